This design comes from an exercise in tuning for small area, a short achievable clock period and few clock cycles on the open sky130 flow, not from production work.
Where RTL was checked, it was by simulation tests only, not by an equivalence proof against the original.
The runs stand in the order in which they began. Some may have run side by side, so a run need not build on the results above it, and the first need not be the original design.
Not every run is shown, and edits may drop behaviour that the tests do not exercise.
The RTL of runs 1 and 3 to 5 was laid out without a check of its function.
In runs 14 to 18 the design's own scripts or RTL, not TritonCTS, make the clock network.
No driver is modelled on the clock port, so clock power and skew are understated where the tree is cut down; a real chip needs a root buffer or a tree.

File: config.mk
export PLATFORM = sky130hd
export DESIGN_NAME = exgcd_recursion
export DESIGN_NICKNAME = exgcd_recursion
export VERILOG_FILES = /design/flow/design.v
export SDC_FILE = /design/flow/constraint.sdc
export NUM_CORES = 4
export LEC_CHECK = 0
export CAP_MARGIN = 20
export CORE_MARGIN = 2
export CORE_UTILIZATION = 40
export SLEW_MARGIN = 20
File: design.v
module exgcd_recursion #(
	parameter WIDTH = 16
) (
	input 	clk,     
	input 	rst_n,   
	input	[WIDTH-1:0] data_a,
	input 	[WIDTH-1:0] data_b,
	input	valid_in,
	output 	[WIDTH-1:0] gcd,
	output  [WIDTH-1:0] inv,
	output  reg valid_out
);
localparam M  = 3;                       
localparam KMAX = (WIDTH - 1) / M;       
localparam KW = $clog2(KMAX + 1) > 0 ? $clog2(KMAX + 1) : 1;
reg             run;
reg [WIDTH-1:0] R;       
reg [WIDTH-1:0] B;       
reg [WIDTH-1:0] S0;      
reg [WIDTH-1:0] SS;      
reg [KW-1:0]    k;
assign gcd = R;
assign inv = S0;
wire bzero = (B == {WIDTH{1'b0}});
wire kzero = (k == {KW{1'b0}});
wire [WIDTH+M-1:0] bup = {B, {M{1'b0}}};
wire up = ~bzero && ({{M{1'b0}}, R} >= bup);
wire [WIDTH-1:0] rem [0:M];
wire [WIDTH-1:0] sacc [0:M];
assign rem[M]  = R;
assign sacc[M] = S0;
genvar i, p;
generate
	for (i = M - 1; i >= 0; i = i - 1) begin : stage
		wire [WIDTH+i-1:0] bs = B << i;
		wire [WIDTH+i-1:0] rx = rem[i+1];
		wire ge = (rx >= (B << i)) ;
		wire qb = ge & ~up;
		wire [WIDTH+i:0] bsx = {1'b0, B, {i{1'b0}}};
		wire [WIDTH+i:0] rsub = {{(i+1){1'b0}}, rem[i+1]} - bsx;
		assign rem[i] = qb ? rsub[WIDTH-1:0] : rem[i+1];
		wire [WIDTH-1:0] rot = (i == 0) ? SS : ((SS << i) | (SS >> (WIDTH - i)));
		wire [WIDTH-1:0] op;
		for (p = 0; p < WIDTH; p = p + 1) begin : bitm
			assign op[p] = rot[p] & qb & (p >= k * M + i);
		end
		assign sacc[i] = sacc[i+1] - op;
	end
endgenerate
wire swap   = run & ~up & kzero & ~bzero;
wire remz   = (rem[0] == {WIDTH{1'b0}});
wire done   = run & (bzero | (swap & remz));
always @(posedge clk or negedge rst_n) begin
	if (~rst_n) begin
		run <= 1'b0;
		valid_out <= 1'b0;
	end else begin
		run <= run ? ~done : valid_in;
		valid_out <= done;
	end
end
always @(posedge clk) begin
	if (~run) begin
		R  <= data_a;
		B  <= data_b;
		S0 <= {{(WIDTH-1){1'b0}}, 1'b1};
		SS <= {WIDTH{1'b0}};
		k  <= {KW{1'b0}};
	end else if (up) begin
		B  <= B << M;
		SS <= (SS << M) | (SS >> (WIDTH - M));
		k  <= k + 1'b1;
	end else if (swap) begin
		R  <= B;
		B  <= rem[0];
		S0 <= SS;
		SS <= sacc[0];
		k  <= {KW{1'b0}};
	end else begin
		R  <= rem[0];
		S0 <= sacc[0];
		B  <= B >> M;
		SS <= (SS >> M) | (SS << (WIDTH - M));
		k  <= k - 1'b1;
	end
end
endmodule
File: constraint.sdc
create_clock -name core_clock -period 50.0 [get_ports {clk}]
set_input_delay 10.0000 -clock core_clock [delete_from_list [all_inputs] [get_ports {clk}]]
set_output_delay 10.0000 -clock core_clock [all_outputs]
set_load 0.01 [all_outputs]
File: run.sh
#!/bin/bash
# synth_recipe.tcl (not shown) runs the flow's synth.tcl, then flattens the netlist and writes it again
# the make line also repeats each setting of config.mk as NAME=value (left out here)
make -C /OpenROAD-flow-scripts/flow DESIGN_CONFIG=/design/flow/config.mk WORK_HOME=/design/flow/orfs CLKGATE_MAP_FILE= SYNTH_SCRIPT=/design/flow/synth_recipe.tcl finish
==> results.json, run 1 <==
{
  "required_ns": 50.27,
  "crit_end": "S0[15]",
  "antennaDiodeCount": 0,
  "root_buffer": "clkbuf_16",
  "critical_path_class": "reg -> reg",
  "post-cts-setup-buffer-count": 0,
  "cts_repair_resize_count": 0,
  "antenna_found_initial": 0,
  "drtIter0Drc": 889,
  "area_delta_synth_final_pct": 13.7,
  "fin_crit_sh_pct": 25.8,
  "clk_latency_ns": 0.35,
  "max_stage_delay_ns": 0.69,
  "grt_overflow_total": 0,
  "nets": 1357,
  "clock_sinks": 69,
  "whs_path_depth": 2,
  "dr.pass1.iters": 5,
  "synth-seq-cells": 69,
  "start_kind": "register",
  "final_antenna_net_count": 0,
  "place_area_um2": 9690,
  "grt_pass1_wl_mm": 49.4,
  "clock_path_buffers": 2,
  "crit_start": "B[1]",
  "final_util_pct": 46.0,
  "drv_slew": 0,
  "finalSetupViolations": 0,
  "die_h_um": 152,
  "worstHoldStart": "S0[1]",
  "drv_cap": 0,
  "fin_skew_ns": 0.0132,
  "slew_headroom_pct": 31.4,
  "holdCritPathClass": "reg -> reg",
  "start_util_pct": 40.4,
  "core_um2": 21700,
  "finalNonFillerCells": 1486,
  "r2r_setup_slack_ns": 37.11,
  "synth_edf_count": 16,
  "grt_max_degree": 67,
  "cp_max_fo": 21,
  "ys_seq_area_share_pct": 17.7,
  "num_vias": 9044,
  "status": "timing/DRC/antenna clean",
  "drc": 0,
  "dp.cells": 1470,
  "rows": 54,
  "max_freq_mhz": 77.6,
  "viasPerCell": 6.09,
  "rsz0062_at_grt": "false",
  "tns_ns": 0,
  "clk_pin_slew_ns": 0.06,
  "pin_count": 68,
  "ys.flop_type": "dfxtp_1",
  "r2r-end": "S0[15]",
  "hold_viol_final": 0,
  "fin_crit_ns": 12.89,
  "end_kind": "register",
  "cts_buffers": 9,
  "syn-num-nets": 1313,
  "ctsHtreeMaxLevel": 3,
  "dp_hpwl_mm": 24.2,
  "reg2reg_depth": 41,
  "routed_wl_mm": 31.4,
  "place_congestion": 0.978,
  "io_buffer_count": 67,
  "grt_pass1_vias": 8920,
  "die_x_um": 152,
  "synthCells": 1157,
  "crit_arrival_ns": 13.16,
  "path_common_cell": "o21ai_0",
  "worstMarginPinSlew_ns": 1.03,
  "syn_area_um2": 8770,
  "ys_warn_count": 1,
  "drive_above_1_share_pct": 5.06,
  "wl_per_cell_um": 21.2,
  "async_reset_ff_share_pct": 2.90,
  "grt_use_total_pct": 26.8,
  "die_area_um2": 23100,
  "avgSynthCellArea_um2": 7.58,
  "finalInstanceArea_um2": 9970,
  "cts_tree": "done",
  "postCtsHoldBufs": 0,
  "synth.distinct_cells": 77,
  "slowest_stage": "nand2_1",
  "r2r_start": "B[1]"
}
[sequential cells by signal, summed over array words and instances, names as in the netlist]
register,flops
B,16
R,16
S0,16
SS,16
k,3
run,1
valid_out,1
[layout make-up]
cell class,instances,area (µm²)
clock inverters,2,10.0
repair buffers,78,753
fillers,2193,11700
clock buffers,14,264
inverters,86,323
well taps,280,350
flip-flops and latches,69,1550
multi-input cells,957,6720
[worst min path at each step]
stage,end
6_report,S0[1]
5_1_grt,S0[1]
4_1_cts,S0[1]
3_5_place_dp,S0[1]
3_3_place_gp,S0[1]
2_1_floorplan,SS[1]
[metal layers]
layer / vias up / wire (µm) / GRT usage, %
met3: 88 / 1890 / 3.11
li1: 4277 / - / -
met5: - / 0 / 0
met2: 406 / 14900 / 45.0
met1: 4273 / 12900 / 33.3
met4: 0 / 1770 / 15.8
[metrics by stage]
step                      hold slack, ns  setup WS [ns]
after CTS                          0.524          37.29
after detailed placement           0.516          37.36
final                              0.515          37.11
after global routing               0.559          36.23
after floorplan                    0.479          39.51
after global placement             0.504          37.69
[Yosys cell counts (4+ instances only)]
cell      number  area (µm²)
xnor2_1       31         272
edfxtp_1      16         480
o22ai_1       10        62.6
o21bai_1       4        30.0
a211oi_1      27         203
inv_1         83         312
fa_1          34         681
nand3b_1       5        37.5
nor4_1         7        43.8
buf_2          4        20.0
a221oi_1       8        70.1
a21o_1        16         120
o21ai_1        4        20.0
or2_2          5        31.3
nor2b_1        9        56.3
dfxtp_1       51        1020
o21a_1        13        97.6
and3_1        27         169
a21oi_1       85         425
xor2_1        26         228
mux2i_1        8        80.1
a22oi_1        8        60.1
ha_1          87        1090
mux2_2         6        67.6
o21ai_0       92         460
nor2_1       122         458
nand4_1       12        75.1
o211ai_1      15         113
a311oi_1       4        35.0
a22o_1         4        35.0
nor3_1        28         140
o31ai_1        9        67.6
o31a_1         4        35.0
nand2b_1      10        62.6
a31oi_1       15        93.8
o221ai_1       4        35.0
and2_1         8        50.1
buf_1          5        18.8
nand3_1       30         150
nand2_1      123         462
nor3b_1        6        45.0
clkbuf_1      34         128
a221o_1        4        40.0
[cells by family after synthesis]
group,Yosys count,synth area share [%]
buffers and inverters,131,5.84
muxes,14,1.68
and+or+nand+nor,404,21.5
adders and majority gates,121,20.2
DFF,69,17.7
AOI/OAI and AO/OA,360,27.1
xor gates and xnor gates,58,5.95
[critical path, delay by kind of cell, from the launching register on]
family | cells | cell delay, ns
flip-flops | 1 | 0.60
AO/OA/AOI/OAI | 23 | 6.06
buffers and inverters | 4 | 0.59
XOR/XNOR | 1 | 0.19
AND/OR/NAND/NOR | 7 | 2.74
adder cells (fa/ha/maj) | 6 | 2.59
[cell usage in the layout (no fill, tap or decap), types with 7 or more instances in the layout]
master and n:
o21a_1 13, ha_1 87, a211oi_1 27, o211ai_1 15
buf_4 11, and3_1 27, nor2b_1 9, a21o_1 16
a21oi_1 85, nor3_1 28, clkbuf_16 9, o22ai_1 10
nor4_1 7, nand2b_1 10, o21ai_0 92, mux2i_1 8
clkdlybuf4s50_1 67, xnor2_1 31, nand4_1 12, and2_1 7
a22oi_1 8, nor2_1 122, xor2_1 26, nand2_1 122
a221oi_1 8, o31ai_1 9, edfxtp_1 16, a31oi_1 15
nand3_1 30, dfxtp_1 51, inv_1 83, fa_1 34
Power of run 1 is not shown: default switching activity piles up to over one toggle a cycle in this logic, so the estimate is an artifact.
==> inputs of run 2 (changes only) <==
--- a/design.v
+++ b/design.v
@@ -12,7 +12,7 @@
 );
 localparam M  = 3;                       
 localparam KMAX = (WIDTH - 1) / M;       
-localparam KW = $clog2(KMAX + 1) > 0 ? $clog2(KMAX + 1) : 1;
+localparam KW = 3;                       
 reg             run;
 reg [WIDTH-1:0] R;       
 reg [WIDTH-1:0] B;       
==> results.json, run 2 <==
{
  "die_x_um": 152,
  "tns_ns": 0,
  "slowest_stage": "nand2_1",
  "io_buffer_count": 67,
  "synthCells": 1157,
  "grt_pass1_vias": 8920,
  "antenna_found_initial": 0,
  "core_um2": 21700,
  "netlist.area_leader.share_pct": 12.4,
  "crit_end": "S0[15]",
  "grt_overflow_total": 0,
  "ys_warn_count": 1,
  "worstMarginPinSlew_ns": 1.03,
  "drc": 0,
  "die_h_um": 152,
  "critical_path_class": "reg -> reg",
  "end_kind": "register",
  "hold_viol_final": 0,
  "dr.pass1.iters": 5,
  "yosys.area.top_type": "ha_1",
  "clock_sinks": 69,
  "ys.flop_type": "dfxtp_1",
  "final_cell_mix": "122 x nor2_1, 122 x nand2_1, 92 x o21ai_0",
  "max_stage_delay_ns": 0.69,
  "fin_skew_ns": 0.0132,
  "die_area_um2": 23100,
  "final_antenna_net_count": 0,
  "whs_path_depth": 2,
  "crit_start": "B[1]",
  "grt_use_total_pct": 26.8,
  "path_common_cell": "o21ai_0",
  "num_vias": 9044,
  "clk_latency_ns": 0.35,
  "async_reset_ff_share_pct": 2.90,
  "viasPerCell": 6.09,
  "cts_buffers": 9,
  "slew_headroom_pct": 31.4,
  "synth_edf_count": 16,
  "drv_cap": 0,
  "r2r-end": "S0[15]",
  "synth.distinct_cells": 77,
  "max_freq_mhz": 77.6,
  "fin_crit_sh_pct": 25.8,
  "syn-num-nets": 1313,
  "area_delta_synth_final_pct": 13.7,
  "holdCritPathClass": "reg -> reg",
  "clk_pin_slew_ns": 0.06,
  "drv_slew": 0,
  "path_depth": 41,
  "rsz0062_at_grt": "false",
  "ctsHtreeMaxLevel": 3,
  "antennaDiodeCount": 0,
  "drive_above_1_share_pct": 5.06,
  "synth_common_cells": "123 x nand2_1, 122 x nor2_1, 92 x o21ai_0",
  "yosysMostFrequentCell": "nand2_1",
  "cts_tree": "done",
  "wl_per_cell_um": 21.2,
  "root_buffer": "clkbuf_16",
  "path_delay_family": "compound AO/OA/AOI/OAI gates",
  "nets": 1357,
  "drtIter0Drc": 889,
  "routed_wl_mm": 31.4,
  "post-cts-setup-buffer-count": 0,
  "grt_max_degree": 67,
  "required_ns": 50.27,
  "crit_buf_inv": 4,
  "place_congestion": 0.978,
  "finalSetupViolations": 0,
  "grt_pass1_wl_mm": 49.4,
  "pin_count": 68,
  "r2r_start": "B[1]",
  "fin_crit_ns": 12.89,
  "postCtsHoldBufs": 0,
  "clock_path_buffers": 2,
  "cts_repair_resize_count": 0,
  "start_kind": "register",
  "status": "timing/DRC/antenna clean",
  "dp_hpwl_mm": 24.2,
  "r2r_setup_slack_ns": 37.11,
  "syn_area_um2": 8770,
  "synth-seq-cells": 69,
  "ys_top_cells_by_area": "ha_1 12%, dfxtp_1 12%, fa_1 7.8%, edfxtp_1 5.5%, nand2_1 5.3%",
  "avgSynthCellArea_um2": 7.58,
  "rows": 54,
  "crit_arrival_ns": 13.16,
  "reg2reg_depth": 41,
  "cp_max_fo": 21,
  "start_util_pct": 40.4,
  "ys_seq_area_share_pct": 17.7
}
==> run 2: layout make-up <==
type                    count  area, µm²
inverters                  86        323
multi-input cells         957       6720
fillers                  2193      11700
flip-flops and latches     69       1550
well taps                 280        350
repair buffers             78        753
clock inverters             2       10.0
clock buffers              14        264
==> run 2: metrics by stage <==
| step | area [µm²] | setup WS, ns | hold WS, ns | utilization [%] | cells |
|---|---|---|---|---|---|
| after floorplan | 8770 | 39.51 | 0.479 | - | 1157 |
| after global placement | 9690 | 37.69 | 0.504 | 44.7 | 1470 |
| after detailed placement | 9690 | 37.36 | 0.516 | 44.7 | 1470 |
| after CTS | 9970 | 37.29 | 0.524 | 46.0 | 1486 |
| after global routing | 9970 | 36.23 | 0.559 | 46.0 | 1486 |
| final | 9970 | 37.11 | 0.515 | 46.0 | 1486 |
==> run 2: worst min path at each step <==
| stage | end | slack, ns | startpoint |
|---|---|---|---|
| CTS | S0[1] | 0.52 | S0[1] |
| global placement | S0[1] | 0.50 | S0[1] |
| floorplan | SS[1] | 0.48 | SS[14] |
| global route | S0[1] | 0.56 | S0[1] |
| finish | S0[1] | 0.51 | S0[1] |
| detailed placement | S0[1] | 0.52 | S0[1] |
==> run 2: logic make-up after synthesis <==
kind of cell    synth area share, %
flops                          17.7
xor+xnor                       5.95
compound gates                 27.1
simple gates                   21.5
mux                            1.68
buf+inv                        5.84
fa+ha+maj                      20.2
==> run 2: worst register-to-register path: cells and delay by family (launching register included) <==
family          cells  cell delay [ns]
compound gates     23             6.08
xor+xnor            1             0.19
fa+ha+maj           6             2.59
buf+inv             4             0.60
flops               1             0.60
simple gates        7             2.74
==> run 2: metal layers <==
metal  track usage [%]  vias up  share of wire (%)
li1                  -     4277                  -
met1              33.3     4273                 41
met2              45.0      406                 47
met3              3.11       88                6.0
met4              15.8        0                5.6
met5                 0        -                  0
Testbench counts for the RTL of run 2, summed over its fixed seeds: cycles 106,906.
Power of run 2 is left out for the same reason.
==> inputs of run 3 (changes only) <==
==> design.v (replaced) <==
module exgcd_recursion #(
	parameter WIDTH = 16
) (
	input 	clk,     
	input 	rst_n,   
	input	[WIDTH-1:0] data_a,
	input 	[WIDTH-1:0] data_b,
	input	valid_in,
	output 	[WIDTH-1:0] gcd,
	output  [WIDTH-1:0] inv,
	output  reg valid_out
);
localparam M  = 3;                       
localparam KW = 3;                       
reg             run;
reg [WIDTH-1:0] R;       
reg [WIDTH-1:0] B;       
reg [WIDTH-1:0] S0;      
reg [WIDTH-1:0] SS;      
reg [KW-1:0]    k;
assign gcd = R;
assign inv = S0;
wire bzero = (B == {WIDTH{1'b0}});
wire kzero = (k == {KW{1'b0}});
wire up = ~bzero && (B[WIDTH-1:WIDTH-M] == {M{1'b0}}) &&
          (R[WIDTH-1:M] >= B[WIDTH-M-1:0]);
reg [WIDTH-1:0] therm;
integer t;
always @(*) begin
	for (t = 0; t < WIDTH; t = t + 1)
		therm[t] = (t >= k * M);
end
wire [WIDTH-1:0] rem [0:M];
wire [M-1:0]     qb;
wire [WIDTH-1:0] sop [0:M-1];    
assign rem[M] = R;
genvar i;
generate
	for (i = M - 1; i >= 0; i = i - 1) begin : stage
		wire [WIDTH-i:0] d = {1'b0, rem[i+1][WIDTH-1:i]} - {1'b0, B[WIDTH-1-i:0]};
		wire hi0 = (i == 0) ? 1'b1 : (B[WIDTH-1:WIDTH-1-i+1] == 0);
		assign qb[i] = hi0 & ~d[WIDTH-i] & ~up;
		if (i == 0) begin : n0
			assign rem[i] = qb[i] ? d[WIDTH-1:0] : rem[i+1];
		end else begin : ni
			assign rem[i] = qb[i] ? {d[WIDTH-i-1:0], rem[i+1][i-1:0]} : rem[i+1];
		end
		wire [WIDTH-1:0] rot = (i == 0) ? SS : ((SS << i) | (SS >> (WIDTH - i)));
		assign sop[i] = rot & (therm << i) & {WIDTH{qb[i]}};
	end
endgenerate
wire [WIDTH-1:0] n2 = ~sop[2], n1 = ~sop[1], n0 = ~sop[0];
wire [WIDTH-1:0] cs1_s = S0 ^ n2 ^ n1;
wire [WIDTH-1:0] cs1_c = {(S0[WIDTH-2:0] & n2[WIDTH-2:0]) | (S0[WIDTH-2:0] & n1[WIDTH-2:0]) |
                          (n2[WIDTH-2:0] & n1[WIDTH-2:0]), 1'b1};
wire [WIDTH-1:0] cs2_s = cs1_s ^ cs1_c ^ n0;
wire [WIDTH-1:0] cs2_c = {(cs1_s[WIDTH-2:0] & cs1_c[WIDTH-2:0]) | (cs1_s[WIDTH-2:0] & n0[WIDTH-2:0]) |
                          (cs1_c[WIDTH-2:0] & n0[WIDTH-2:0]), 1'b1};
wire [WIDTH-1:0] snew = cs2_s + cs2_c + 1'b1;
wire swap   = run & ~up & kzero & ~bzero;
wire remz   = (rem[0] == {WIDTH{1'b0}});
wire done   = run & (bzero | (swap & remz));
always @(posedge clk or negedge rst_n) begin
	if (~rst_n) begin
		run <= 1'b0;
		valid_out <= 1'b0;
	end else begin
		run <= run ? ~done : valid_in;
		valid_out <= done;
	end
end
always @(posedge clk) begin
	if (~run) begin
		R  <= data_a;
		B  <= data_b;
		S0 <= {{(WIDTH-1){1'b0}}, 1'b1};
		SS <= {WIDTH{1'b0}};
		k  <= {KW{1'b0}};
	end else if (up) begin
		B  <= B << M;
		SS <= (SS << M) | (SS >> (WIDTH - M));
		k  <= k + 1'b1;
	end else if (swap) begin
		R  <= B;
		B  <= rem[0];
		S0 <= SS;
		SS <= snew;
		k  <= {KW{1'b0}};
	end else begin
		R  <= rem[0];
		S0 <= snew;
		B  <= B >> M;
		SS <= (SS >> M) | (SS << (WIDTH - M));
		k  <= k - 1'b1;
	end
end
endmodule
==> flow/run.sh (new file) <==
#!/bin/bash
set -euo pipefail
MARGIN=$(cat flow/margin.txt)
bash standard.sh SETUP_SLACK_MARGIN=$MARGIN finish > standard_flow.log 2>&1
==> flow/margin.txt (new file) <==
39
==> standard.sh (new file) <==
#!/bin/bash
# synth_recipe.tcl (not shown) runs the flow's synth.tcl, then flattens the netlist and writes it again
# the make line also repeats each setting of config.mk as NAME=value (left out here)
make -C /OpenROAD-flow-scripts/flow DESIGN_CONFIG=/design/flow/config.mk WORK_HOME=/design/flow/orfs CLKGATE_MAP_FILE= SYNTH_SCRIPT=/design/flow/synth_recipe.tcl "${@:-finish}"
removed: run.sh
==> results.json, run 3 <==
{
  "synthCells": 1081,
  "dp_hpwl_mm": 20.9,
  "busiest_layer": "met2",
  "yosysMostFrequentCell": "nor2_1",
  "setup_ws_ns": 39.03,
  "yosys.area.top_type": "ha_1",
  "grt_pass1_vias": 8057,
  "rows": 53,
  "ys_top_cells_by_area": "ha_1 12%, dfxtp_1 12%, fa_1 7.4%, edfxtp_1 5.7%, nor2_1 5.1%",
  "end_kind": "output port",
  "slew_headroom_pct": 38.7,
  "synth.distinct_cells": 83,
  "io_buffer_count": 67,
  "viasPerCell": 5.93,
  "crit_path_cell_trace": "clkbuf_2",
  "grt_overflow_total": 0,
  "drv_cap": 0,
  "core_um2": 20900,
  "final_common_cell": "nor2_1",
  "die_x_um": 149,
  "ys_warn_count": 1,
  "dp.cells": 1388,
  "crit_start": "R[9]",
  "grt_max_degree": 68,
  "ctsHtreeMaxLevel": 3,
  "cts_tree": "done",
  "netlist.area_leader.share_pct": 12.3,
  "drc": 0,
  "crit_arrival_ns": 0.97,
  "rsz0062_at_grt": "false",
  "path_delay_family": "flip-flops",
  "slowest_stage": "edfxtp_1",
  "root_buffer": "clkbuf_16",
  "fin_crit_sh_pct": 21.9,
  "nets": 1288,
  "drtIter0Drc": 673,
  "antenna_found_initial": 1,
  "tns_ns": 0,
  "routed_wl_mm": 28.2,
  "grt_use_total_pct": 25.3,
  "async_reset_ff_share_pct": 2.90,
  "grt_pass1_wl_mm": 44.0,
  "place_congestion": 0.924,
  "r2r_setup_slack_ns": 39.46,
  "syn-num-nets": 1230,
  "clock_sinks": 69,
  "status": "timing/DRC/antenna clean",
  "drive_above_1_share_pct": 10.5,
  "finalSetupViolations": 0,
  "clk_pin_slew_ns": 0.07,
  "max_freq_mhz": 91.1,
  "grt_util_met1_pct": 32.7,
  "synth-seq-cells": 69,
  "ys.flop_type": "dfxtp_1",
  "cp_max_fo": 2,
  "area_delta_synth_final_pct": 15.3,
  "num_vias": 8416,
  "required_ns": 40.00,
  "start_util_pct": 40.4,
  "dr.pass1.iters": 5,
  "drv_slew": 0,
  "final_util_pct": 46.6,
  "avgSynthCellArea_um2": 7.80,
  "holdCritPathClass": "reg -> reg",
  "critical_path_class": "reg -> out",
  "fin_crit_ns": 10.97,
  "worstHoldStart": "S0[1]",
  "start_kind": "register",
  "die_area_um2": 22300,
  "ys_seq_area_share_pct": 18.4,
  "die_h_um": 149,
  "r2r_start": "B[10]",
  "grtUsageMet2_pct": 43.7,
  "clk_latency_ns": 0.36,
  "fin_skew_ns": 0.0106,
  "crit_buf_inv": 1,
  "worstMarginPinSlew_ns": 0.918,
  "synth_common_cells": "115 x nor2_1, 113 x nand2_1, 83 x ha_1",
  "final_antenna_net_count": 0,
  "cts_buffers": 9,
  "postCtsHoldBufs": 0,
  "syn_area_um2": 8430,
  "pin_count": 68,
  "wl_per_cell_um": 19.9,
  "dp_slack_ns": 38.96,
  "hold_viol_final": 0,
  "gr-usage-met3_pct": 2.97,
  "clock_path_buffers": 2,
  "final_cell_mix": "115 x nor2_1, 111 x nand2_1, 83 x ha_1",
  "finalNonFillerCells": 1420,
  "synth_edf_count": 16,
  "max_stage_delay_ns": 0.45
}
run 3: final timing paths:
check | endpoint | depth (start not counted)
setup / recovery | gcd[9] | 1
hold / removal | S0[1] | 2
setup reg to reg | S0[15] | 37
hold reg to reg | S0[1] | 2
max in group asynchronous | valid_out | 1
min in group asynchronous | run | 1
run 3: area by class of cell:
class,instances,area [µm²]
clock inverter,5,61.3
clock buffer,11,275
multi-input combinational,888,6440
timing repair buffer,93,758
sequential,69,1550
inverter,78,293
antenna,1,2.50
fill,2101,11200
tap,275,344
run 3: per-stage QoR:
stage | hold slack (ns) | instance area [µm²]
after global placement | 0.481 | 9330
after detailed placement | 0.491 | 9330
after floorplan | 0.459 | 8430
after CTS | 0.500 | 9720
after global routing | 0.522 | 9720
final | 0.490 | 9730
run 3: cells by family (layout without fill, tap and decap cells):
logic type      Yosys count  after routing  synth area share [%]
fa+ha+maj               114            114                  19.7
xor+xnor                 43             43                  4.64
mux                      28             28                  3.58
simple gates            382            382                  21.2
flops                    69             69                  18.4
buf+inv                 125            187                  6.22
compound gates          320            321                  26.3
other cells               0              1                     0
run 3: timing repair:
item | 4_1_cts | 5_1_grt
gates resized for setup | 64 | 35
setup buffers | 14 | 0
pin swaps | 0 | 1
gates cloned | 0 | 1
setup endpoints to repair | 33 | 32
run 3: routing by layer:
metal,up-vias,share of wire (%)
li1,4043,-
met1,4039,43
met2,280,48
met3,54,5.2
met4,0,3.2
met5,-,0
Power of run 3 is left out for the same reason.
==> inputs of run 4 (changes only) <==
--- a/design.v
+++ b/design.v
@@ -12,6 +12,30 @@
 );
 localparam M  = 3;                       
 localparam KW = 3;                       
+function [WIDTH:0] add16;
+	input [WIDTH-1:0] a;
+	input [WIDTH-1:0] b;
+	input             cin;
+	reg   [WIDTH-1:0] g, p, G, P;
+	integer n, l;
+	begin
+		p = a ^ b;
+		g = a & b;
+		g[0] = g[0] | (p[0] & cin);
+		G = g; P = p;
+		for (l = 1; l < WIDTH; l = l * 2)
+			for (n = 2 * l - 1; n < WIDTH; n = n + 2 * l) begin
+				G[n] = G[n] | (P[n] & G[n-l]);
+				P[n] = P[n] & P[n-l];
+			end
+		for (l = WIDTH / 4; l >= 1; l = l / 2)
+			for (n = 3 * l - 1; n < WIDTH; n = n + 2 * l) begin
+				G[n] = G[n] | (P[n] & G[n-l]);
+				P[n] = P[n] & P[n-l];
+			end
+		add16 = {G[WIDTH-1], p ^ {G[WIDTH-2:0], cin}};
+	end
+endfunction
 reg             run;
 reg [WIDTH-1:0] R;       
 reg [WIDTH-1:0] B;       
@@ -22,8 +46,8 @@
 assign inv = S0;
 wire bzero = (B == {WIDTH{1'b0}});
 wire kzero = (k == {KW{1'b0}});
-wire up = ~bzero && (B[WIDTH-1:WIDTH-M] == {M{1'b0}}) &&
-          (R[WIDTH-1:M] >= B[WIDTH-M-1:0]);
+wire [WIDTH:0] upd = add16({{M{1'b0}}, R[WIDTH-1:M]}, ~{{M{1'b0}}, B[WIDTH-M-1:0]}, 1'b1);
+wire up = ~bzero && (B[WIDTH-1:WIDTH-M] == {M{1'b0}}) && upd[WIDTH];
 reg [WIDTH-1:0] therm;
 integer t;
 always @(*) begin
@@ -37,7 +61,8 @@
 genvar i;
 generate
 	for (i = M - 1; i >= 0; i = i - 1) begin : stage
-		wire [WIDTH-i:0] d = {1'b0, rem[i+1][WIDTH-1:i]} - {1'b0, B[WIDTH-1-i:0]};
+		wire [WIDTH:0] dd = add16(rem[i+1] >> i, ~({{i{1'b0}}, B[WIDTH-1-i:0]}), 1'b1);
+		wire [WIDTH-i:0] d = {~dd[WIDTH], dd[WIDTH-i-1:0]};
 		wire hi0 = (i == 0) ? 1'b1 : (B[WIDTH-1:WIDTH-1-i+1] == 0);
 		assign qb[i] = hi0 & ~d[WIDTH-i] & ~up;
 		if (i == 0) begin : n0
@@ -56,7 +81,8 @@
 wire [WIDTH-1:0] cs2_s = cs1_s ^ cs1_c ^ n0;
 wire [WIDTH-1:0] cs2_c = {(cs1_s[WIDTH-2:0] & cs1_c[WIDTH-2:0]) | (cs1_s[WIDTH-2:0] & n0[WIDTH-2:0]) |
                           (cs1_c[WIDTH-2:0] & n0[WIDTH-2:0]), 1'b1};
-wire [WIDTH-1:0] snew = cs2_s + cs2_c + 1'b1;
+wire [WIDTH:0] sadd = add16(cs2_s, cs2_c, 1'b1);
+wire [WIDTH-1:0] snew = sadd[WIDTH-1:0];
 wire swap   = run & ~up & kzero & ~bzero;
 wire remz   = (rem[0] == {WIDTH{1'b0}});
 wire done   = run & (bzero | (swap & remz));
==> flow/run.sh (replaced) <==
#!/bin/bash
set -euo pipefail
args=()
while IFS= read -r line; do
	[[ -z "$line" || "$line" == \#* ]] && continue
	args+=("$line")
done < flow/extra.txt
bash standard.sh "${args[@]}" finish > standard_flow.log 2>&1
==> flow/extra.txt (new file) <==
SETUP_SLACK_MARGIN=39.3
BUFFER_PORTS_ARGS=-buffer_cell sky130_fd_sc_hd__buf_2
--- a/config.mk
+++ b/config.mk
@@ -7,5 +7,5 @@
 export LEC_CHECK = 0
 export CAP_MARGIN = 20
 export CORE_MARGIN = 2
-export CORE_UTILIZATION = 40
+export CORE_UTILIZATION = 65
 export SLEW_MARGIN = 20
removed: flow/margin.txt
==> results.json, run 4 <==
{
  "r2r_start": "R[3]",
  "clk_pin_slew_ns": 0.07,
  "ys_top_cells_by_area": "fa_1 14%, dfxtp_1 13%, ha_1 12%, edfxtp_1 6.2%, nand2_1 6.1%",
  "synthCells": 925,
  "critical_path_class": "reg -> out",
  "ys_seq_area_share_pct": 19.9,
  "crit_buf_inv": 1,
  "antennaDiodeCount": 0,
  "antenna_found_initial": 0,
  "place_congestion": 0.941,
  "async_reset_ff_share_pct": 2.90,
  "clock_sinks": 69,
  "die_x_um": 114,
  "fin_crit_ns": 10.95,
  "path_delay_family": "flip-flops",
  "yosys.area_share.xor_xnor_pct": 3.92,
  "viasPerCell": 6.49,
  "cts_buffers": 9,
  "grt_pass1_wl_mm": 39.2,
  "ys.flop_type": "dfxtp_1",
  "num_vias": 7625,
  "start_util_pct": 65.9,
  "crit_start": "R[14]",
  "grt_max_degree": 96,
  "drtIter0Drc": 797,
  "fill_cells": 811,
  "grt_pass1_vias": 7553,
  "synth-compound-area-share_pct": 19.6,
  "routed_wl_mm": 25.6,
  "synth_edf_count": 16,
  "rows": 40,
  "ys_warn_count": 1,
  "ctsHtreeMaxLevel": 3,
  "end_kind": "output port",
  "avgSynthCellArea_um2": 8.44,
  "holdCritPathClass": "reg -> reg",
  "die_h_um": 114,
  "nets": 1191,
  "drv_slew": 0,
  "final_antenna_net_count": 0,
  "max_stage_delay_ns": 0.42,
  "synth.distinct_cells": 74,
  "grt_overflow_total": 0,
  "grt_use_total_pct": 39.7,
  "io_buffer_count": 67,
  "slew_headroom_pct": 34.8,
  "synth_common_cells": "127 x nand2_1, 97 x inv_1, 78 x ha_1",
  "path_depth": 1,
  "crit_end": "gcd[14]",
  "dp_hpwl_mm": 17.8,
  "cp_max_fo": 2,
  "synth-seq-cells": 69,
  "core_um2": 11900,
  "tns_ns": 0,
  "area_delta_synth_final_pct": 19.1,
  "max_freq_mhz": 91.3,
  "hold_viol_final": 0,
  "final_cell_mix": "127 x nand2_1, 92 x inv_1, 77 x ha_1",
  "fin_skew_ns": 0.00905,
  "fin_crit_sh_pct": 21.9,
  "drive_above_1_share_pct": 22.8,
  "rsz0062_at_grt": "true",
  "finalSetupViolations": 0,
  "dr.pass1.iters": 5,
  "status": "timing/DRC/antenna clean",
  "syn-num-nets": 1094,
  "clock_path_buffers": 2,
  "clk_latency_ns": 0.36,
  "crit_arrival_ns": 0.95,
  "required_ns": 40.00,
  "syn_area_um2": 7810,
  "synthSimpleGateAreaFrac_pct": 18.4,
  "yosys.area.top_type": "fa_1",
  "yosysMostFrequentCell": "nand2_1",
  "pin_count": 68,
  "r2r_setup_slack_ns": 39.59,
  "root_buffer": "clkbuf_16",
  "worstMarginPinSlew_ns": 0.978,
  "die_area_um2": 12900,
  "synth_adder_area_share_pct": 26.8,
  "final_common_cell": "nand2_1",
  "slowest_stage": "edfxtp_1",
  "reg2reg_depth": 46,
  "whs_path_depth": 2,
  "drv_cap": 0,
  "crit_path_cell_trace": "buf_2",
  "postCtsHoldBufs": 0,
  "wl_per_cell_um": 21.8,
  "synth_top_family_by_area": "adder cells",
  "cts_tree": "done",
  "netlist.area_leader.share_pct": 14.4,
  "synth_mux_area_share_pct": 4.34,
  "start_kind": "register",
  "drc": 0,
  "r2r-end": "S0[15]"
}
[run 4: changes by cell type in the layout (fill, tap and decap cells not counted), moves of 22 or more]
cell             previous run  this run
a21oi_1                    74        25
buf_2                       8        50
buf_4                      26        58
clkdlybuf4s50_1            34         0
dfxtp_1                    51        28
fa_1                       31        55
nor2_1                    115        37
o211ai_1                   15        37
[run 4: worst min path at each step]
| stage | start | slack [ns] | end |
|---|---|---|---|
| after detailed placement | S0[10] | 0.50 | S0[10] |
| final | SS[15] | 0.53 | S0[15] |
| after global routing | SS[2] | 0.57 | SS[5] |
| after CTS | SS[15] | 0.53 | S0[15] |
| after floorplan | SS[10] | 0.46 | SS[13] |
| after global placement | S0[13] | 0.50 | S0[13] |
[run 4: kinds of logic after synthesis]
kind of cell | Yosys count
AOI/OAI and AO/OA | 224
xor gates and xnor gates | 35
adders and majority gates | 134
buffers and inverters | 141
DFF | 69
muxes | 31
and+or+nand+nor | 291
[run 4: area by class of cell]
cell class                      instances  area (µm²)  area share (%)
Clock buffer                           11         264            2.84
Clock inverter                          5        37.5           0.404
Inverter                               98         372            4.00
Multi-Input combinational cell        715        5920            63.6
Sequential cell                        69        1590            17.1
Tap cell                              147         184            1.98
Timing Repair Buffer                  129         931            10.0
[run 4: metrics by stage]
step,util (%),cells,instance area (µm²),hold slack (ns),worst slack [ns]
6_report,78.4,1174,9300,0.526,39.05
5_1_grt,78.4,1174,9300,0.570,39.05
4_1_cts,75.7,1156,8980,0.530,39.07
3_5_place_dp,69.4,1104,8230,0.502,38.29
3_3_place_gp,69.4,1104,8230,0.500,38.53
2_1_floorplan,-,925,7810,0.463,39.51
[run 4: metal layers]
layer	vias up	global-route usage [%]	part of all wire (%)	routed length (µm)
met3	126	7.23	8.9	2280
met5	-	0	0	0
met1	3635	47.3	36	9240
met2	445	67.9	49	12500
met4	0	22.1	6.0	1540
li1	3419	-	-	-
[run 4: what timing repair did]
action / 4_1_cts / 5_1_grt
pin swaps: 2 / 6
endpoints found under the setup margin: 45 / 35
buffers inserted: 36 / 17
resized for setup: 53 / 34
cloned: 0 / 0
Power of run 4 is left out for the same reason.
==> inputs of run 5 (changes only) <==
==> flow/extra.txt (replaced) <==
SETUP_SLACK_MARGIN=39.3
--- a/config.mk
+++ b/config.mk
@@ -7,5 +7,5 @@
 export LEC_CHECK = 0
 export CAP_MARGIN = 20
 export CORE_MARGIN = 2
-export CORE_UTILIZATION = 65
+export CORE_UTILIZATION = 40
 export SLEW_MARGIN = 20
==> results.json, run 5 <==
{
  "drv_cap": 0,
  "cts_tree": "done",
  "start_util_pct": 40.4,
  "status": "timing/DRC/antenna clean",
  "r2r_setup_slack_ns": 39.73,
  "io_buffer_count": 67,
  "fin_crit_sh_pct": 21.9,
  "rsz0062_at_grt": "true",
  "dp_hpwl_mm": 18.4,
  "fin_crit_ns": 10.94,
  "cts_buffers": 9,
  "grt_pass1_wl_mm": 39.5,
  "final-seq-area_um2": 1590,
  "die_h_um": 144,
  "fill_cells": 1898,
  "grt_pass1_vias": 6900,
  "ys_seq_area_share_pct": 19.9,
  "final_cell_mix": "127 x nand2_1, 96 x inv_1, 78 x ha_1",
  "rows": 51,
  "root_buffer": "clkbuf_16",
  "ctsHtreeMaxLevel": 3,
  "ys.flop_type": "dfxtp_1",
  "required_ns": 40.00,
  "num_vias": 7232,
  "hold_viol_final": 0,
  "clk_latency_ns": 0.36,
  "setup_ws_ns": 39.06,
  "dr.pass1.iters": 5,
  "critical_path_class": "reg -> out",
  "max_stage_delay_ns": 0.43,
  "start_kind": "register",
  "grt_use_total_pct": 25.2,
  "grt_max_degree": 74,
  "final_antenna_net_count": 0,
  "viasPerCell": 5.62,
  "syn_area_um2": 7810,
  "async_reset_ff_share_pct": 2.90,
  "drv_slew": 0,
  "clock_sinks": 69,
  "postCtsHoldBufs": 0,
  "antennaDiodeCount": 0,
  "slowest_stage": "edfxtp_1",
  "core_um2": 19300,
  "ys_top_cells_by_area": "fa_1 14%, dfxtp_1 13%, ha_1 12%, edfxtp_1 6.2%, nand2_1 6.1%",
  "synth_edf_count": 16,
  "drc": 0,
  "die_x_um": 144,
  "crit_path_cell_trace": "buf_2",
  "pin_count": 68,
  "slew_headroom_pct": 41.6,
  "finalSetupViolations": 0,
  "drtIter0Drc": 610,
  "drive_above_1_share_pct": 17.9,
  "multiInputGateArea_um2": 5840,
  "yosys.area.top_type": "fa_1",
  "crit_buf_inv": 1,
  "ys_warn_count": 1,
  "tns_ns": 0,
  "synth.distinct_cells": 74,
  "fin_skew_ns": 0.0149,
  "antenna_found_initial": 0,
  "area_delta_synth_final_pct": 20.8,
  "grt_overflow_total": 0,
  "yosysMostFrequentCell": "nand2_1",
  "clock_path_buffers": 2,
  "die_area_um2": 20700,
  "clk_pin_slew_ns": 0.06,
  "wl_per_cell_um": 19.5,
  "final_common_cell": "nand2_1",
  "path_delay_family": "flip-flops",
  "end_kind": "output port",
  "avgSynthCellArea_um2": 8.44,
  "max_freq_mhz": 91.4,
  "crit_arrival_ns": 0.94,
  "cp_max_fo": 2,
  "holdCritPathClass": "reg -> reg",
  "synth_common_cells": "127 x nand2_1, 97 x inv_1, 78 x ha_1",
  "nets": 1186,
  "routed_wl_mm": 25.1,
  "synth-seq-cells": 69,
  "syn-num-nets": 1094,
  "netlist.area_leader.share_pct": 14.4,
  "dp_slack_ns": 38.91,
  "synthCells": 925,
  "place_congestion": 0.962,
  "worstMarginPinSlew_ns": 0.877
}
-- run 5: routing by layer --
metal / wire [µm] / part of all wire, % / track usage, % / vias to the layer above
met3: 1490 / 5.9 / 3.47 / 47
met4: 675 / 2.7 / 9.60 / 0
li1: - / - / - / 3420
met2: 11300 / 45 / 39.0 / 263
met5: 0 / 0 / 0 / -
met1: 11700 / 46 / 35.8 / 3502
-- run 5: through the flow --
| stage | utilization (%) | cells | instance area (µm²) | hold slack [ns] |
|---|---|---|---|---|
| floorplan | - | 925 | 7810 | 0.463 |
| global placement | 45.1 | 1223 | 8720 | 0.473 |
| detailed placement | 45.1 | 1223 | 8720 | 0.480 |
| CTS | 47.5 | 1269 | 9190 | 0.485 |
| global route | 48.8 | 1287 | 9440 | 0.531 |
| finish | 48.8 | 1287 | 9440 | 0.480 |
-- run 5: final cells by class --
class | instances | share of cell area [%]
Tap cell | 265 | 3.51
Inverter | 98 | 3.94
Clock buffer | 12 | 2.61
Clock inverter | 4 | 0.252
Sequential cell | 69 | 16.8
Timing Repair Buffer | 124 | 11.0
Multi-Input combinational cell | 715 | 61.9
-- run 5: cells by family (layout without fill, tap and decap cells) --
group                      after synthesis  count (layout)  synth area share (%)
adders and majority gates              134             134                  26.8
muxes                                   31              31                  4.34
and+or+nand+nor                        291             291                  18.4
DFF                                     69              69                  19.9
AOI/OAI and AO/OA                      224             224                  19.6
buffers and inverters                  141             238                  7.02
xor gates and xnor gates                35              35                  3.92
-- run 5: worst paths after layout --
check,startpoint,endpoint,cells past startpoint
setup reg to reg,R[2],SS[15],47
hold reg to reg,S0[1],S0[1],2
setup / recovery,R[3],gcd[3],1
min in group asynchronous,rst_n,valid_out,1
hold / removal,S0[1],S0[1],2
max in group asynchronous,rst_n,run,1
-- run 5: what timing repair did --
action | in CTS | in global routing
buffers inserted | 30 | 18
resized for setup | 168 | 29
pin swaps | 1 | 10
endpoints found under the setup margin | 35 | 39
Power of run 5 is left out for the same reason.
==> inputs of run 6 (changes only) <==
--- a/design.v
+++ b/design.v
@@ -54,6 +54,7 @@
 	for (t = 0; t < WIDTH; t = t + 1)
 		therm[t] = (t >= k * M);
 end
+wire [WIDTH-1:0] SSm = SS & therm;    
 wire [WIDTH-1:0] rem [0:M];
 wire [M-1:0]     qb;
 wire [WIDTH-1:0] sop [0:M-1];    
@@ -70,8 +71,7 @@
 		end else begin : ni
 			assign rem[i] = qb[i] ? {d[WIDTH-i-1:0], rem[i+1][i-1:0]} : rem[i+1];
 		end
-		wire [WIDTH-1:0] rot = (i == 0) ? SS : ((SS << i) | (SS >> (WIDTH - i)));
-		assign sop[i] = rot & (therm << i) & {WIDTH{qb[i]}};
+		assign sop[i] = (SSm << i) & {WIDTH{qb[i]}};
 	end
 endgenerate
 wire [WIDTH-1:0] n2 = ~sop[2], n1 = ~sop[1], n0 = ~sop[0];
@@ -102,10 +102,6 @@
 		S0 <= {{(WIDTH-1){1'b0}}, 1'b1};
 		SS <= {WIDTH{1'b0}};
 		k  <= {KW{1'b0}};
-	end else if (up) begin
-		B  <= B << M;
-		SS <= (SS << M) | (SS >> (WIDTH - M));
-		k  <= k + 1'b1;
 	end else if (swap) begin
 		R  <= B;
 		B  <= rem[0];
@@ -115,9 +111,15 @@
 	end else begin
 		R  <= rem[0];
 		S0 <= snew;
-		B  <= B >> M;
-		SS <= (SS >> M) | (SS << (WIDTH - M));
-		k  <= k - 1'b1;
+		if (up) begin
+			B  <= B << M;
+			SS <= (SS << M) | (SS >> (WIDTH - M));
+			k  <= k + 1'b1;
+		end else begin
+			B  <= B >> M;
+			SS <= (SS >> M) | (SS << (WIDTH - M));
+			k  <= k - 1'b1;
+		end
 	end
 end
 endmodule
==> flow/extra.txt (replaced) <==
SETUP_SLACK_MARGIN=39.3
BUFFER_PORTS_ARGS=-buffer_cell sky130_fd_sc_hd__buf_2
--- a/config.mk
+++ b/config.mk
@@ -5,7 +5,8 @@
 export SDC_FILE = /design/flow/constraint.sdc
 export NUM_CORES = 4
 export LEC_CHECK = 0
+export ABC_AREA = 1
 export CAP_MARGIN = 20
 export CORE_MARGIN = 2
-export CORE_UTILIZATION = 40
+export CORE_UTILIZATION = 65
 export SLEW_MARGIN = 20
==> results.json, run 6 <==
{
  "slew_headroom_pct": 25.0,
  "clk_latency_ns": 0.36,
  "path_delay_family": "flip-flops",
  "fin_crit_ns": 10.83,
  "drtIter0Drc": 507,
  "start_kind": "register",
  "end_kind": "output port",
  "drive_above_1_share_pct": 19.6,
  "crit_arrival_ns": 0.83,
  "nets": 1262,
  "rsz0062_at_grt": "true",
  "start_util_pct": 66.2,
  "pin_count": 68,
  "fill_cells": 927,
  "async_reset_ff_share_pct": 2.90,
  "core_um2": 11300,
  "critical_path_class": "reg -> out",
  "final_common_cell": "nand2_1",
  "synth.distinct_cells": 49,
  "num_vias": 7100,
  "max_freq_mhz": 92.3,
  "ys_top_cells_by_area": "dfxtp_1 18%, fa_1 15%, ha_1 13%, nand2_1 11%, inv_1 7.7%",
  "place_congestion": 0.927,
  "ys.flop_type": "dfxtp_1",
  "yosys.area.top_type": "dfxtp_1",
  "ys_seq_area_share_pct": 18.6,
  "wl_per_cell_um": 16.7,
  "dr.pass1.iters": 7,
  "die_h_um": 111,
  "ys_warn_count": 1,
  "cts_buffers": 9,
  "clk_pin_slew_ns": 0.06,
  "cp_max_fo": 1,
  "cts_tree": "done",
  "synth_common_cells": "213 x nand2_1, 153 x inv_1, 79 x ha_1",
  "crit_buf_inv": 1,
  "crit_path_cell_trace": "buf_2",
  "root_buffer": "clkbuf_16",
  "synth-seq-cells": 69,
  "clock_path_buffers": 2,
  "ctsHtreeMaxLevel": 3,
  "holdCritPathClass": "reg -> reg",
  "grt_pass1_wl_mm": 34.6,
  "slowest_stage": "dfrtp_1",
  "avgSynthCellArea_um2": 7.36,
  "postCtsHoldBufs": 0,
  "fin_skew_ns": 0.00684,
  "tns_ns": 0,
  "clock_sinks": 69,
  "syn-num-nets": 1189,
  "routed_wl_mm": 20.7,
  "grt_pass1_vias": 7259,
  "die_area_um2": 12400,
  "antennaDiodeCount": 0,
  "syn_area_um2": 7490,
  "io_buffer_count": 67,
  "viasPerCell": 5.73,
  "synth_edf_count": 0,
  "grt_overflow_total": 0,
  "yosysMostFrequentCell": "nand2_1",
  "area_delta_synth_final_pct": 15.2,
  "hold_viol_final": 0,
  "drc": 0,
  "netlist.area_leader.share_pct": 17.9,
  "synthCells": 1018,
  "rows": 39,
  "worstMarginPinSlew_ns": 1.12,
  "final_antenna_net_count": 0,
  "antenna_found_initial": 0,
  "max_stage_delay_ns": 0.35,
  "fin_crit_sh_pct": 21.7,
  "dp_hpwl_mm": 14.9,
  "die_x_um": 111,
  "grt_use_total_pct": 34.9,
  "required_ns": 40.00,
  "grt_max_degree": 65,
  "final_cell_mix": "213 x nand2_1, 153 x inv_1, 79 x ha_1",
  "status": "timing/DRC/antenna clean",
  "finalSetupViolations": 0,
  "drv_slew": 0,
  "drv_cap": 0
}
run 6: layer usage:
layer,track usage (%),vias up,routed length (µm)
li1,-,3423,-
met3,3.32,67,1280
met1,41.8,3328,8080
met4,20.5,0,959
met2,61.3,282,10400
met5,0,-,0
run 6: area by class of cell:
cell class,count,area [µm²],share of cell area [%]
clock buffer,9,225,2.61
clock inverter,7,52.6,0.609
inverter,166,633,7.34
multi-input combinational,747,5320,61.7
sequential,69,1450,16.8
tap,143,179,2.07
timing repair buffer,98,768,8.90
run 6: cells by family (layout without fill, tap and decap cells):
logic type,count (synthesis),after routing,share of synthesized area [%]
buffers and inverters,202,280,10.7
adders and majority gates,136,136,28.4
DFF,69,69,18.6
and+or+nand+nor,410,410,24.6
xor gates and xnor gates,33,33,3.86
AOI/OAI and AO/OA,168,168,13.8
run 6: final timing paths:
check | to | slack [ns] | from | cells after the start
setup reg to reg | S0[15] | 40.06 | B[4] | 53
hold reg to reg | SS[12] | 0.47 | SS[9] | 2
hold / removal | SS[12] | 0.47 | SS[9] | 2
max in group asynchronous | valid_out | 40.46 | rst_n | 1
min in group asynchronous | run | 9.43 | rst_n | 1
setup / recovery | valid_out | 39.17 | valid_out | 1
run 6: metrics by stage:
stage               utilization (%)  setup slack (ns)  hold slack [ns]  instance area (µm²)  cells
floorplan                         -             39.56            0.444                 7490   1018
CTS                            75.8             39.16            0.463                 8580   1237
global route                   76.2             39.15            0.510                 8630   1239
global placement               69.5             39.42            0.456                 7870   1196
finish                         76.2             39.17            0.466                 8630   1239
detailed placement             69.5             39.41            0.455                 7870   1196
run 6: what timing repair did:
action | CTS | global route
gates resized for setup | 69 | 7
endpoints found under the setup margin | 33 | 41
buffers inserted | 25 | 2
Testbench counts for the RTL of run 6, summed over its fixed seeds: cycles 106,906.
Power of run 6 is left out for the same reason.
==> inputs of run 7 (changes only) <==
--- a/config.mk
+++ b/config.mk
@@ -9,4 +9,7 @@
 export CAP_MARGIN = 20
 export CORE_MARGIN = 2
 export CORE_UTILIZATION = 65
+export CTS_BUF_LIST = sky130_fd_sc_hd__clkbuf_8
+export CTS_CLUSTER_DIAMETER = 100
+export CTS_CLUSTER_SIZE = 40
 export SLEW_MARGIN = 20
==> results.json, run 7 <==
{
  "status": "timing/DRC/antenna clean",
  "grtUsageMet2_pct": 60.9,
  "finalInstanceArea_um2": 8540,
  "grt_pass1_wl_mm": 34.4,
  "rsz0062_at_grt": "true",
  "slew_headroom_pct": 26.0,
  "cts_buffers": 9,
  "holdCritPathClass": "reg -> reg",
  "cts_tree": "done",
  "worstMarginPinSlew_ns": 1.11,
  "crit_path_cell_trace": "buf_2",
  "die_h_um": 111,
  "syn_area_um2": 7490,
  "tns_ns": 0,
  "final_antenna_net_count": 0,
  "drtIter0Drc": 375,
  "ys_warn_count": 1,
  "dp_hpwl_mm": 14.9,
  "crit_buf_inv": 1,
  "fin_crit_ns": 10.86,
  "finalNonFillerCells": 1241,
  "r2r_setup_slack_ns": 40.15,
  "synthCells": 1018,
  "area_delta_synth_final_pct": 14.0,
  "antennaDiodeCount": 0,
  "wl_per_cell_um": 16.5,
  "clk_latency_ns": 0.38,
  "place_congestion": 0.927,
  "gr-usage-met3_pct": 3.59,
  "async_reset_ff_share_pct": 2.90,
  "fin_crit_sh_pct": 21.7,
  "fin_skew_ns": 0.00979,
  "drive_above_1_share_pct": 19.8,
  "routed_wl_mm": 20.4,
  "max_stage_delay_ns": 0.36,
  "antenna_found_initial": 0,
  "start_kind": "register",
  "yosysMostFrequentCell": "nand2_1",
  "dp.cells": 1196,
  "yosys.area.top_type": "dfxtp_1",
  "root_buffer": "clkbuf_8",
  "ys_seq_area_share_pct": 18.6,
  "grt_util_met1_pct": 41.8,
  "slowest_stage": "dfrtp_1",
  "max_freq_mhz": 92.1,
  "clk_pin_slew_ns": 0.09,
  "grt_pass1_vias": 7229,
  "pin_count": 68,
  "drv_slew": 0,
  "ys.flop_type": "dfxtp_1",
  "drc": 0,
  "nets": 1264,
  "viasPerCell": 5.68,
  "netlist.area_leader.share_pct": 17.9,
  "required_ns": 40.00,
  "avgSynthCellArea_um2": 7.36,
  "postCtsHoldBufs": 0,
  "cp_max_fo": 1,
  "die_x_um": 111,
  "end_kind": "output port",
  "io_buffer_count": 67,
  "dr.pass1.iters": 5,
  "path_delay_family": "flip-flops",
  "die_area_um2": 12400,
  "core_um2": 11300,
  "synth_common_cells": "213 x nand2_1, 153 x inv_1, 79 x ha_1",
  "ctsHtreeMaxLevel": 3,
  "ys_top_cells_by_area": "dfxtp_1 18%, fa_1 15%, ha_1 13%, nand2_1 11%, inv_1 7.7%",
  "rows": 39,
  "grt_overflow_total": 0,
  "hold_viol_final": 0,
  "synth_edf_count": 0,
  "synth.distinct_cells": 49,
  "critical_path_class": "reg -> out",
  "clock_sinks": 69,
  "busiest_layer": "met2",
  "clock_path_buffers": 2,
  "drv_cap": 0,
  "finalSetupViolations": 0,
  "final_cell_mix": "213 x nand2_1, 153 x inv_1, 79 x ha_1",
  "grt_max_degree": 65,
  "place_area_um2": 7870,
  "syn-num-nets": 1189,
  "final_util_pct": 75.5,
  "synth-seq-cells": 69,
  "grt_use_total_pct": 34.5,
  "final_common_cell": "nand2_1",
  "start_util_pct": 66.2,
  "num_vias": 7054,
  "crit_arrival_ns": 0.86
}
==> run 7: kinds of logic (layout without fill, tap and decap cells) <==
kind of cell | after synthesis | in the layout | synth area share [%]
AND/OR/NAND/NOR | 410 | 410 | 24.6
buffers and inverters | 202 | 282 | 10.7
AO/OA/AOI/OAI | 168 | 168 | 13.8
adder cells (fa/ha/maj) | 136 | 136 | 28.4
flip-flops | 69 | 69 | 18.6
XOR/XNOR | 33 | 33 | 3.86
==> run 7: per-layer routing <==
| layer | vias to the layer above | wire length, µm |
|---|---|---|
| met2 | 238 | 10400 |
| met1 | 3329 | 8180 |
| met4 | 0 | 845 |
| met3 | 59 | 1040 |
| met5 | - | 0 |
| li1 | 3428 | - |
==> run 7: worst reg2reg max path: cells and delay by family (launching register included) <==
family          cells  cell delay, ns
buf+inv             4            0.45
xor+xnor            3            0.51
simple gates       29            3.75
compound gates     11            2.26
fa+ha+maj           6            2.18
flops               1            0.56
==> run 7: timing repair <==
action	4_1_cts	5_1_grt
setup endpoints to repair	33	41
buffers inserted	25	4
resized for setup	70	7
==> run 7: cell type report <==
cell class | count | area [µm²]
timing repair buffer | 100 | 783
sequential | 69 | 1450
tap | 143 | 179
multi-input combinational | 747 | 5320
inverter | 166 | 633
fill | 952 | 2780
clock inverter | 7 | 52.6
clock buffer | 9 | 124
==> run 7: metrics by stage <==
stage / setup slack (ns) / hold slack [ns]
after floorplan: 39.56 / 0.444
after CTS: 39.12 / 0.467
final: 39.14 / 0.468
after global routing: 39.11 / 0.514
after detailed placement: 39.41 / 0.455
after global placement: 39.42 / 0.456
==> run 7: final timing paths <==
kind / end / cells after the start / startpoint
max: valid_out / 1 / valid_out
min: SS[12] / 2 / SS[9]
max reg2reg: S0[15] / 53 / B[4]
min reg2reg: SS[12] / 2 / SS[9]
max in group asynchronous: valid_out / 1 / rst_n
min in group asynchronous: run / 1 / rst_n
Power of run 7 is left out for the same reason.
==> inputs of run 8 (changes only) <==
==> flow/extra.txt (replaced) <==
SETUP_SLACK_MARGIN=39.1
BUFFER_PORTS_ARGS=-buffer_cell sky130_fd_sc_hd__buf_2
==> results.json, run 8 <==
{
  "crit_path_cell_trace": "buf_2",
  "area_delta_synth_final_pct": 9.22,
  "die_h_um": 111,
  "final_cell_mix": "213 x nand2_1, 153 x inv_1, 79 x ha_1",
  "yosys.area.top_type": "dfxtp_1",
  "holdCritPathClass": "reg -> reg",
  "async_reset_ff_share_pct": 2.90,
  "fin_skew_ns": 0.0128,
  "wl_per_cell_um": 16.5,
  "drtIter0Drc": 455,
  "pin_count": 68,
  "critical_path_class": "reg -> out",
  "synth_common_cells": "213 x nand2_1, 153 x inv_1, 79 x ha_1",
  "root_buffer": "clkbuf_8",
  "ys.flop_type": "dfxtp_1",
  "die_area_um2": 12400,
  "ys_warn_count": 1,
  "syn_area_um2": 7490,
  "synth-seq-cells": 69,
  "end_kind": "output port",
  "viasPerCell": 5.68,
  "netlist.area_leader.share_pct": 17.9,
  "grt_overflow_total": 0,
  "cts_buffers": 9,
  "final_common_cell": "nand2_1",
  "syn-num-nets": 1189,
  "antennaDiodeCount": 0,
  "clk_pin_slew_ns": 0.09,
  "final-seq-area_um2": 1440,
  "clock_sinks": 69,
  "drv_slew": 0,
  "multiInputGateArea_um2": 5320,
  "finalNonFillerCells": 1222,
  "max_stage_delay_ns": 0.37,
  "path_delay_family": "flip-flops",
  "place_area_um2": 7870,
  "slew_headroom_pct": 27.7,
  "drive_above_1_share_pct": 18.0,
  "avgSynthCellArea_um2": 7.36,
  "die_x_um": 111,
  "ys_top_cells_by_area": "dfxtp_1 18%, fa_1 15%, ha_1 13%, nand2_1 11%, inv_1 7.7%",
  "core_um2": 11300,
  "crit_arrival_ns": 0.89,
  "hold_ws_ns": 0.468,
  "num_vias": 6944,
  "rsz0062_at_grt": "true",
  "nets": 1245,
  "rows": 39,
  "drc": 0,
  "ctsHtreeMaxLevel": 3,
  "hold_viol_final": 0,
  "place_congestion": 0.927,
  "fin_crit_sh_pct": 21.8,
  "finalSetupViolations": 0,
  "dp.cells": 1196,
  "synth_edf_count": 0,
  "antenna_found_initial": 0,
  "synth.distinct_cells": 49,
  "grt_pass1_wl_mm": 33.8,
  "cts_tree": "done",
  "synthCells": 1018,
  "dr.pass1.iters": 5,
  "yosysMostFrequentCell": "nand2_1",
  "grt_use_total_pct": 34.0,
  "grt_max_degree": 65,
  "crit_buf_inv": 1,
  "required_ns": 40.00,
  "finalInstanceArea_um2": 8180,
  "max_freq_mhz": 91.9,
  "worstMarginPinSlew_ns": 1.08,
  "tns_ns": 0,
  "grt_pass1_vias": 7040,
  "start_kind": "register",
  "routed_wl_mm": 20.1,
  "status": "timing/DRC/antenna clean",
  "cp_max_fo": 5,
  "ys_seq_area_share_pct": 18.6,
  "start_util_pct": 66.2,
  "clk_latency_ns": 0.38,
  "clock_path_buffers": 2,
  "fin_crit_ns": 10.89,
  "final_antenna_net_count": 0,
  "dp_hpwl_mm": 14.9,
  "slowest_stage": "dfxtp_4",
  "io_buffer_count": 67,
  "drv_cap": 0,
  "fill_cells": 1017
}
## run 8: cell count changes in the layout (fill, tap and decap cells not counted), sizes merged
| cell | delta |
|---|---|
| buf | -19 |
## run 8: cell families after synthesis
group | Yosys count | share of synthesized area, %
AO/OA/AOI/OAI | 168 | 13.8
XOR/XNOR | 33 | 3.86
flip-flops | 69 | 18.6
AND/OR/NAND/NOR | 410 | 24.6
adder cells (fa/ha/maj) | 136 | 28.4
buffers and inverters | 202 | 10.7
## run 8: timing repair
action,4_1_cts,5_1_grt
hold buffers,0,0
pin swaps,0,0
resized for setup,23,15
setup buffers,5,5
endpoints found under the setup margin,18,22
## run 8: area by class of cell
type | instances | area share, %
Inverter | 166 | 7.71
Tap cell | 143 | 2.19
Clock inverter | 7 | 0.642
Timing Repair Buffer | 81 | 5.38
Multi-Input combinational cell | 747 | 65.0
Sequential cell | 69 | 17.6
Clock buffer | 9 | 1.51
## run 8: path summary, 6_finish.rpt
kind,start,endpoint,slack (ns),cells after the start
setup reg to reg,B[4],S0[15],40.03,55
max in group asynchronous,rst_n,valid_out,40.49,1
setup / recovery,R[10],gcd[10],39.11,1
min in group asynchronous,rst_n,run,9.39,1
hold / removal,SS[9],SS[12],0.47,2
hold reg to reg,SS[9],SS[12],0.47,2
## run 8: metrics by stage
stage | util (%) | setup slack (ns)
after CTS | 71.7 | 39.07
after floorplan | - | 39.56
after global routing | 72.3 | 39.06
after global placement | 69.5 | 39.42
final | 72.3 | 39.11
after detailed placement | 69.5 | 39.41
## run 8: routing by layer
layer,vias up,global-route usage [%],share of wire [%]
li1,3392,-,-
met1,3273,41.5,40
met2,219,60.1,50
met3,60,3.70,5.3
met4,0,16.5,4.1
met5,-,0,0
Power of run 8 is left out for the same reason.
==> inputs of run 9 (changes only) <==
==> flow/extra.txt (replaced) <==
SETUP_SLACK_MARGIN=38.9
BUFFER_PORTS_ARGS=-buffer_cell sky130_fd_sc_hd__buf_2
==> results.json, run 9 <==
{
  "crit_path_cell_trace": "buf_2",
  "grt_pass1_wl_mm": 33.4,
  "cts_buffers": 9,
  "start_kind": "register",
  "avgSynthCellArea_um2": 7.36,
  "die_area_um2": 12400,
  "cp_max_fo": 5,
  "grt_pass1_vias": 6999,
  "final_cell_mix": "213 x nand2_1, 153 x inv_1, 79 x ha_1",
  "syn_area_um2": 7490,
  "final_antenna_net_count": 0,
  "path_delay_family": "flip-flops",
  "rsz0062_at_grt": "false",
  "final-seq-area_um2": 1390,
  "post-cts-setup-buffer-count": 0,
  "antennaDiodeCount": 0,
  "end_kind": "output port",
  "fin_crit_sh_pct": 22.0,
  "dp_hpwl_mm": 14.9,
  "tns_ns": 0,
  "slew_headroom_pct": 24.9,
  "wl_per_cell_um": 16.3,
  "routed_wl_mm": 19.7,
  "grt_max_degree": 65,
  "fin_crit_ns": 11.00,
  "slowest_stage": "dfxtp_1",
  "finalSetupViolations": 0,
  "yosys.area.top_type": "dfxtp_1",
  "drtIter0Drc": 446,
  "clock_path_buffers": 2,
  "netlist.area_leader.share_pct": 17.9,
  "grt_use_total_pct": 33.5,
  "status": "timing/DRC/antenna clean",
  "max_freq_mhz": 90.9,
  "grt_overflow_total": 0,
  "cts_repair_resize_count": 0,
  "drive_above_1_share_pct": 14.6,
  "ys_warn_count": 1,
  "area_delta_synth_final_pct": 7.55,
  "ctsHtreeMaxLevel": 3,
  "syn-num-nets": 1189,
  "die_h_um": 111,
  "crit_buf_inv": 1,
  "cts_tree": "done",
  "place_congestion": 0.927,
  "drv_slew": 0,
  "ys_seq_area_share_pct": 18.6,
  "synth_common_cells": "213 x nand2_1, 153 x inv_1, 79 x ha_1",
  "hold_ws_ns": 0.470,
  "ys_top_cells_by_area": "dfxtp_1 18%, fa_1 15%, ha_1 13%, nand2_1 11%, inv_1 7.7%",
  "synthCells": 1018,
  "crit_arrival_ns": 1.00,
  "multiInputGateArea_um2": 5320,
  "required_ns": 40.00,
  "yosysMostFrequentCell": "nand2_1",
  "core_um2": 11300,
  "final_common_cell": "nand2_1",
  "dp_slack_ns": 39.41,
  "die_x_um": 111,
  "start_util_pct": 66.2,
  "ys.flop_type": "dfxtp_1",
  "drc": 0,
  "setup_ws_ns": 39.00,
  "root_buffer": "clkbuf_8",
  "clk_pin_slew_ns": 0.09,
  "io_buffer_count": 67,
  "synth.distinct_cells": 49,
  "worstMarginPinSlew_ns": 1.12,
  "fin_skew_ns": 0.0134,
  "max_stage_delay_ns": 0.45,
  "pin_count": 68,
  "hold_viol_final": 0,
  "num_vias": 6889,
  "critical_path_class": "reg -> out",
  "antenna_found_initial": 0,
  "async_reset_ff_share_pct": 2.90,
  "nets": 1235,
  "holdCritPathClass": "reg -> reg",
  "fill_cells": 1040,
  "dr.pass1.iters": 7,
  "viasPerCell": 5.68,
  "postCtsHoldBufs": 0,
  "drv_cap": 0,
  "clk_latency_ns": 0.38,
  "synth-seq-cells": 69,
  "synth_edf_count": 0,
  "rows": 39,
  "clock_sinks": 69
}
==> run 9: cell counts after synthesis <==
Identical to the previous run, type by type.
==> run 9: cell type report <==
class | count | area share, %
multi-input cells | 747 | 66.0
flip-flops and latches | 69 | 17.3
inverters | 166 | 7.83
repair buffers | 71 | 4.53
well taps | 143 | 2.22
clock buffers | 9 | 1.54
clock inverters | 7 | 0.652
==> run 9: metal layers <==
metal / share of wire [%] / global-route usage (%) / routed length, µm / up-vias
li1: - / - / - / 3363
met1: 42 / 41.0 / 8210 / 3268
met3: 4.8 / 3.76 / 940 / 54
met5: 0 / 0 / 0 / -
met2: 50 / 58.9 / 9840 / 204
met4: 3.9 / 16.7 / 761 / 0
==> run 9: final timing paths <==
kind                       cells after the start  start   endpoint  slack (ns)
setup / recovery                               1   R[8]     gcd[8]       39.00
hold / removal                                 2  SS[9]     SS[12]        0.47
setup reg to reg                              54   B[4]     S0[15]       40.03
hold reg to reg                                2  SS[9]     SS[12]        0.47
max in group asynchronous                      1  rst_n  valid_out       40.49
min in group asynchronous                      1  rst_n        run        9.39
==> run 9: through the flow <==
step | cells | area [µm²] | util [%]
after floorplan | 1018 | 7490 | -
after global placement | 1196 | 7870 | 69.5
after detailed placement | 1196 | 7870 | 69.5
after CTS | 1212 | 8040 | 71.0
after global routing | 1212 | 8060 | 71.2
final | 1212 | 8060 | 71.2
==> run 9: cells by family after synthesis <==
family	synth area share (%)
and+or+nand+nor	24.6
buffers and inverters	10.7
AOI/OAI and AO/OA	13.8
adders and majority gates	28.4
DFF	18.6
xor gates and xnor gates	3.86
Power of run 9 is left out for the same reason.
==> inputs of run 10 (changes only) <==
==> design.v (replaced) <==
module exgcd_recursion #(
	parameter WIDTH = 16
) (
	input 	clk,     
	input 	rst_n,   
	input	[WIDTH-1:0] data_a,
	input 	[WIDTH-1:0] data_b,
	input	valid_in,
	output 	[WIDTH-1:0] gcd,
	output  [WIDTH-1:0] inv,
	output  reg valid_out
);
localparam M  = 4;                       
localparam KW = 2;                       
function [WIDTH:0] add16;
	input [WIDTH-1:0] a;
	input [WIDTH-1:0] b;
	input             cin;
	reg   [WIDTH-1:0] g, p, G, P;
	integer n, l;
	begin
		p = a ^ b;
		g = a & b;
		g[0] = g[0] | (p[0] & cin);
		G = g; P = p;
		for (l = 1; l < WIDTH; l = l * 2)
			for (n = 2 * l - 1; n < WIDTH; n = n + 2 * l) begin
				G[n] = G[n] | (P[n] & G[n-l]);
				P[n] = P[n] & P[n-l];
			end
		for (l = WIDTH / 4; l >= 1; l = l / 2)
			for (n = 3 * l - 1; n < WIDTH; n = n + 2 * l) begin
				G[n] = G[n] | (P[n] & G[n-l]);
				P[n] = P[n] & P[n-l];
			end
		add16 = {G[WIDTH-1], p ^ {G[WIDTH-2:0], cin}};
	end
endfunction
reg             run;
reg [WIDTH-1:0] R;       
reg [WIDTH-1:0] B;       
reg [KW-1:0]    k;
reg [WIDTH-1:0] S0;      
reg [WIDTH-1:0] SS;      
reg [M-1:0]     qd;      
reg             upd;     
reg             swd;     
reg [KW-1:0]    kd;      
assign gcd = R;
assign inv = SS;
wire bzero = (B == {WIDTH{1'b0}});
wire kzero = (k == {KW{1'b0}});
wire [WIDTH:0] upc = add16({{M{1'b0}}, R[WIDTH-1:M]}, ~{{M{1'b0}}, B[WIDTH-M-1:0]}, 1'b1);
wire up = ~bzero && (B[WIDTH-1:WIDTH-M] == {M{1'b0}}) && upc[WIDTH];
wire [WIDTH-1:0] rem [0:M];
wire [M-1:0]     qb;
assign rem[M] = R;
genvar i;
generate
	for (i = M - 1; i >= 0; i = i - 1) begin : stage
		wire [WIDTH:0] dd = add16(rem[i+1] >> i, ~({{i{1'b0}}, B[WIDTH-1-i:0]}), 1'b1);
		wire hi0 = (i == 0) ? 1'b1 : (B[WIDTH-1:WIDTH-1-i+1] == 0);
		assign qb[i] = hi0 & dd[WIDTH] & ~up;
		if (i == 0) begin : n0
			assign rem[i] = qb[i] ? dd[WIDTH-1:0] : rem[i+1];
		end else begin : ni
			assign rem[i] = qb[i] ? {dd[WIDTH-i-1:0], rem[i+1][i-1:0]} : rem[i+1];
		end
	end
endgenerate
wire swap = run & ~up & kzero & ~bzero;
wire remz = (rem[0] == {WIDTH{1'b0}});
wire done = run & ((bzero & swd) | (swap & remz));
always @(posedge clk or negedge rst_n) begin
	if (~rst_n) begin
		run <= 1'b0;
		valid_out <= 1'b0;
	end else begin
		run <= run ? ~done : valid_in;
		valid_out <= done;
	end
end
always @(posedge clk) begin
	qd  <= qb & {M{run & ~bzero}};
	upd <= run & up;
	swd <= run & (swap | bzero);
	kd  <= k;
	if (~run) begin
		R  <= data_a;
		B  <= data_b;
		k  <= {KW{1'b0}};
	end else if (swap) begin
		R  <= B;
		B  <= rem[0];
		k  <= {KW{1'b0}};
	end else begin
		R  <= rem[0];
		if (up) begin
			B  <= B << M;
			k  <= k + 1'b1;
		end else begin
			B  <= B >> M;
			k  <= k - 1'b1;
		end
	end
end
reg [WIDTH-1:0] therm;           
integer t;
always @(*) begin
	for (t = 0; t < WIDTH; t = t + 1)
		therm[t] = (t >= kd * M);
end
wire [WIDTH-1:0] SSm = SS & therm;       
wire [WIDTH-1:0] nop [0:M-1];
wire [WIDTH-1:0] acs [1:M];      
wire [WIDTH-1:0] acc [1:M];      
generate
	for (i = 0; i < M; i = i + 1) begin : ops
		assign nop[i] = ~((SSm << i) & {WIDTH{qd[i]}});
	end
endgenerate
assign acs[1] = S0;
assign acc[1] = nop[M-1];
generate
	for (i = 1; i < M; i = i + 1) begin : csa
		wire [WIDTH-1:0] n = nop[M-1-i];
		assign acs[i+1] = acs[i] ^ acc[i] ^ n;
		assign acc[i+1] = {(acs[i][WIDTH-2:0] & acc[i][WIDTH-2:0]) | (acs[i][WIDTH-2:0] & n[WIDTH-2:0]) |
		                   (acc[i][WIDTH-2:0] & n[WIDTH-2:0]), 1'b1};
	end
endgenerate
wire [WIDTH-1:0] cs2_s = acs[M];
wire [WIDTH-1:0] cs2_c = acc[M];
wire [WIDTH:0]   sc;
wire [WIDTH-1:0] snew;
assign sc[0] = 1'b1;
generate
	for (i = 0; i < WIDTH; i = i + 1) begin : rip
		assign snew[i]  = cs2_s[i] ^ cs2_c[i] ^ sc[i];
		assign sc[i+1]  = (cs2_s[i] & cs2_c[i]) | (cs2_s[i] & sc[i]) | (cs2_c[i] & sc[i]);
	end
endgenerate
always @(posedge clk) begin
	if (~run) begin
		S0 <= {{(WIDTH-1){1'b0}}, 1'b1};
		SS <= {WIDTH{1'b0}};
	end else if (swd) begin
		S0 <= SS;
		SS <= snew;
	end else begin
		S0 <= snew;
		if (upd)
			SS <= (SS << M) | (SS >> (WIDTH - M));
		else
			SS <= (SS >> M) | (SS << (WIDTH - M));
	end
end
endmodule
==> flow/extra.txt (replaced) <==
SETUP_SLACK_MARGIN=39.1
BUFFER_PORTS_ARGS=-buffer_cell sky130_fd_sc_hd__buf_2
==> results.json, run 10 <==
{
  "critical_path_class": "reg -> out",
  "drv_cap": 0,
  "synth-seq-cells": 76,
  "ys_seq_area_share_pct": 18.4,
  "synth.distinct_cells": 52,
  "area_delta_synth_final_pct": 9.90,
  "crit_path_cell_trace": "buf_2",
  "holdCritPathClass": "reg -> reg",
  "die_h_um": 117,
  "hold_ws_ns": 0.384,
  "crit_buf_inv": 1,
  "drtIter0Drc": 668,
  "slowest_stage": "dfxtp_4",
  "fin_skew_ns": 0.0136,
  "final_antenna_net_count": 0,
  "root_buffer": "clkbuf_8",
  "path_delay_family": "flip-flops",
  "synthCells": 1120,
  "async_reset_ff_share_pct": 2.63,
  "grt_pass1_wl_mm": 35.7,
  "grt_overflow_total": 0,
  "netlist.area_leader.share_pct": 19.0,
  "rsz0062_at_grt": "true",
  "nets": 1361,
  "yosysMostFrequentCell": "nand2_1",
  "routed_wl_mm": 22.3,
  "r2r_setup_slack_ns": 40.78,
  "worstMarginPinSlew_ns": 1.00,
  "final_cell_mix": "200 x nand2_1, 195 x inv_1, 111 x nor2_1",
  "syn_area_um2": 8340,
  "grt_pass1_vias": 7292,
  "end_kind": "output port",
  "viasPerCell": 5.61,
  "grt_use_total_pct": 34.1,
  "max_freq_mhz": 91.8,
  "ys_top_cells_by_area": "fa_1 19%, dfxtp_1 18%, ha_1 11%, nand2_1 9.0%, inv_1 8.7%",
  "die_area_um2": 13800,
  "drc": 0,
  "ctsHtreeMaxLevel": 3,
  "max_stage_delay_ns": 0.37,
  "core_um2": 12600,
  "finalSetupViolations": 0,
  "clock_path_buffers": 2,
  "ys_warn_count": 1,
  "tns_ns": 0,
  "fill_cells": 1063,
  "crit_arrival_ns": 0.89,
  "synth_common_cells": "200 x nand2_1, 194 x inv_1, 111 x nor2_1",
  "synth_edf_count": 0,
  "clk_latency_ns": 0.39,
  "ys.flop_type": "dfxtp_1",
  "drive_above_1_share_pct": 15.7,
  "clk_pin_slew_ns": 0.09,
  "grt_max_degree": 52,
  "cts_tree": "done",
  "dr.pass1.iters": 6,
  "die_x_um": 117,
  "dp_hpwl_mm": 16.9,
  "start_kind": "register",
  "clock_sinks": 76,
  "antenna_found_initial": 0,
  "wl_per_cell_um": 16.5,
  "num_vias": 7597,
  "status": "timing/DRC/antenna clean",
  "fin_crit_ns": 10.89,
  "slew_headroom_pct": 32.9,
  "drv_slew": 0,
  "place_congestion": 0.935,
  "antennaDiodeCount": 0,
  "hold_viol_final": 0,
  "final_common_cell": "nand2_1",
  "rows": 41,
  "io_buffer_count": 67,
  "required_ns": 40.00,
  "yosys.area.top_type": "fa_1",
  "cp_max_fo": 5,
  "avgSynthCellArea_um2": 7.45,
  "fin_crit_sh_pct": 21.8,
  "syn-num-nets": 1305,
  "start_util_pct": 66.4,
  "cts_buffers": 9,
  "pin_count": 68
}
[run 10: cell families (layout without fill, tap and decap cells)]
family,Yosys count,after routing,synth area share [%]
adders and majority gates,150,150,29.6
and+or+nand+nor,444,444,24.0
AOI/OAI and AO/OA,173,173,12.6
buffers and inverters,240,301,11.5
xor gates and xnor gates,37,37,3.88
DFF,76,76,18.4
[run 10: final timing paths]
kind | end | from | cells after the start
worst max-delay path | gcd[7] | R[7] | 1
worst min-delay path | kd[1] | k[1] | 0
worst max register to register | run | B[4] | 48
worst min register to register | kd[1] | k[1] | 0
max in group asynchronous | run | rst_n | 1
min in group asynchronous | run | rst_n | 1
[run 10: area by class of cell]
type	instances	area, µm²	share of cell area (%)
multi-input combinational	804	5850	63.8
sequential	76	1610	17.5
inverter	204	768	8.38
timing repair buffer	81	502	5.47
tap	172	215	2.35
clock buffer	10	138	1.50
clock inverter	6	86.3	0.942
[run 10: repair_timing]
item / in CTS / in global routing
gates cloned: 0 / 0
hold endpoints to repair: 0 / 0
buffers inserted: 1 / 9
setup endpoints to repair: 22 / 27
hold buffers: 0 / 0
gates resized for setup: 31 / 26
[run 10: per-stage QoR]
step | area [µm²] | setup slack, ns | util, % | cells
floorplan | 8340 | 39.56 | - | 1120
CTS | 9010 | 39.05 | 71.7 | 1344
global placement | 8730 | 39.39 | 69.5 | 1327
detailed placement | 8730 | 39.37 | 69.5 | 1327
finish | 9170 | 39.11 | 72.9 | 1353
global route | 9170 | 39.10 | 72.9 | 1353
[run 10: layer usage]
| layer | track usage, % | wire length (µm) |
|---|---|---|
| met5 | 0 | 0 |
| met4 | 16.7 | 1020 |
| met3 | 5.46 | 1490 |
| met2 | 57.9 | 10700 |
| met1 | 42.1 | 9100 |
Testbench counts for the RTL of run 10, summed over its fixed seeds: cycles 93,720.
Power of run 10 is left out for the same reason.
==> inputs of run 11 (changes only) <==
==> design.v: back to that of run 6 <==
--- a/config.mk
+++ b/config.mk
@@ -9,7 +9,7 @@
 export CAP_MARGIN = 20
 export CORE_MARGIN = 2
 export CORE_UTILIZATION = 65
-export CTS_BUF_LIST = sky130_fd_sc_hd__clkbuf_8
-export CTS_CLUSTER_DIAMETER = 100
-export CTS_CLUSTER_SIZE = 40
+export CTS_BUF_LIST = sky130_fd_sc_hd__clkbuf_16
+export CTS_CLUSTER_DIAMETER = 500
+export CTS_CLUSTER_SIZE = 100
 export SLEW_MARGIN = 20
==> results.json, run 11 <==
{
  "status": "timing/DRC/antenna clean",
  "fin_skew_ns": 0.00828,
  "drv_cap": 0,
  "dp.cells": 1196,
  "drtIter0Drc": 457,
  "max_freq_mhz": 91.8,
  "crit_arrival_ns": 0.90,
  "ys_seq_area_share_pct": 18.6,
  "nets": 1235,
  "rsz0062_at_grt": "false",
  "tns_ns": 0,
  "slew_headroom_pct": 23.1,
  "synth_mux_area_share_pct": 0,
  "cts_buffers": 9,
  "end_kind": "output port",
  "ctsHtreeMaxLevel": 3,
  "slowest_stage": "dfxtp_2",
  "final_cell_mix": "213 x nand2_1, 153 x inv_1, 79 x ha_1",
  "setup_ws_ns": 39.10,
  "required_ns": 40.00,
  "synth_top_family_by_area": "adder cells",
  "grt_overflow_total": 0,
  "synthCells": 1018,
  "path_delay_family": "flip-flops",
  "core_um2": 11300,
  "yosysMostFrequentCell": "nand2_1",
  "synth_common_cells": "213 x nand2_1, 153 x inv_1, 79 x ha_1",
  "rows": 39,
  "max_stage_delay_ns": 0.39,
  "yosys.area_share.xor_xnor_pct": 3.86,
  "finalInstanceArea_um2": 8180,
  "async_reset_ff_share_pct": 2.90,
  "synth.distinct_cells": 49,
  "syn_area_um2": 7490,
  "root_buffer": "clkbuf_16",
  "clk_latency_ns": 0.36,
  "clk_pin_slew_ns": 0.06,
  "grt_pass1_wl_mm": 33.6,
  "place_congestion": 0.927,
  "io_buffer_count": 67,
  "die_x_um": 111,
  "r2r_setup_slack_ns": 39.98,
  "final_common_cell": "nand2_1",
  "hold_viol_final": 0,
  "dr.pass1.iters": 7,
  "antenna_found_initial": 0,
  "worstMarginPinSlew_ns": 1.15,
  "wl_per_cell_um": 16.6,
  "drv_slew": 0,
  "ys.flop_type": "dfxtp_1",
  "clock_path_buffers": 2,
  "crit_path_cell_trace": "buf_2",
  "place_area_um2": 7870,
  "start_util_pct": 66.2,
  "critical_path_class": "reg -> out",
  "area_delta_synth_final_pct": 9.20,
  "synth_adder_area_share_pct": 28.4,
  "viasPerCell": 5.72,
  "yosys.area.top_type": "dfxtp_1",
  "fin_crit_ns": 10.90,
  "grt_pass1_vias": 7022,
  "holdCritPathClass": "reg -> reg",
  "num_vias": 6930,
  "netlist.area_leader.share_pct": 17.9,
  "dp_hpwl_mm": 14.9,
  "synth-compound-area-share_pct": 13.8,
  "ys_warn_count": 1,
  "antennaDiodeCount": 0,
  "final_antenna_net_count": 0,
  "avgSynthCellArea_um2": 7.36,
  "fin_crit_sh_pct": 21.8,
  "fill_cells": 996,
  "synthSimpleGateAreaFrac_pct": 24.6,
  "syn-num-nets": 1189,
  "drc": 0,
  "synth-seq-cells": 69,
  "dp_slack_ns": 39.41,
  "synth_edf_count": 0,
  "finalSetupViolations": 0,
  "drive_above_1_share_pct": 15.7,
  "pin_count": 68,
  "grt_max_degree": 65,
  "finalNonFillerCells": 1212,
  "cp_max_fo": 5,
  "clock_sinks": 69,
  "cts_tree": "done",
  "die_h_um": 111,
  "crit_buf_inv": 1,
  "grt_use_total_pct": 34.0,
  "routed_wl_mm": 20.1,
  "start_kind": "register",
  "die_area_um2": 12400,
  "ys_top_cells_by_area": "dfxtp_1 18%, fa_1 15%, ha_1 13%, nand2_1 11%, inv_1 7.7%"
}
==> run 11: changes by cell type after synthesis, sizes merged, moves of 13 or more <==
cell	delta
inv	-35
nand3	-13
a22oi	-16
nand2	+15
nor2	-39
o21ai	-18
fa	-22
==> run 11: tightest hold or removal path, cell delays in order (launching register included) <==
cell	delay [ns]
dfxtp_1	0.31
nand2_1	0.06
a21oi_1	0.05
==> run 11: cells by family (layout without fill, tap and decap cells) <==
group                      after synthesis  in the layout
AOI/OAI and AO/OA                      168            168
xor gates and xnor gates                33             33
adders and majority gates              136            136
buffers and inverters                  202            253
DFF                                     69             69
and+or+nand+nor                        410            410
==> run 11: per-layer routing <==
metal	up-vias	wire [µm]	GRT usage, %
li1	3367	-	-
met1	3278	8110	41.2
met2	231	10000	59.1
met3	54	1090	3.76
met4	0	841	18.8
met5	-	0	0
==> run 11: worst paths after layout <==
kind,startpoint,to,cells after the start
worst max-delay path,R[8],gcd[8],1
worst min-delay path,SS[9],SS[12],2
worst max register to register,B[4],S0[15],55
worst min register to register,SS[9],SS[12],2
max in group asynchronous,rst_n,valid_out,1
min in group asynchronous,rst_n,run,1
==> run 11: stage by stage <==
stage	util, %	hold slack [ns]
3_5_place_dp	69.5	0.455
2_1_floorplan	-	0.444
6_report	72.3	0.466
5_1_grt	72.3	0.510
4_1_cts	72.0	0.463
3_3_place_gp	69.5	0.456
==> run 11: area by class of cell <==
type	instances	area, µm²	area share (%)
clock buffer	9	225	2.75
timing repair buffer	71	365	4.47
inverter	166	631	7.71
multi-input combinational	747	5320	65.0
tap	143	179	2.19
clock inverter	7	52.6	0.642
sequential	69	1410	17.3
==> run 11: timing repair <==
item	CTS	global route
gates cloned	0	0
gates resized for setup	8	11
hold buffers	0	0
setup endpoints to repair	8	14
buffers inserted	0	0
Testbench counts for the RTL of run 11, summed over its fixed seeds: cycles 106,906.
Power of run 11 is left out for the same reason.
==> inputs of run 12 (changes only) <==
==> design.v: back to that of run 10 <==
--- a/config.mk
+++ b/config.mk
@@ -8,8 +8,8 @@
 export ABC_AREA = 1
 export CAP_MARGIN = 20
 export CORE_MARGIN = 2
-export CORE_UTILIZATION = 65
-export CTS_BUF_LIST = sky130_fd_sc_hd__clkbuf_16
-export CTS_CLUSTER_DIAMETER = 500
-export CTS_CLUSTER_SIZE = 100
+export CORE_UTILIZATION = 78
+export CTS_BUF_LIST = sky130_fd_sc_hd__clkbuf_8
+export CTS_CLUSTER_DIAMETER = 100
+export CTS_CLUSTER_SIZE = 40
 export SLEW_MARGIN = 20
==> results.json, run 12 <==
{
  "critical_path_class": "reg -> out",
  "drive_above_1_share_pct": 16.4,
  "ys.flop_type": "dfxtp_1",
  "clk_pin_slew_ns": 0.10,
  "final_common_cell": "nand2_1",
  "ctsHtreeMaxLevel": 3,
  "cts_buffers": 9,
  "netlist.area_leader.share_pct": 19.0,
  "fill_cells": 599,
  "nets": 1370,
  "worstMarginPinSlew_ns": 0.978,
  "place_congestion": 0.935,
  "max_stage_delay_ns": 0.39,
  "fin_crit_ns": 10.90,
  "async_reset_ff_share_pct": 2.63,
  "synth_common_cells": "200 x nand2_1, 194 x inv_1, 111 x nor2_1",
  "drc": 0,
  "synth_adder_area_share_pct": 29.6,
  "grt_pass1_vias": 7986,
  "required_ns": 40.00,
  "dr.pass1.iters": 7,
  "root_buffer": "clkbuf_8",
  "die_h_um": 107,
  "crit_arrival_ns": 0.90,
  "synth_edf_count": 0,
  "grt_overflow_total": 0,
  "cp_max_fo": 4,
  "drv_cap": 0,
  "slowest_stage": "dfxtp_2",
  "fin_crit_sh_pct": 21.8,
  "status": "timing/DRC/antenna clean",
  "pin_count": 68,
  "dp_hpwl_mm": 17.1,
  "rows": 37,
  "grt_max_degree": 53,
  "drtIter0Drc": 1054,
  "syn_area_um2": 8340,
  "final_antenna_net_count": 0,
  "synthSimpleGateAreaFrac_pct": 24.0,
  "die_x_um": 107,
  "holdCritPathClass": "reg -> reg",
  "die_area_um2": 11500,
  "cts_tree": "done",
  "ys_seq_area_share_pct": 18.4,
  "end_kind": "output port",
  "grt_util_met1_pct": 54.7,
  "ys_warn_count": 1,
  "fin_skew_ns": 0.0169,
  "core_um2": 10400,
  "antenna_found_initial": 0,
  "synth_mux_area_share_pct": 0,
  "syn-num-nets": 1305,
  "synth_top_family_by_area": "adder cells",
  "busiest_layer": "met2",
  "synth.distinct_cells": 52,
  "rsz0062_at_grt": "true",
  "clock_path_buffers": 2,
  "avgSynthCellArea_um2": 7.45,
  "yosys.area.top_type": "fa_1",
  "hold_ws_ns": 0.396,
  "crit_buf_inv": 1,
  "gr-usage-met3_pct": 12.0,
  "clock_sinks": 76,
  "drv_slew": 0,
  "hold_viol_final": 0,
  "synthCells": 1120,
  "num_vias": 8140,
  "routed_wl_mm": 24.1,
  "max_freq_mhz": 91.7,
  "ys_top_cells_by_area": "fa_1 19%, dfxtp_1 18%, ha_1 11%, nand2_1 9.0%, inv_1 8.7%",
  "viasPerCell": 6.13,
  "final_cell_mix": "200 x nand2_1, 194 x inv_1, 111 x nor2_1",
  "start_util_pct": 80.4,
  "grt_use_total_pct": 43.0,
  "yosys.area_share.xor_xnor_pct": 3.88,
  "path_delay_family": "flip-flops",
  "synth-seq-cells": 76,
  "tns_ns": 0,
  "synth-compound-area-share_pct": 12.6,
  "grtUsageMet2_pct": 68.9,
  "area_delta_synth_final_pct": 9.82,
  "clk_latency_ns": 0.40,
  "finalSetupViolations": 0,
  "yosysMostFrequentCell": "nand2_1",
  "grt_pass1_wl_mm": 38.0,
  "slew_headroom_pct": 34.7,
  "crit_path_cell_trace": "buf_6",
  "wl_per_cell_um": 18.1,
  "postCtsHoldBufs": 0,
  "io_buffer_count": 67,
  "start_kind": "register"
}
==> run 12: cell count changes after synthesis, sizes merged, moves of 15 or more <==
cell and delta:
nor2 +39, inv +35, fa +22, o21ai +18, a22oi +16, nand2 -15
==> run 12: stage by stage <==
stage	instances	setup slack (ns)	util, %	instance area, µm²
3_3_place_gp	1291	39.36	83.8	8690
6_report	1327	39.10	88.3	9160
3_5_place_dp	1291	39.34	83.8	8690
5_1_grt	1326	39.09	88.3	9160
4_1_cts	1309	39.04	86.5	8960
2_1_floorplan	1120	39.56	-	8340
==> run 12: final timing paths <==
path                       startpoint      to  slack, ns  depth (start not counted)
setup / recovery                 R[8]  gcd[8]      39.10                          1
max in group asynchronous       rst_n     run      40.53                          1
setup reg to reg                 B[6]     run      40.07                         48
min in group asynchronous       rst_n     run       9.37                          1
hold reg to reg                  k[1]   kd[1]       0.40                          0
hold / removal                   k[1]   kd[1]       0.40                          0
==> run 12: cells by family (layout without fill, tap and decap cells) <==
| group | count (synthesis) | in the layout |
|---|---|---|
| compound gates | 173 | 173 |
| xor+xnor | 37 | 37 |
| fa+ha+maj | 150 | 150 |
| buf+inv | 240 | 310 |
| flops | 76 | 76 |
| other cells | 0 | 1 |
| simple gates | 444 | 444 |
==> run 12: cell type report <==
type / instances / area (µm²) / area share (%)
Antenna cell: 1 / 2.50 / 0.0273
Clock buffer: 10 / 138 / 1.50
Clock inverter: 6 / 87.6 / 0.956
Inverter: 204 / 768 / 8.39
Multi-Input combinational cell: 804 / 5850 / 63.9
Sequential cell: 76 / 1600 / 17.5
Tap cell: 136 / 170 / 1.86
Timing Repair Buffer: 90 / 546 / 5.95
==> run 12: per-layer routing <==
metal / vias to the layer above / wire length, µm
met1: 3778 / 9030
li1: 3668 / -
met2: 573 / 11100
met3: 121 / 2990
met4: 0 / 930
met5: - / 0
==> run 12: what timing repair did <==
action / 4_1_cts / 5_1_grt
resized for setup: 26 / 22
gates cloned: 0 / 0
endpoints found under the setup margin: 21 / 27
buffers inserted: 2 / 17
Testbench counts for the RTL of run 12, summed over its fixed seeds: cycles 93,720.
Power of run 12 is left out for the same reason.
==> inputs of run 13 (changes only) <==
==> flow/extra.txt (replaced) <==
SETUP_SLACK_MARGIN=39.1
BUFFER_PORTS_ARGS=-buffer_cell sky130_fd_sc_hd__buf_1
--- a/config.mk
+++ b/config.mk
@@ -8,7 +8,7 @@
 export ABC_AREA = 1
 export CAP_MARGIN = 20
 export CORE_MARGIN = 2
-export CORE_UTILIZATION = 78
+export CORE_UTILIZATION = 65
 export CTS_BUF_LIST = sky130_fd_sc_hd__clkbuf_8
 export CTS_CLUSTER_DIAMETER = 100
 export CTS_CLUSTER_SIZE = 40
==> results.json, run 13 <==
{
  "die_area_um2": 13800,
  "tns_ns": 0,
  "async_reset_ff_share_pct": 2.63,
  "pin_count": 68,
  "ys_warn_count": 1,
  "grt_pass1_vias": 7232,
  "ys_top_cells_by_area": "fa_1 19%, dfxtp_1 18%, ha_1 11%, nand2_1 9.0%, inv_1 8.7%",
  "rows": 41,
  "cp_max_fo": 2,
  "grt_pass1_wl_mm": 35.2,
  "yosysMostFrequentCell": "nand2_1",
  "required_ns": 40.00,
  "drc": 0,
  "drive_above_1_share_pct": 12.6,
  "crit_buf_inv": 1,
  "clock_path_buffers": 2,
  "yosys.area.top_type": "fa_1",
  "start_kind": "register",
  "path_delay_family": "flip-flops",
  "wl_per_cell_um": 16.1,
  "crit_arrival_ns": 0.89,
  "avgSynthCellArea_um2": 7.45,
  "drv_cap": 0,
  "clk_latency_ns": 0.38,
  "syn_area_um2": 8340,
  "path_depth": 1,
  "ys_seq_area_share_pct": 18.4,
  "final_common_cell": "nand2_1",
  "crit_path_cell_trace": "buf_2",
  "io_buffer_count": 67,
  "dp_hpwl_mm": 16.7,
  "finalNonFillerCells": 1355,
  "num_vias": 7488,
  "rsz0062_at_grt": "true",
  "dp.cells": 1327,
  "max_stage_delay_ns": 0.37,
  "final_antenna_net_count": 0,
  "max_freq_mhz": 91.8,
  "netlist.area_leader.share_pct": 19.0,
  "cts_tree": "done",
  "place_congestion": 0.910,
  "area_delta_synth_final_pct": 8.05,
  "slowest_stage": "dfxtp_4",
  "fin_crit_sh_pct": 21.8,
  "synth_edf_count": 0,
  "syn-num-nets": 1305,
  "holdCritPathClass": "reg -> reg",
  "synth-seq-cells": 76,
  "viasPerCell": 5.53,
  "drtIter0Drc": 617,
  "core_um2": 12600,
  "root_buffer": "clkbuf_8",
  "postCtsHoldBufs": 0,
  "start_util_pct": 66.4,
  "die_h_um": 117,
  "routed_wl_mm": 21.9,
  "grt_max_degree": 52,
  "die_x_um": 117,
  "ctsHtreeMaxLevel": 3,
  "hold_viol_final": 0,
  "reg2reg_depth": 47,
  "final_cell_mix": "200 x nand2_1, 196 x inv_1, 111 x nor2_1",
  "nets": 1363,
  "synth.distinct_cells": 52,
  "worstMarginPinSlew_ns": 0.992,
  "dr.pass1.iters": 6,
  "fin_skew_ns": 0.0112,
  "status": "timing/DRC/antenna clean",
  "clock_sinks": 76,
  "ys.flop_type": "dfxtp_1",
  "clk_pin_slew_ns": 0.10,
  "slew_headroom_pct": 33.8,
  "whs_path_depth": 0,
  "finalSetupViolations": 0,
  "fin_crit_ns": 10.89,
  "antenna_found_initial": 0,
  "drv_slew": 0,
  "critical_path_class": "reg -> out",
  "grt_use_total_pct": 33.9,
  "synth_common_cells": "200 x nand2_1, 194 x inv_1, 111 x nor2_1",
  "cts_buffers": 9,
  "end_kind": "output port",
  "synthCells": 1120,
  "grt_overflow_total": 0,
  "antennaDiodeCount": 0
}
==> run 13: cell types whose count changed in the layout (fill, tap and decap cells not counted), sizes merged <==
cell | previous run | this run
bufinv | 2 | 0
buf | 90 | 75
inv | 200 | 202
clkinv | 8 | 6
clkinvlp | 0 | 2
clkbuf | 10 | 18
diode | 1 | 0
==> run 13: cells by family (layout without fill, tap and decap cells) <==
kind of cell,count (synthesis),in the layout,share of synthesized area [%]
simple gates,444,444,24.0
buf+inv,240,303,11.5
compound gates,173,173,12.6
fa+ha+maj,150,150,29.6
flops,76,76,18.4
xor+xnor,37,37,3.88
==> run 13: layout make-up <==
cell class,count,area (µm²)
Multi-Input combinational cell,804,5850
Fill cell,1107,3550
Sequential cell,76,1590
Inverter,204,768
Timing Repair Buffer,83,417
Tap cell,172,215
Clock buffer,10,138
Clock inverter,6,32.5
==> run 13: repair_timing <==
item,CTS,global route
gates resized for setup,52,20
buffers inserted,3,9
endpoints found under the setup margin,26,21
==> run 13: path summary, 6_finish.rpt <==
path,slack [ns],endpoint,from
worst max-delay path,39.11,gcd[6],R[6]
worst min register to register,0.39,kd[1],k[1]
max in group asynchronous,40.50,run,rst_n
min in group asynchronous,9.38,run,rst_n
worst max register to register,40.69,run,B[4]
worst min-delay path,0.39,kd[1],k[1]
==> run 13: through the flow <==
stage	setup slack [ns]	util, %	area (µm²)	hold WS, ns
after floorplan	39.56	-	8340	0.364
after global placement	39.32	68.8	8650	0.368
after detailed placement	39.31	68.8	8650	0.375
after CTS	39.06	70.9	8910	0.388
after global routing	39.08	71.7	9010	0.417
final	39.11	71.7	9010	0.391
==> run 13: routing by layer <==
layer  up-vias  global-route usage [%]  part of all wire, %
met5         -                       0                    0
met4         0                    18.4                  4.4
met3        74                    4.63                  5.6
met2       255                    56.6                   48
met1      3503                    42.7                   43
li1       3656                       -                    -
Power of run 13 is left out for the same reason.
==> inputs of run 14 (changes only) <==
==> flow/run.sh (replaced) <==
#!/bin/bash
# The standard layout (standard.sh) with three changes:
#  - extra ORFS make variables from flow/extra.txt, one per line: a setup
#    margin for repair_timing so the achieved period is optimised below the
#    50 ns constraint, and the port buffer cell;
#  - the clock tree is built by flow/clock_tree.tcl instead of TritonCTS:
#    one level of identical clock buffers, each driving the flip-flops of
#    one quadrant of the core, all fed straight from the clock port;
#  - everything else (synthesis, floorplan, placement, routing, finishing)
#    is standard.sh unchanged.
set -euo pipefail
args=()
while IFS= read -r line; do
	[[ -z "$line" || "$line" == \#* ]] && continue
	args+=("$line")
done < flow/extra.txt
bash standard.sh "${args[@]}" place > standard_place.log 2>&1
openroad -no_init -exit flow/clock_tree.tcl > clock_tree.log 2>&1
bash standard.sh "${args[@]}" finish > standard_finish.log 2>&1
==> flow/clock_tree.tcl (new file) <==
# One-level clock tree: split the flip-flops into quadrants around the
# median x and y of their clock pins and drive each quadrant from its own
# clock buffer placed at the quadrant's centroid; the clock port feeds only
# these buffers. Writes the results the ORFS cts step would.
set res orfs/results/sky130hd/exgcd_recursion/base
set buf_master sky130_fd_sc_hd__clkbuf_16
read_db $res/3_place.odb
set block [ord::get_db_block]
set clknet [$block findNet clk]
set sinks {}
foreach it [$clknet getITerms] {
	lappend sinks $it
}
puts "clock sinks: [llength $sinks]"
set xs {}; set ys {}
foreach it $sinks {
	set bb [[$it getInst] getBBox]
	lappend xs [expr {([$bb xMin] + [$bb xMax]) / 2}]
	lappend ys [expr {([$bb yMin] + [$bb yMax]) / 2}]
}
proc median {l} { set s [lsort -integer $l]; return [lindex $s [expr {[llength $s] / 2}]] }
set mx [median $xs]; set my [median $ys]
array set grp {}
foreach it $sinks x $xs y $ys {
	set g [expr {($x >= $mx ? 1 : 0) + ($y >= $my ? 2 : 0)}]
	lappend grp($g) [list $it $x $y]
}
set master [[ord::get_db] findMaster $buf_master]
$clknet setSigType CLOCK
foreach g [lsort [array names grp]] {
	set sx 0; set sy 0; set n 0
	foreach e $grp($g) { incr sx [lindex $e 1]; incr sy [lindex $e 2]; incr n }
	set inst [odb::dbInst_create $block $master clkbuf_q$g]
	set net [odb::dbNet_create $block clk_q$g]
	$net setSigType CLOCK
	[$inst findITerm A] connect $clknet
	[$inst findITerm X] connect $net
	foreach e $grp($g) {
		set it [lindex $e 0]
		$it disconnect
		$it connect $net
	}
	$inst setLocation [expr {$sx / $n}] [expr {$sy / $n}]
	$inst setPlacementStatus PLACED
	puts "quadrant $g: $n sinks"
}
global_connect
detailed_placement
check_placement -verbose
write_db $res/4_1_cts.odb
write_db $res/4_cts.odb
exec cp $res/3_place.sdc $res/4_cts.sdc
==> flow/extra.txt (replaced) <==
SETUP_SLACK_MARGIN=39.3
BUFFER_PORTS_ARGS=-buffer_cell sky130_fd_sc_hd__buf_1
--- a/config.mk
+++ b/config.mk
@@ -9,7 +9,4 @@
 export CAP_MARGIN = 20
 export CORE_MARGIN = 2
 export CORE_UTILIZATION = 65
-export CTS_BUF_LIST = sky130_fd_sc_hd__clkbuf_8
-export CTS_CLUSTER_DIAMETER = 100
-export CTS_CLUSTER_SIZE = 40
 export SLEW_MARGIN = 20
==> results.json, run 14 <==
{
  "status": "timing/DRC/antenna clean",
  "hold_viol_final": 0,
  "ys_warn_count": 1,
  "required_ns": 40.00,
  "grt_max_degree": 52,
  "drive_above_1_share_pct": 10.2,
  "fin_crit_sh_pct": 21.4,
  "dp_hpwl_mm": 16.7,
  "critical_path_class": "reg -> out",
  "synth_edf_count": 0,
  "worstMarginPinSlew_ns": 0.972,
  "tns_ns": 0,
  "drc": 0,
  "synth-seq-cells": 76,
  "syn-num-nets": 1305,
  "holdPathEnd": "kd[1]",
  "cp_max_fo": 8,
  "rsz0062_at_grt": "true",
  "grt_overflow_total": 0,
  "viasPerCell": 5.49,
  "yosys.area.top_type": "fa_1",
  "whs_path_depth": 0,
  "fill_cells": 1133,
  "grt_use_total_pct": 32.7,
  "rows": 41,
  "start_util_pct": 66.4,
  "r2r_start": "B[6]",
  "final_common_cell": "nand2_1",
  "die_area_um2": 13800,
  "synth.distinct_cells": 52,
  "die_x_um": 117,
  "start_kind": "register",
  "yosysMostFrequentCell": "nand2_1",
  "place_congestion": 0.910,
  "dr.pass1.iters": 7,
  "grt_pass1_wl_mm": 34.8,
  "clk_pin_slew_ns": 0.09,
  "drv_cap": 0,
  "final_antenna_net_count": 0,
  "num_vias": 7324,
  "nets": 1348,
  "ys_top_cells_by_area": "fa_1 19%, dfxtp_1 18%, ha_1 11%, nand2_1 9.0%, inv_1 8.7%",
  "netlist.area_leader.share_pct": 19.0,
  "max_freq_mhz": 93.4,
  "ys_seq_area_share_pct": 18.4,
  "holdCritPathClass": "reg -> reg",
  "synth_common_cells": "200 x nand2_1, 194 x inv_1, 111 x nor2_1",
  "finalSetupViolations": 0,
  "drv_slew": 0,
  "reg2reg_depth": 48,
  "crit_arrival_ns": 0.70,
  "syn_area_um2": 8340,
  "async_reset_ff_share_pct": 2.63,
  "slowest_stage": "dfxtp_4",
  "avgSynthCellArea_um2": 7.45,
  "clk_latency_ns": 0.16,
  "dp_slack_ns": 39.31,
  "worstHoldStart": "k[1]",
  "synthCells": 1120,
  "pin_count": 68,
  "crit_path_cell_trace": "clkbuf_2",
  "die_h_um": 117,
  "crit_buf_inv": 1,
  "antenna_found_initial": 0,
  "r2r_setup_slack_ns": 40.61,
  "path_delay_family": "flip-flops",
  "ys.flop_type": "dfxtp_1",
  "fin_crit_ns": 10.70,
  "max_stage_delay_ns": 0.41,
  "core_um2": 12600,
  "wl_per_cell_um": 16.1,
  "r2r-end": "run",
  "slew_headroom_pct": 35.1,
  "antennaDiodeCount": 0,
  "grt_pass1_vias": 7197,
  "end_kind": "output port",
  "area_delta_synth_final_pct": 6.06,
  "fin_skew_ns": 0.0150,
  "final_cell_mix": "200 x nand2_1, 194 x inv_1, 111 x nor2_1",
  "io_buffer_count": 67,
  "drtIter0Drc": 581,
  "setup_ws_ns": 39.30,
  "routed_wl_mm": 21.5
}
[run 14: cell counts after synthesis]
Identical to the previous run, type by type.
[run 14: per-layer routing]
metal  vias to the layer above  GRT usage, %  wire length [µm]
met5                         -             0                 0
met4                         0          12.9               847
met3                        67          2.99              1260
met2                       237          57.4             10300
met1                      3394          41.7              9020
li1                       3626             -                 -
[run 14: how the worst max path moves through the flow]
stage,startpoint,to,slack (ns),depth (start not counted)
final,SS[12],inv[12],39.30,1
after floorplan,SS[12],inv[12],39.56,0
after global routing,SS[12],inv[12],39.28,1
after detailed placement,SS[12],inv[12],39.31,1
after global placement,SS[12],inv[12],39.32,1
[run 14: through the flow]
stage	cells	hold slack, ns	area (µm²)	util, %
after global routing	1333	0.418	8850	70.4
after floorplan	1120	0.364	8340	-
after global placement	1327	0.368	8650	68.8
after detailed placement	1327	0.375	8650	68.8
final	1333	0.390	8850	70.4
[run 14: layout make-up]
cell class / count / area, µm² / share of cell area [%]
Buffer: 4 / 100 / 1.13
Inverter: 204 / 768 / 8.68
Multi-Input combinational cell: 804 / 5850 / 66.1
Sequential cell: 76 / 1580 / 17.9
Tap cell: 172 / 215 / 2.43
Timing Repair Buffer: 73 / 329 / 3.72
[run 14: logic make-up after synthesis]
family / synth area share (%)
fa+ha+maj: 29.6
compound gates: 12.6
buf+inv: 11.5
flops: 18.4
simple gates: 24.0
xor+xnor: 3.88
Power of run 14 is left out for the same reason.
==> inputs of run 15 (changes only) <==
==> flow/extra.txt (replaced) <==
SETUP_SLACK_MARGIN=39.45
BUFFER_PORTS_ARGS=-buffer_cell sky130_fd_sc_hd__buf_1
==> results.json, run 15 <==
{
  "status": "timing/DRC/antenna clean",
  "max_stage_delay_ns": 0.40,
  "yosys.area.top_type": "fa_1",
  "ys_top_cells_by_area": "fa_1 19%, dfxtp_1 18%, ha_1 11%, nand2_1 9.0%, inv_1 8.7%",
  "async_reset_ff_share_pct": 2.63,
  "finalNonFillerCells": 1351,
  "slowest_stage": "dfxtp_4",
  "viasPerCell": 5.55,
  "crit_buf_inv": 1,
  "antennaDiodeCount": 0,
  "cp_max_fo": 5,
  "io_buffer_count": 67,
  "area_delta_synth_final_pct": 10.3,
  "rows": 41,
  "pin_count": 68,
  "ys.flop_type": "dfxtp_1",
  "grt_pass1_wl_mm": 34.8,
  "critical_path_class": "reg -> out",
  "fin_skew_ns": 0.0154,
  "tns_ns": 0,
  "drv_cap": 0,
  "grt_use_total_pct": 32.7,
  "die_area_um2": 13800,
  "synthCells": 1120,
  "dp.cells": 1327,
  "drtIter0Drc": 643,
  "path_delay_family": "flip-flops",
  "antenna_found_initial": 0,
  "wl_per_cell_um": 16.4,
  "core_um2": 12600,
  "fill_cells": 1084,
  "synth_edf_count": 0,
  "synth-seq-cells": 76,
  "place_congestion": 0.910,
  "dp_hpwl_mm": 16.7,
  "worstMarginPinSlew_ns": 0.997,
  "nets": 1366,
  "ys_seq_area_share_pct": 18.4,
  "synth.distinct_cells": 52,
  "ys_warn_count": 1,
  "routed_wl_mm": 22.2,
  "grt_overflow_total": 0,
  "slew_headroom_pct": 33.4,
  "grt_max_degree": 52,
  "finalSetupViolations": 0,
  "drive_above_1_share_pct": 12.9,
  "holdCritPathClass": "reg -> reg",
  "fin_crit_ns": 10.67,
  "clk_pin_slew_ns": 0.10,
  "drc": 0,
  "grt_pass1_vias": 7197,
  "die_h_um": 117,
  "max_freq_mhz": 93.8,
  "crit_path_cell_trace": "buf_6",
  "dr.pass1.iters": 5,
  "start_kind": "register",
  "die_x_um": 117,
  "final_common_cell": "nand2_1",
  "drv_slew": 0,
  "synth_common_cells": "200 x nand2_1, 194 x inv_1, 111 x nor2_1",
  "clk_latency_ns": 0.16,
  "start_util_pct": 66.4,
  "netlist.area_leader.share_pct": 19.0,
  "end_kind": "output port",
  "num_vias": 7504,
  "final_antenna_net_count": 0,
  "yosysMostFrequentCell": "nand2_1",
  "crit_arrival_ns": 0.67,
  "rsz0062_at_grt": "true",
  "required_ns": 40.00,
  "fin_crit_sh_pct": 21.3,
  "avgSynthCellArea_um2": 7.45,
  "syn-num-nets": 1305,
  "hold_viol_final": 0,
  "syn_area_um2": 8340,
  "final_cell_mix": "200 x nand2_1, 194 x inv_1, 111 x nor2_1"
}
[run 15: cell count changes in the layout (fill, tap and decap cells not counted)]
| cell | delta |
|---|---|
| buf_6 | +31 |
| dfxtp_1 | -8 |
| clkbuf_2 | -24 |
| buf_1 | -7 |
| dfxtp_4 | +4 |
| dfxtp_2 | +4 |
| buf_4 | +18 |
[run 15: per-stage QoR]
stage / cell area (µm²) / hold WS [ns] / setup slack, ns / util (%)
after detailed placement: 8650 / 0.375 / 39.31 / 68.8
after floorplan: 8340 / 0.364 / 39.56 / -
final: 9210 / 0.391 / 39.33 / 73.2
after global placement: 8650 / 0.368 / 39.32 / 68.8
after global routing: 9210 / 0.418 / 39.32 / 73.2
[run 15: metal layers]
| metal | up-vias | routed length, µm | global-route usage, % |
|---|---|---|---|
| met4 | 0 | 951 | 12.9 |
| li1 | 3655 | - | - |
| met2 | 259 | 10800 | 57.4 |
| met1 | 3508 | 9120 | 41.7 |
| met5 | - | 0 | 0 |
| met3 | 82 | 1300 | 2.99 |
[run 15: layout make-up]
class                           instances  area (µm²)  area share, %
Buffer                                  4         100           1.09
Inverter                              204         768           8.35
Multi-Input combinational cell        804        5850           63.6
Sequential cell                        76        1600           17.4
Tap cell                              172         215           2.34
Timing Repair Buffer                   91         667           7.24
[run 15: logic make-up (layout without fill, tap and decap cells)]
family                     Yosys count  in the layout  share of synthesized area, %
DFF                                 76             76                          18.4
and+or+nand+nor                    444            444                          24.0
xor gates and xnor gates            37             37                          3.88
AOI/OAI and AO/OA                  173            173                          12.6
buffers and inverters              240            299                          11.5
adders and majority gates          150            150                          29.6
[run 15: final timing paths]
check | startpoint | to | slack, ns | cells past startpoint
min in group asynchronous | rst_n | run | 9.62 | 1
max in group asynchronous | rst_n | run | 40.26 | 1
setup reg to reg | B[6] | run | 40.63 | 48
hold / removal | k[1] | kd[1] | 0.39 | 0
setup / recovery | R[13] | gcd[13] | 39.33 | 1
hold reg to reg | k[1] | kd[1] | 0.39 | 0
Power of run 15 is left out for the same reason.
==> inputs of run 16 (changes only) <==
==> flow/extra.txt (replaced) <==
SETUP_SLACK_MARGIN=39.2
BUFFER_PORTS_ARGS=-buffer_cell sky130_fd_sc_hd__buf_1
==> results.json, run 16 <==
{
  "status": "timing/DRC/antenna clean",
  "hold_viol_final": 0,
  "synth_edf_count": 0,
  "place_congestion": 0.910,
  "cp_max_fo": 5,
  "end_kind": "output port",
  "fin_skew_ns": 0.0139,
  "final_cell_mix": "200 x nand2_1, 194 x inv_1, 111 x nor2_1",
  "viasPerCell": 5.48,
  "rows": 41,
  "dp_hpwl_mm": 16.7,
  "crit_arrival_ns": 0.77,
  "final_common_cell": "nand2_1",
  "syn_area_um2": 8340,
  "slew_headroom_pct": 35.2,
  "drtIter0Drc": 553,
  "clk_pin_slew_ns": 0.09,
  "finalNonFillerCells": 1331,
  "num_vias": 7300,
  "start_util_pct": 66.4,
  "required_ns": 40.00,
  "critical_path_class": "reg -> out",
  "final_antenna_net_count": 0,
  "syn-num-nets": 1305,
  "crit_path_cell_trace": "buf_1",
  "fin_crit_sh_pct": 21.5,
  "ys.flop_type": "dfxtp_1",
  "grt_pass1_wl_mm": 34.8,
  "yosys.area.top_type": "fa_1",
  "area_delta_synth_final_pct": 4.93,
  "drc": 0,
  "drv_cap": 0,
  "ys_warn_count": 1,
  "max_freq_mhz": 92.8,
  "synth.distinct_cells": 52,
  "nets": 1346,
  "dr.pass1.iters": 5,
  "dp.cells": 1327,
  "grt_overflow_total": 0,
  "synth-seq-cells": 76,
  "antenna_found_initial": 0,
  "worstMarginPinSlew_ns": 0.971,
  "antennaDiodeCount": 0,
  "slowest_stage": "dfxtp_1",
  "clk_latency_ns": 0.16,
  "crit_buf_inv": 1,
  "netlist.area_leader.share_pct": 19.0,
  "die_area_um2": 13800,
  "pin_count": 68,
  "tns_ns": 0,
  "max_stage_delay_ns": 0.43,
  "drv_slew": 0,
  "fin_crit_ns": 10.77,
  "die_h_um": 117,
  "grt_max_degree": 52,
  "grt_use_total_pct": 32.7,
  "final-seq-area_um2": 1540,
  "avgSynthCellArea_um2": 7.45,
  "io_buffer_count": 67,
  "wl_per_cell_um": 16.1,
  "path_delay_family": "flip-flops",
  "die_x_um": 117,
  "hold_ws_ns": 0.391,
  "async_reset_ff_share_pct": 2.63,
  "grt_pass1_vias": 7197,
  "multiInputGateArea_um2": 5850,
  "finalSetupViolations": 0,
  "drive_above_1_share_pct": 6.21,
  "synth_common_cells": "200 x nand2_1, 194 x inv_1, 111 x nor2_1",
  "ys_seq_area_share_pct": 18.4,
  "yosysMostFrequentCell": "nand2_1",
  "core_um2": 12600,
  "rsz0062_at_grt": "false",
  "start_kind": "register",
  "ys_top_cells_by_area": "fa_1 19%, dfxtp_1 18%, ha_1 11%, nand2_1 9.0%, inv_1 8.7%",
  "fill_cells": 1162,
  "synthCells": 1120,
  "holdCritPathClass": "reg -> reg",
  "routed_wl_mm": 21.4
}
==> run 16: cell counts after synthesis <==
No cell type changed its count.
==> run 16: cells by family after synthesis <==
kind of cell,synth area share [%]
and+or+nand+nor,24.0
buffers and inverters,11.5
AOI/OAI and AO/OA,12.6
adders and majority gates,29.6
DFF,18.4
xor gates and xnor gates,3.88
==> run 16: area by class of cell <==
class                   count  area share (%)
multi-input cells         804            66.8
flip-flops and latches     76            17.6
inverters                 204            8.78
repair buffers             71            3.22
well taps                 172            2.46
plain buffers               4            1.14
==> run 16: final timing paths <==
check | startpoint | depth (start not counted) | endpoint | slack, ns
max | R[13] | 1 | gcd[13] | 39.23
min | k[1] | 0 | kd[1] | 0.39
max reg2reg | B[6] | 48 | run | 40.66
min reg2reg | k[1] | 0 | kd[1] | 0.39
max in group asynchronous | rst_n | 1 | valid_out | 40.26
min in group asynchronous | rst_n | 1 | run | 9.62
==> run 16: routing by layer <==
metal  vias up  global-route usage, %  wire (µm)
met5         -                      0          0
met1      3363                   41.7       8920
li1       3609                      -          -
met2       268                   57.4      10300
met3        60                   2.99       1360
met4         0                   12.9        809
==> run 16: stage by stage <==
stage,utilization [%],cell area [µm²],setup slack [ns]
floorplan,-,8340,39.56
global placement,68.8,8650,39.32
detailed placement,68.8,8650,39.31
global route,69.6,8750,39.20
finish,69.6,8750,39.23
Power of run 16 is left out for the same reason.
==> inputs of run 17 (changes only) <==
==> flow/extra.txt (replaced) <==
SETUP_SLACK_MARGIN=39.3
BUFFER_PORTS_ARGS=-buffer_cell sky130_fd_sc_hd__buf_1
--- a/config.mk
+++ b/config.mk
@@ -9,4 +9,5 @@
 export CAP_MARGIN = 20
 export CORE_MARGIN = 2
 export CORE_UTILIZATION = 65
+export PLACE_DENSITY = 0.8
 export SLEW_MARGIN = 20
==> results.json, run 17 <==
{
  "dp_hpwl_mm": 17.3,
  "slew_headroom_pct": 33.8,
  "antennaDiodeCount": 0,
  "area_delta_synth_final_pct": 6.15,
  "fin_skew_ns": 0.0251,
  "whs_path_depth": 0,
  "r2r_start": "B[6]",
  "yosys.area.top_type": "fa_1",
  "place_congestion": 0.979,
  "start_kind": "register",
  "nets": 1349,
  "synth_mux_area_share_pct": 0,
  "synth_top_family_by_area": "adder cells",
  "finalSetupViolations": 0,
  "syn_area_um2": 8340,
  "synth-seq-cells": 76,
  "holdCritPathClass": "reg -> reg",
  "pin_count": 68,
  "rows": 41,
  "netlist.area_leader.share_pct": 19.0,
  "start_util_pct": 66.4,
  "required_ns": 40.00,
  "slowest_stage": "dfxtp_4",
  "fin_crit_sh_pct": 21.4,
  "rsz0062_at_grt": "true",
  "yosysMostFrequentCell": "nand2_1",
  "cp_max_fo": 8,
  "ys_seq_area_share_pct": 18.4,
  "synth.distinct_cells": 52,
  "r2r-end": "run",
  "drv_slew": 0,
  "grt_max_degree": 52,
  "synthSimpleGateAreaFrac_pct": 24.0,
  "ys.flop_type": "dfxtp_1",
  "drive_above_1_share_pct": 10.3,
  "critical_path_class": "reg -> out",
  "path_delay_family": "flip-flops",
  "ys_top_cells_by_area": "fa_1 19%, dfxtp_1 18%, ha_1 11%, nand2_1 9.0%, inv_1 8.7%",
  "reg2reg_depth": 47,
  "die_h_um": 117,
  "crit_end": "inv[12]",
  "num_vias": 7668,
  "max_stage_delay_ns": 0.41,
  "routed_wl_mm": 22.9,
  "syn-num-nets": 1305,
  "final_cell_mix": "200 x nand2_1, 194 x inv_1, 111 x nor2_1",
  "clk_latency_ns": 0.16,
  "path_depth": 1,
  "synth_common_cells": "200 x nand2_1, 194 x inv_1, 111 x nor2_1",
  "wl_per_cell_um": 17.1,
  "drc": 0,
  "end_kind": "output port",
  "crit_start": "SS[12]",
  "grt_pass1_vias": 7034,
  "final_antenna_net_count": 0,
  "grt_use_total_pct": 33.6,
  "die_x_um": 117,
  "grt_overflow_total": 0,
  "synth-compound-area-share_pct": 12.6,
  "dr.pass1.iters": 5,
  "core_um2": 12600,
  "crit_buf_inv": 1,
  "r2r_setup_slack_ns": 39.88,
  "avgSynthCellArea_um2": 7.45,
  "tns_ns": 0,
  "crit_arrival_ns": 0.71,
  "worstMarginPinSlew_ns": 0.992,
  "die_area_um2": 13800,
  "io_buffer_count": 67,
  "ys_warn_count": 1,
  "antenna_found_initial": 1,
  "max_freq_mhz": 93.4,
  "clk_pin_slew_ns": 0.10,
  "crit_path_cell_trace": "clkbuf_2",
  "yosys.area_share.xor_xnor_pct": 3.88,
  "synthCells": 1120,
  "status": "timing/DRC/antenna clean",
  "hold_viol_final": 0,
  "fin_crit_ns": 10.71,
  "synth_adder_area_share_pct": 29.6,
  "synth_edf_count": 0,
  "viasPerCell": 5.75,
  "final_common_cell": "nand2_1",
  "drtIter0Drc": 950,
  "async_reset_ff_share_pct": 2.63,
  "drv_cap": 0,
  "grt_pass1_wl_mm": 35.8
}
-- run 17: cell counts after synthesis --
No cell type changed its count.
-- run 17: kinds of logic (layout without fill, tap and decap cells) --
family                   after synthesis  in the layout
AND/OR/NAND/NOR                      444            444
flip-flops                            76             76
AO/OA/AOI/OAI                        173            173
buffers and inverters                240            282
adder cells (fa/ha/maj)              150            150
XOR/XNOR                              37             37
-- run 17: final cells by class --
class	count	area [µm²]
Buffer	4	100
Fill cell	1070	3710
Inverter	204	768
Multi-Input combinational cell	804	5850
Sequential cell	76	1580
Tap cell	172	215
Timing Repair Buffer	74	338
-- run 17: how the worst min path moves through the flow --
stage	from	endpoint	slack, ns
after floorplan	k[1]	kd[1]	0.36
after global placement	k[1]	kd[1]	0.37
after detailed placement	k[1]	kd[1]	0.37
after global routing	k[1]	kd[1]	0.40
final	k[1]	kd[1]	0.39
-- run 17: layer usage --
| metal | vias up | wire [µm] | global-route usage [%] |
|---|---|---|---|
| met5 | - | 0 | 0 |
| met4 | 0 | 446 | 6.20 |
| met3 | 43 | 2560 | 4.63 |
| met2 | 436 | 10300 | 53.9 |
| met1 | 3561 | 9570 | 49.0 |
| li1 | 3628 | - | - |
-- run 17: through the flow --
step                utilization (%)  hold slack [ns]  cell area (µm²)  worst slack, ns  std cells
finish                         70.5            0.392             8850            39.29       1334
global route                   70.5            0.403             8850            39.26       1334
detailed placement             68.8            0.372             8650            39.35       1327
global placement               68.8            0.375             8650            39.37       1327
floorplan                         -            0.364             8340            39.56       1120
Power of run 17 is left out for the same reason.
==> inputs of run 18 (changes only) <==
--- a/design.v
+++ b/design.v
@@ -38,7 +38,8 @@
 endfunction
 reg             run;
 reg [WIDTH-1:0] R;       
-reg [WIDTH-1:0] B;       
+reg [WIDTH-1:0] Bn;      
+wire [WIDTH-1:0] B = ~Bn;
 reg [KW-1:0]    k;
 reg [WIDTH-1:0] S0;      
 reg [WIDTH-1:0] SS;      
@@ -87,19 +88,19 @@
 	kd  <= k;
 	if (~run) begin
 		R  <= data_a;
-		B  <= data_b;
+		Bn <= ~data_b;
 		k  <= {KW{1'b0}};
 	end else if (swap) begin
 		R  <= B;
-		B  <= rem[0];
+		Bn <= ~rem[0];
 		k  <= {KW{1'b0}};
 	end else begin
 		R  <= rem[0];
 		if (up) begin
-			B  <= B << M;
+			Bn <= ~(B << M);
 			k  <= k + 1'b1;
 		end else begin
-			B  <= B >> M;
+			Bn <= ~(B >> M);
 			k  <= k - 1'b1;
 		end
 	end
==> flow/extra.txt (replaced) <==
SETUP_SLACK_MARGIN=39.2
BUFFER_PORTS_ARGS=-buffer_cell sky130_fd_sc_hd__buf_1
--- a/config.mk
+++ b/config.mk
@@ -9,5 +9,4 @@
 export CAP_MARGIN = 20
 export CORE_MARGIN = 2
 export CORE_UTILIZATION = 65
-export PLACE_DENSITY = 0.8
 export SLEW_MARGIN = 20
==> results.json, run 18 <==
{
  "num_vias": 7390,
  "required_ns": 40.00,
  "grt_max_degree": 47,
  "grt_overflow_total": 0,
  "drc": 0,
  "slowest_stage": "dfxtp_1",
  "drv_slew": 0,
  "final_antenna_net_count": 0,
  "yosysMostFrequentCell": "nand2_1",
  "crit_path_cell_trace": "buf_1",
  "rsz0062_at_grt": "false",
  "yosys.area.top_type": "fa_1",
  "grt_pass1_vias": 6957,
  "worstMarginPinSlew_ns": 1.00,
  "critical_path_class": "reg -> out",
  "end_kind": "output port",
  "final_util_pct": 69.2,
  "holdCritPathClass": "reg -> reg",
  "dr.pass1.iters": 7,
  "final_common_cell": "nand2_1",
  "drv_cap": 0,
  "avgSynthCellArea_um2": 7.48,
  "fin_crit_ns": 10.76,
  "die_x_um": 117,
  "max_freq_mhz": 93.0,
  "place_congestion": 0.937,
  "drive_above_1_share_pct": 5.87,
  "finalSetupViolations": 0,
  "grt_pass1_wl_mm": 35.3,
  "cp_max_fo": 6,
  "drtIter0Drc": 660,
  "dp_hpwl_mm": 16.9,
  "crit_arrival_ns": 0.76,
  "wl_per_cell_um": 16.8,
  "tns_ns": 0,
  "ys_warn_count": 1,
  "fin_crit_sh_pct": 21.5,
  "netlist.area_leader.share_pct": 18.9,
  "area_delta_synth_final_pct": 4.96,
  "finalInstanceArea_um2": 8660,
  "viasPerCell": 5.63,
  "die_area_um2": 13600,
  "path_delay_family": "flip-flops",
  "synth_edf_count": 0,
  "start_kind": "register",
  "ys_seq_area_share_pct": 18.6,
  "crit_buf_inv": 1,
  "async_reset_ff_share_pct": 2.63,
  "synthCells": 1102,
  "ys.flop_type": "dfxtp_1",
  "routed_wl_mm": 22.0,
  "rows": 41,
  "max_stage_delay_ns": 0.42,
  "ys_top_cells_by_area": "fa_1 19%, dfxtp_1 18%, ha_1 11%, nand2_1 10%, inv_1 7.8%",
  "hold_viol_final": 0,
  "synth-seq-cells": 76,
  "synth_common_cells": "221 x nand2_1, 172 x inv_1, 114 x nor2_1",
  "place_area_um2": 8550,
  "antennaDiodeCount": 0,
  "start_util_pct": 65.9,
  "grt_use_total_pct": 33.1,
  "nets": 1327,
  "synth.distinct_cells": 51,
  "pin_count": 68,
  "clk_pin_slew_ns": 0.10,
  "antenna_found_initial": 0,
  "core_um2": 12500,
  "status": "timing/DRC/antenna clean",
  "final_cell_mix": "221 x nand2_1, 172 x inv_1, 114 x nor2_1",
  "clk_latency_ns": 0.16,
  "io_buffer_count": 67,
  "syn_area_um2": 8250,
  "fin_skew_ns": 0.0142,
  "die_h_um": 117,
  "syn-num-nets": 1286,
  "slew_headroom_pct": 32.9
}
-- run 18: changes by cell type after synthesis, moves of 6 or more --
| cell | before | now |
|---|---|---|
| nand3_1 | 69 | 56 |
| or2_2 | 2 | 8 |
| inv_1 | 194 | 172 |
| nand2_2 | 14 | 7 |
| o221ai_1 | 5 | 28 |
| a22oi_1 | 16 | 0 |
| nand2_1 | 200 | 221 |
-- run 18: final cells by class --
class / instances / area, µm²
Timing Repair Buffer: 72 / 289
Inverter: 185 / 694
Fill cell: 1144 / 3860
Sequential cell: 76 / 1540
Tap cell: 172 / 215
Multi-Input combinational cell: 804 / 5820
Buffer: 4 / 100
-- run 18: per-stage QoR --
step	hold WS (ns)	setup slack [ns]	cells
after global placement	0.358	39.40	1309
after detailed placement	0.359	39.37	1309
final	0.377	39.24	1313
after floorplan	0.344	39.57	1102
after global routing	0.398	39.21	1313
-- run 18: final timing paths --
| path | startpoint | end | slack, ns | cells past startpoint |
|---|---|---|---|---|
| worst max-delay path | SS[14] | inv[14] | 39.24 | 1 |
| worst min-delay path | k[1] | kd[1] | 0.38 | 0 |
| worst max register to register | Bn[1] | run | 40.80 | 51 |
| worst min register to register | k[1] | kd[1] | 0.38 | 0 |
| max in group asynchronous | rst_n | run | 40.26 | 1 |
| min in group asynchronous | rst_n | valid_out | 9.62 | 1 |
-- run 18: cell families after synthesis --
logic type,count (synthesis),share of synthesized area [%]
AO/OA/AOI/OAI,166,12.7
XOR/XNOR,35,3.72
adder cells (fa/ha/maj),149,29.7
buffers and inverters,222,10.8
flip-flops,76,18.6
multiplexers,1,0.121
AND/OR/NAND/NOR,453,24.3
-- run 18: layer usage --
metal	vias up	share of wire, %	GRT usage [%]
li1	3598	-	-
met1	3446	46	49.4
met2	306	43	51.6
met3	40	8.6	4.72
met4	0	2.1	7.22
met5	-	0	0
Testbench counts for the RTL of run 18, summed over its fixed seeds: cycles 93,720.
Power of run 18 is left out for the same reason.

[static timing again, ports no longer ideal]
The flow's constraints put no driver on any port. The routed layouts listed below were extracted and timed again, unchanged, in two steps. Step 1 assumes that a clkbuf_16 drives the clock port and a buf_2 every other input. Step 2 also shifts input and output timing later by t, the mid clock arrival at the registers, as if the neighbouring blocks saw the same clock. Three values: no drivers, after step 1, after step 2; two values: the first two.
| run | shift t [ns] | slack for setup (ns) | hold WS [ns] | slew at the worst register clock pin (ns) | worst slew at a driven data input, ns |
|---|---|---|---|---|---|
| run 1 | 0.389 | 37.112 / 37.112 / 37.112 | 0.515 / 0.515 / 0.515 | 0.07 / 0.07 | 0.04 |
| run 2 | 0.389 | 37.112 / 37.112 / 37.112 | 0.515 / 0.515 / 0.515 | 0.07 / 0.07 | 0.04 |
| run 3 | 0.397 | 39.028 / 38.986 / 39.057 | 0.490 / 0.490 / 0.490 | 0.07 / 0.07 | 0.07 |
| run 4 | 0.398 | 39.049 / 39.009 / 39.341 | 0.526 / 0.526 / 0.526 | 0.07 / 0.07 | 0.04 |
| run 5 | 0.396 | 39.060 / 39.015 / 39.001 | 0.480 / 0.480 / 0.480 | 0.07 / 0.07 | 0.04 |
| run 6 | 0.396 | 39.168 / 39.126 / 39.521 | 0.466 / 0.466 / 0.466 | 0.06 / 0.06 | 0.04 |
| run 7 | 0.410 | 39.141 / 39.105 / 39.515 | 0.468 / 0.468 / 0.468 | 0.09 / 0.09 | 0.03 |
| run 8 | 0.413 | 39.115 / 39.079 / 39.493 | 0.468 / 0.468 / 0.468 | 0.09 / 0.09 | 0.03 |
| run 9 | 0.411 | 38.997 / 38.961 / 39.372 | 0.470 / 0.470 / 0.470 | 0.09 / 0.09 | 0.04 |
| run 10 | 0.420 | 39.113 / 39.073 / 39.437 | 0.384 / 0.384 / 0.384 | 0.10 / 0.10 | 0.04 |
| run 11 | 0.401 | 39.104 / 39.061 / 39.461 | 0.466 / 0.466 / 0.466 | 0.06 / 0.06 | 0.03 |
| run 12 | 0.428 | 39.098 / 39.060 / 39.374 | 0.396 / 0.396 / 0.396 | 0.10 / 0.10 | 0.04 |
| run 13 | 0.418 | 39.112 / 39.072 / 39.438 | 0.391 / 0.391 / 0.391 | 0.10 / 0.10 | 0.04 |
| run 14 | 0.247 | 39.298 / 39.203 / 39.433 | 0.390 / 0.390 / 0.390 | 0.10 / 0.10 | 0.03 |
| run 15 | 0.245 | 39.333 / 39.241 / 39.431 | 0.391 / 0.391 / 0.391 | 0.10 / 0.10 | 0.03 |
| run 16 | 0.247 | 39.230 / 39.134 / 39.382 | 0.391 / 0.391 / 0.391 | 0.09 / 0.09 | 0.03 |
| run 17 | 0.240 | 39.289 / 39.199 / 39.388 | 0.392 / 0.392 / 0.392 | 0.10 / 0.10 | 0.05 |
| run 18 | 0.242 | 39.244 / 39.153 / 39.395 | 0.377 / 0.377 / 0.377 | 0.10 / 0.10 | 0.06 |
After both steps setup and hold are still met in every run listed. For run 5, which loses most, drivers alone change the setup slack by -0.045 ns; drivers and shift together by -0.059 ns.
